This is an optimization exercise on Yosys and OpenROAD, whose aim is small area, not a production implementation.
At most, simulation tests tie the RTL to the original design; equivalence was not proved.
Order is by start time. A run may have started before the one above it ended, and the first run may already hold edits.
Some runs may be left out. An edit can pass the tests and still lose a function that they never use.
The RTL of run 8 was laid out without a check of its function.
No driver is modelled on the clock port, so clocking that relies on it looks cheaper here than on a real chip.
Power is estimated from default activity; no workload was simulated.

==> flow/config.mk <==
export PLATFORM = sky130hd
export DESIGN_NAME = temp_ctrl_periph
export DESIGN_NICKNAME = temp_ctrl_periph
export VERILOG_FILES = /design/flow/design.v
export SDC_FILE = /design/flow/constraint.sdc
export NUM_CORES = 4
export LEC_CHECK = 0
export CAP_MARGIN = 20
export CORE_MARGIN = 2
export CORE_UTILIZATION = 40
export SLEW_MARGIN = 20
==> flow/constraint.sdc <==
create_clock -name core_clock -period 10.0 [get_ports {clk}]
set_input_delay 2.0000 -clock core_clock [delete_from_list [all_inputs] [get_ports {clk}]]
set_output_delay 2.0000 -clock core_clock [all_outputs]
set_load 0.01 [all_outputs]
==> flow/design.v <==
module spi_ctrl
(
    input wire i_clk,
    input wire i_rst,
    input wire i_en,
    input wire i_miso,
    output wire o_spi_clk,
    output wire o_spi_cs_n,
    output wire [15:0] o_data,
    output wire o_status
);
reg s1, s0;
reg [3:0] bit_count;
reg [15:0] data_r;
reg [15:0] clk_cnt;
reg latch_r;
wire recv = s0 & ~s1;
wire last = (bit_count == 4'd15);
always @(posedge i_clk, posedge i_rst)
    if (i_rst) begin
        s1        <= 1'b0;
        s0        <= 1'b0;
        bit_count <= 4'd0;
        data_r    <= 16'd0;
        clk_cnt   <= 16'd0;
        latch_r   <= 1'b0;
    end else begin
        clk_cnt   <= i_en ? clk_cnt + 16'd1 : 16'd0;
        latch_r   <= (clk_cnt[15:7] != 9'd0) && (clk_cnt[6:0] == 7'd10);
        s1        <= s0 & (s1 | last);
        s0        <= s0 ? ~s1 : i_en;
        bit_count <= recv ? bit_count + {3'd0, latch_r} : 4'd0;
        if (recv && latch_r)
            data_r <= {data_r[14:0], i_miso};
    end
assign o_spi_clk = clk_cnt[6];
assign o_status = s1;
assign o_data = data_r;
assign o_spi_cs_n = ~recv;
endmodule
module pwm_ctrl(
    input wire clk,
    input wire rst,
    input wire En,
    input wire [31:0] Ton,
    input wire [31:0] Tp,
    output wire  op,
    output wire [31:0] cnt_val,
    output wire [31:0] milli_cnt
);
reg [31:0] q_reg;
reg [31:0] q2_reg;
reg op_r;
wire milli_tick;
lfsr_prescaler #(
    .R    (17'h0e39a),
    .T    (17'h171cc),
    .MASK (17'h17dff),
    .J    (1)
) u_pre (
    .clk  (clk),
    .rst  (rst),
    .term (milli_tick)
);
always @(posedge clk, posedge rst)
    if (rst) begin
        q_reg  <= 32'd0;
        q2_reg <= 32'd0;
        op_r   <= 1'b0;
    end else begin
        q_reg  <= (En && (q_reg < Tp)) ? q_reg + 32'd1 : 32'd0;
        q2_reg <= q2_reg + {31'd0, milli_tick};
        op_r   <= En && (q_reg < Ton);
    end
assign op = op_r;
assign cnt_val = q_reg;
assign milli_cnt = q2_reg;
endmodule
module sevensegment(clk, reset, temp1, temp2, temp3, temp4, seg_out, seg_clk, anode);
input clk;
input reset;
input [3:0] temp1;
input [3:0] temp2;
input [3:0] temp3;
input [3:0] temp4;
output reg seg_clk;
output reg [6:0] seg_out;
output reg [3:0] anode;
wire term;
lfsr_prescaler #(
    .R    (17'h04da4),
    .T    (17'h126d6),
    .MASK (17'h17ffb),
    .J    (3)
) u_pre (
    .clk  (clk),
    .rst  (reset),
    .term (term)
);
wire seg_tick = term & ~seg_clk;
wire first = anode[3] & anode[2] & anode[1];
wire shown = ~(first & anode[0]);
reg [3:0] bcd;       
reg [3:0] disp;      
wire [3:0] sel = ({4{first}}     & temp1) |
                 ({4{~anode[3]}} & temp2) |
                 ({4{~anode[2]}} & temp3) |
                 ({4{~anode[1]}} & temp4);
always @(posedge clk, posedge reset)
    if (reset) begin
        seg_clk <= 1'b0;
    end else if (term) begin
        seg_clk <= ~seg_clk;
    end
always @(posedge clk, posedge reset)
    if (reset) begin
        bcd   <= 4'b0000;
        disp  <= 4'b0000;
        anode <= 4'b1111;
    end else if (seg_tick) begin
        bcd   <= sel;
        disp  <= bcd;
        anode <= {~first, anode[3:1]};
    end
always @* begin
    case (disp)
        4'd0: seg_out = 7'b100_0000;
        4'd1: seg_out = 7'b111_1001;
        4'd2: seg_out = 7'b010_0100;
        4'd3: seg_out = 7'b011_0000;
        4'd4: seg_out = 7'b001_1001;
        4'd5: seg_out = 7'b001_0010;
        4'd6: seg_out = 7'b000_0010;
        4'd7: seg_out = 7'b111_1000;
        4'd8: seg_out = 7'b000_0000;
        4'd9: seg_out = 7'b001_0000;
        default: seg_out = 7'b100_0000;
    endcase
    if (!shown) seg_out = 7'b111_1111;
end
endmodule
module temp_ctrl_periph (
    input  wire        clk,
    input  wire        rst,
    input  wire        spi_en,
    input  wire        spi_miso,
    output wire        spi_clk,
    output wire        spi_cs_n,
    output wire [15:0] spi_data,
    output wire        spi_status,
    input  wire        pwm_en,
    input  wire [31:0] pwm_ton,
    input  wire [31:0] pwm_tp,
    output wire        pwm_out,
    output wire [31:0] pwm_cnt,
    output wire [31:0] pwm_milli_cnt,
    input  wire [3:0]  disp_d0,
    input  wire [3:0]  disp_d1,
    input  wire [3:0]  disp_d2,
    input  wire [3:0]  disp_d3,
    output wire [6:0]  seg_out,
    output wire        seg_clk,
    output wire [3:0]  anode
);
spi_ctrl u_spi (
    .i_clk      (clk),
    .i_rst      (rst),
    .i_en       (spi_en),
    .i_miso     (spi_miso),
    .o_spi_clk  (spi_clk),
    .o_spi_cs_n (spi_cs_n),
    .o_data     (spi_data),
    .o_status   (spi_status)
);
pwm_ctrl u_pwm (
    .clk       (clk),
    .rst       (rst),
    .En        (pwm_en),
    .Ton       (pwm_ton),
    .Tp        (pwm_tp),
    .op        (pwm_out),
    .cnt_val   (pwm_cnt),
    .milli_cnt (pwm_milli_cnt)
);
sevensegment u_seg (
    .clk     (clk),
    .reset   (rst),
    .temp1   (disp_d0),
    .temp2   (disp_d1),
    .temp3   (disp_d2),
    .temp4   (disp_d3),
    .seg_out (seg_out),
    .seg_clk (seg_clk),
    .anode   (anode)
);
endmodule
module lfsr_prescaler #(
    parameter [16:0] R    = 17'h0,
    parameter [16:0] T    = 17'h0,
    parameter [16:0] MASK = 17'h1ffff,
    parameter integer J   = 0
) (
    input  wire clk,
    input  wire rst,
    output wire term
);
reg  [16:0] s;
wire [16:0] step = {s[15:0], s[16] ^ s[2]};
assign term = ((s ^ T) & MASK) == 17'b0;
integer i;
reg [16:0] nxt;
always @* begin
    nxt = step;
    if (term) nxt[J] = R[J];
end
always @(posedge clk, posedge rst)
    if (rst) s <= R;
    else     s <= nxt;
endmodule
==> flow/run.sh <==
#!/bin/bash
# synth_recipe.tcl (not shown) runs the flow's synth.tcl, then flattens the netlist and writes it again
# the make line also repeats each setting of config.mk as NAME=value (left out here)
make -C /OpenROAD-flow-scripts/flow DESIGN_CONFIG=/design/flow/config.mk WORK_HOME=/design/flow/orfs CLKGATE_MAP_FILE= SYNTH_SCRIPT=/design/flow/synth_recipe.tcl finish
==> results of run 1 <==
[stage by stage]
stage / utilization / cells / setup slack, ns / area, µm²
6_report: 0.546 / 1210 / 5.77 / 10600
5_1_grt: 0.546 / 1210 / 5.58 / 10600
4_1_cts: 0.546 / 1210 / 5.75 / 10600
3_5_place_dp: 0.515 / 1178 / 5.32 / 10000
3_3_place_gp: 0.515 / 1178 / 5.37 / 10000
2_1_floorplan: - / 742 / 3.97 / 7960
[logic make-up (layout without fill, tap and decap cells)]
logic type | Yosys count | count (layout) | synth area share
mux | 22 | 22 | 0.0310
simple gates | 243 | 243 | 0.176
fa+ha+maj | 73 | 73 | 0.115
buf+inv | 91 | 294 | 0.0479
compound gates | 85 | 85 | 0.0676
xor+xnor | 77 | 77 | 0.0847
flops | 151 | 151 | 0.478
[synthesized netlist by cell type (all sizes together), types with 2 or more instances]
cell,instances,share of area
dfrtp,131,0.41
inv,80,0.038
ha,73,0.11
nor2,69,0.054
nand2,46,0.022
nand3,44,0.028
xor2,41,0.045
xnor2,36,0.040
a21oi,32,0.020
o21ai,23,0.014
mux2,21,0.030
dfstp,20,0.066
nand4,19,0.015
and3,11,0.0086
and4,11,0.012
a21o,10,0.0094
nor3,10,0.0063
clkbuf,7,0.0033
and2,6,0.0047
a221oi,5,0.0055
nor4,5,0.0039
nor4b,4,0.0044
o22ai,4,0.0031
a211oi,3,0.0028
buf,3,0.0064
nand2b,3,0.0033
nand4b,3,0.0033
nor2b,3,0.0024
or3,3,0.0024
o2111ai,2,0.0022
or2,2,0.0016
[layer usage]
layer | share of wire | wire length (µm) | vias up | track usage
met5 | 0 | 0 | - | 0
met4 | 0.013 | 230 | 0 | 0.0500
met1 | 0.48 | 8420 | 2765 | 0.235
met2 | 0.45 | 7880 | 132 | 0.266
met3 | 0.050 | 874 | 20 | 0.0447
li1 | - | - | 2925 | -
[cell type report]
class | count | area, µm²
Clock inverter | 15 | 168
Clock buffer | 17 | 425
Fill cell | 1760 | 8840
Sequential cell | 151 | 3800
Tap cell | 265 | 332
Inverter | 81 | 309
Multi-Input combinational cell | 500 | 3780
Timing Repair Buffer | 181 | 1810
[power by group]
part | switching, mW | total, mW | internal [mW]
registers | 0.00413 | 0.618 | 0.614
logic | 0.0408 | 0.0877 | 0.0469
clock network | 0.263 | 0.636 | 0.374
[path summary, 6_finish.rpt]
check / slack (ns) / cells past startpoint / startpoint / endpoint
min in group asynchronous: 2.03 / 2 / rst / u_spi.data_r[0]
setup reg to reg: 6.93 / 11 / u_pwm.u_pre.s[0] / u_pwm.q2_reg[26]
setup / recovery: 5.77 / 9 / pwm_tp[27] / u_pwm.q_reg[2]
hold reg to reg: 0.35 / 0 / u_seg.u_pre.s[15] / u_seg.u_pre.s[16]
max in group asynchronous: 6.82 / 3 / rst / u_pwm.q_reg[2]
hold / removal: 0.35 / 0 / u_seg.u_pre.s[15] / u_seg.u_pre.s[16]
[worst register-to-register path, stage by stage, from the launching register on]
cell and delay (ns):
dfrtp_1 0.38, nor4b_1 0.34, nand4b_1 0.14, nor3_1 0.24
ha_1 0.26, ha_1 0.20, nand3_1 0.16, or2_2 0.35
nor3_1 0.36, and2_1 0.28, nand3_1 0.12, xnor2_1 0.13
==> summary.txt, run 1 <==
CTS max path bufs=2; commonest non-fill, non-tap cell in the layout=clkdlybuf4s50_1; status=timing/DRC/antenna clean; post-DP HPWL=around 13000 µm; GP Congestion=0.784; Post-DRT Antenna Nets=0; WL per Instance=14.4 µm; post-layout total power=1.34 mW; crit path DAT=4.49 ns; via count=5842; Clock Sink Count=151; routed wire length=roughly 17000 µm; Leak Pwr=between 4 and 5 nW; crit path cell chain=clkdlybuf4s50_1 -> inv_1 -> ha_1 -> and4_1 -> nor4b_1 -> nand2_1 -> o211ai_1 -> a41o_4 -> nor2_1; Iteration-0 DRC Markers=174; Slowest-stage cell, CP=a41o_4; Die Y=145 µm; Detailed Routing Iterations Pass 1=4; startpoint types=primary input; pin count of the biggest net entering global routing=90; Clock Latency Late Sink=0.42 ns; Mapped Cells=742; chip width=145 µm; cts hold-fix bufs=0; #FFs+latches synth=151; clk root buf=clkbuf_16; row count=between 50 and 60; top_reg_cell synth=dfrtp_1; f_max=0.237 GHz; HP Class=flop to flop; Nets=1090; CP required=between 10 and 15 ns; max-slew violations=0; most frequent cells in the layout=180 x clkdlybuf4s50_1, 131 x dfrtp_1, 79 x inv_1, 73 x ha_1, 46 x nand2_1; global-route wire length before repair=around 29000 µm; Antenna diodes=0; post-layout min period=about 4.2 ns; layout cell share with drive strength beyond 1=0.116; Slew headroom=0.453; Cell Pwr Density=between 100 and 150 nW/µm²; unrepaired setup endpoints after global routing=false; max incr delay on CP=0.63 ns; vias in the first global route=5738; setup TNS=0 ns; Post-CTS Repair Setup Buffers=0; Fin. Hold Viols=0; antenna violations before repair=0; All-Layer GR Usage=0.171; worst hold margin=approximately 0.35 ns; Vias per Instance=4.83; Crit path max-delay family=simple AND/OR/NAND/NOR gates; Mean Syn Cell Area=10.7 µm²; post-cts sizing count=0; yosys warns=5; H-Tree Depth=4; CP Max Fanout=32; worst vdd ir=approximately 0.10 mV; core area=19500 µm²; synthesized area=approximately 8000 µm²; Starting Density=0.409; Final setup viols=0; Worst-Margin Slew=0.813 ns; CTS Buf Count=17; Async SR Flop Fraction=1.00; grt total ovfl=0; Port-buffer cells=180; part of the Yosys area used for sequential elements=0.478; max_cap viols=0; CTS tree=done; Die ar.=21000 µm²; post-synthesis cell type count=47; setup clock skew after layout=0.00802 ns; Buf+Inv Stages, Crit Path=2; final period utilization=0.423; Remaining DRCs=0; Layout area overhead=33.5%; Setup CP Type=primary input to flop; number of flops mapped to enable cells by yosys=0; Crit. End Element=flop; clock-pin slew on the worst setup and hold paths=0.06 ns; I/O pin cnt=approximately 180
==> run 2, diff against run 1 <==
==> flow/flow/run.sh (new file) <==
#!/bin/bash
# The standard layout, with two changes: the port buffers are the smallest
# buffer (buf_1) and clock tree synthesis adds no dummy loads and uses the
# clock buffers listed in CTS_BUF_LIST.
set -euo pipefail
export BUFFER_PORTS_ARGS="-buffer_cell sky130_fd_sc_hd__buf_1"
export CTS_ARGS="-sink_clustering_enable -repair_clock_nets -dont_use_dummy_load -buf_list {${CTS_BUFS:-sky130_fd_sc_hd__clkbuf_4}}"
bash standard.sh > standard.log 2>&1
==> flow/standard.sh (new file) <==
#!/bin/bash
# synth_recipe.tcl (not shown) runs the flow's synth.tcl, then flattens the netlist and writes it again
# the make line also repeats each setting of config.mk as NAME=value (left out here)
make -C /OpenROAD-flow-scripts/flow DESIGN_CONFIG=/design/flow/config.mk WORK_HOME=/design/flow/orfs CLKGATE_MAP_FILE= SYNTH_SCRIPT=/design/flow/synth_recipe.tcl "${@:-finish}"
--- a/flow/config.mk
+++ b/flow/config.mk
@@ -6,4 +6,5 @@
 export NUM_CORES = 4
 export LEC_CHECK = 0
+export ABC_AREA = 1
 export CAP_MARGIN = 20
 export CORE_MARGIN = 2
removed: flow/run.sh
==> run 2 against run 1 <==
Worst setup slack gained 0.14 ns. Largest power group is now sequential cells. Cell count is 20% higher. Fmax is 3.4% higher. Power shrank 30%. Cell area decreased by 10%. Core utilization decreased by 8.8 points. Clock skew up 0.038 ns. Highest routed layer unchanged. Via count rose by 16%. Critical path depth is 4 lower. First-iteration DRC count up 44%. Routed wire length up 3.6%. Sequential power about the same.
==> summary.txt, run 2 <==
Net Switching=223 µW; Crit path max-delay family=simple AND/OR/NAND/NOR gates; layout cell share with drive strength beyond 1=0.0638; via count=between 6000 and 7000; Worst-Margin Slew=about 0.9 ns; Mapped Cells=986; GP Congestion=0.817; Remaining DRCs=0; Buf+Inv Stages, Crit Path=2; sequential share of power=0.659; worst hold margin=0.361 ns; P_int=712 µW; pin count of the biggest net entering global routing=90; Mean Syn Cell Area=8.54 µm²; Detailed Routing Iterations Pass 1=6; Post-Synth XOR/XNOR Area=0.0655; crit path cell chain=inv_1 -> nor3_2 -> nand2_1 -> o211ai_1 -> buf_1; row count=53; Die Y=149 µm; yosys warns=5; synth cell count leaders=186 x nand2_1, 159 x inv_1, 131 x dfrtp_1, 106 x nor2_1, 73 x ha_1; Clock Latency Late Sink=roughly 0.53 ns; core area=20800 µm²; number of flops mapped to enable cells by yosys=0; Starting Density=0.404; status=timing/DRC/antenna clean; combinational family with the most area after synthesis=simple AND/OR/NAND/NOR gates; Nets=1335; setup TNS=0 ns; Slew headroom=0.401; max incr delay on CP=0.55 ns; WL per Instance=about 12 µm; Post-CTS Repair Setup Buffers=0; Setup CP Type=flop to output pin; post-layout min period=4.09 ns; Crit. End Element=output pin; Fin. Hold Viols=0; I/O pin cnt=between 150 and 200; CTS max path bufs=2; sw frac=0.238; grt total ovfl=0; top_reg_cell synth=dfrtp_1; Cell Pwr Density=97.9 nW/µm²; setup clock skew after layout=0.0460 ns; worst vdd ir=0.0698 mV; Post-Synth Adder-Cell Area=0.108; cts hold-fix bufs=0; Synth Area in Simple Gates=0.226; Layout area overhead=13.4%; Post-DRT Antenna Nets=0; antenna violations before repair=1; routed wire length=between 15000 and 20000 µm; chip width=~150 µm; Synth top area share=0.389; post-synthesis mux area share=0; Vias per Instance=4.67; clock-pin slew on the worst setup and hold paths=roughly 0.12 ns; All-Layer GR Usage=0.168; post-DP HPWL=approximately 14000 µm; post-synthesis cell type count=45; most area-hungry cell type in the Yosys netlist=dfrtp_1; unrepaired setup endpoints after global routing=false; Clock Sink Count=151; synthesized area=8420 µm²; clk root buf=clkbuf_4; global-route wire length before repair=30400 µm; final period utilization=0.409; Slowest-stage cell, CP=dfstp_2; Iteration-0 DRC Markers=250; crit path DAT=between 2 and 2.5 ns; CP required=8.00 ns; CP Max Fanout=7; Final setup viols=0; most frequent cells in the layout=185 x nand2_1, 180 x buf_1, 158 x inv_1, 131 x dfrtp_1, 106 x nor2_1; CTS tree=done; Port-buffer cells=180; HP Class=flop to flop; Comb power frac=0.063; H-Tree Depth=4; #FFs+latches synth=151; Async SR Flop Fraction=1.00; max_cap viols=0; vias in the first global route=about 6400; commonest non-fill, non-tap cell in the layout=nand2_1; CTS Buf Count=17; Die ar.=roughly 22000 µm²; Synth Area in Compound Gates=0.0707; most common cell in the synthesized netlist=nand2_1; f_max=0.245 GHz; startpoint types=flop; Clock power frac=0.277; Synth area leaders=dfrtp_1 39%, ha_1 11%, nand2_1 8.3%; post-cts sizing count=0; max-slew violations=0; part of the Yosys area used for sequential elements=0.452; Leak Pwr=4.67 nW
-- run 2: cell count changes in the layout (fill, tap and decap cells not counted), moves of 22 or more --
cell,previous run,this run
nor2_1,39,106
nand2_1,46,185
clkdlybuf4s50_1,180,0
inv_1,79,158
nor3_1,10,32
buf_1,0,180
-- run 2: layout make-up --
cell class              instances  area [µm²]
well taps                     275         344
fillers                      2152       11300
clock buffers                  17         128
multi-input cells             663        3970
inverters                     163         617
repair buffers                181         683
diodes                          1        2.50
flip-flops and latches        151        3800
-- run 2: final timing paths --
| kind | startpoint | endpoint | slack (ns) | depth (start not counted) |
|---|---|---|---|---|
| min reg2reg | u_seg.u_pre.s[15] | u_seg.u_pre.s[16] | 0.36 | 0 |
| min in group asynchronous | rst | u_pwm.q2_reg[14] | 1.61 | 2 |
| max in group asynchronous | rst | u_pwm.q_reg[6] | 7.06 | 3 |
| min | u_seg.u_pre.s[15] | u_seg.u_pre.s[16] | 0.36 | 0 |
| max | u_seg.anode[2] | seg_out[6] | 5.91 | 5 |
| max reg2reg | u_pwm.u_pre.s[8] | u_pwm.q2_reg[24] | 7.34 | 15 |
-- run 2: stage by stage --
| stage | worst slack [ns] | power, mW | instances | util | instance area [µm²] |
|---|---|---|---|---|---|
| after floorplan | 3.97 | 0.665 | 986 | - | 8420 |
| after global placement | 5.99 | 0.688 | 1433 | 0.452 | 9410 |
| after detailed placement | 5.95 | 0.689 | 1433 | 0.452 | 9410 |
| after CTS | 5.86 | 0.951 | 1450 | 0.458 | 9540 |
| after global routing | 5.71 | 0.985 | 1451 | 0.458 | 9540 |
| final | 5.91 | 0.935 | 1451 | 0.458 | 9540 |
-- run 2: metal layers --
metal / up-vias / share of wire / GRT usage
li1: 3531 / - / -
met5: - / 0 / 0
met2: 123 / 0.46 / 0.270
met1: 3104 / 0.49 / 0.233
met4: 0 / 0.015 / 0.0500
met3: 21 / 0.036 / 0.0306
-- run 2: worst register-to-register path: cells and delay by family, from the launching register on --
family | cells | cell delay, ns
AO/OA/AOI/OAI | 1 | 0.14
adder cells (fa/ha/maj) | 2 | 0.38
buffers and inverters | 2 | 0.14
AND/OR/NAND/NOR | 10 | 1.37
flip-flops | 1 | 0.55
-- run 2: cell families (layout without fill, tap and decap cells) --
family	count (synthesis)	count (layout)
flip-flops	151	151
buffers and inverters	172	361
AO/OA/AOI/OAI	109	109
adder cells (fa/ha/maj)	73	73
AND/OR/NAND/NOR	418	418
XOR/XNOR	63	63
other	0	1
-- run 2: power groups by stage --
| stage | Sequential, mW | Clock [mW] | Combinational, mW |
|---|---|---|---|
| 4_1_cts | 0.617 | 0.273 | 0.0612 |
| 5_1_grt | 0.617 | 0.297 | 0.0707 |
| 3_3_place_gp | 0.628 | 0 | 0.0596 |
| 6_report | 0.616 | 0.259 | 0.0592 |
| 2_1_floorplan | 0.628 | 0 | 0.0369 |
| 3_5_place_dp | 0.628 | 0 | 0.0607 |
==> run 3, diff against run 2 <==
==> flow/flow/run.sh (replaced) <==
#!/bin/bash
# The standard layout with these changes: the port buffers are the smallest
# buffer (buf_1); after floorplan every logic cell is set to drive strength 1
# (repair_design and repair_timing size up what needs it); clock tree
# synthesis adds no dummy loads.
set -euo pipefail
here=$(pwd)
export BUFFER_PORTS_ARGS="-buffer_cell sky130_fd_sc_hd__buf_1"
export POST_FLOORPLAN_TCL="$here/flow/downsize.tcl"
export CTS_ARGS="-sink_clustering_enable -repair_clock_nets -dont_use_dummy_load -buf_list {$(cat flow/cts_bufs)} $(cat flow/cts_extra 2>/dev/null || true)"
bash standard.sh > standard.log 2>&1
==> flow/flow/cts_bufs (new file) <==
sky130_fd_sc_hd__clkbuf_8
==> flow/flow/downsize.tcl (new file) <==
# After synthesis and floorplan: put every logic cell at its smallest drive
# strength (X_1), leaving repair_design and repair_timing to size up what the
# layout needs.
set n 0
foreach inst [get_cells *] {
  set m [get_property $inst ref_name]
  if {[regexp {^(sky130_fd_sc_hd__[a-z0-9]+)_([0-9]+)$} $m -> base d]} {
    if {$d == 1 || [string match *tap* $base] || [string match *conb* $base]} { continue }
    set lc [get_lib_cells -quiet ${base}_1]
    if {$lc eq ""} { continue }
    if {[catch {replace_cell $inst $lc} err]} { puts "downsize: $inst $m: $err"; continue }
    incr n
  }
}
puts "downsize: $n cells set to drive strength 1"
--- a/flow/config.mk
+++ b/flow/config.mk
@@ -6,5 +6,4 @@
 export NUM_CORES = 4
 export LEC_CHECK = 0
-export ABC_AREA = 1
 export CAP_MARGIN = 20
 export CORE_MARGIN = 2
==> run 3 against run 2 <==
Sequential power about the same. Cell count down 18%. First-iteration DRC count down 12%. Routed wire length down 8.5%. Largest cell class is now sequential cells. Cell area down 6.3%. Still clean on timing, DRC and antenna. Worst setup slack better by 0.20 ns. Global-route usage down 0.35 points. Critical endpoint unchanged. Critical path depth down 1. Clock-buffer cell count unchanged.
==> summary.txt, run 3 <==
All-Layer GR Usage=0.165; Slew headroom=0.427; Synth area leaders=dfrtp_1 41%, ha_1 11%, dfstp_2 6.6%; f_max=0.258 GHz; most common cell in the synthesized netlist=dfrtp_1; post-layout min period=3.88 ns; top_reg_cell synth=dfrtp_1; Die ar.=21000 µm²; Starting Density=0.409; number of flops mapped to enable cells by yosys=0; setup TNS=0 ns; HP Class=flop to flop; post-cts sizing count=0; worst vdd ir=0.0630 mV; WL per Instance=13.8 µm; Cell Pwr Density=114 nW/µm²; clk root buf=clkbuf_8; Worst-Margin Slew=roughly 0.85 ns; synthesized area=roughly 8000 µm²; Crit. End Element=output pin; CTS tree=done; max-slew violations=0; yosys warns=5; commonest non-fill, non-tap cell in the layout=buf_1; worst hold path startpoint=u_seg.u_pre.s[15]; most area-hungry cell type in the Yosys netlist=dfrtp_1; Post-CTS Repair Setup Buffers=0; setup clock skew after layout=0.0198 ns; cts hold-fix bufs=0; Nets=1091; GP Congestion=0.815; reg2reg end=u_pwm.q2_reg[26]; setup ws final=6.12 ns; layout cell share with drive strength beyond 1=0.0226; chip width=around 150 µm; Buf+Inv Stages, Crit Path=1; Clock Sink Count=151; vias in the first global route=5769; max_cap viols=0; part of the Yosys area used for sequential elements=0.478; startpoint types=flop; post-DP HPWL=12400 µm; Async SR Flop Fraction=1.00; I/O pin cnt=181; Iteration-0 DRC Markers=220; Leak Pwr=4.39 nW; Die Y=145 µm; Post-DRT Antenna Nets=0; #FFs+latches synth=151; clock-pin slew on the worst setup and hold paths=about 0.070 ns; global-route wire length before repair=roughly 28000 µm; CTS Buf Count=17; grt total ovfl=0; status=timing/DRC/antenna clean; routed wire length=approximately 17000 µm; row count=roughly 50; post-synthesis cell type count=47; Fillers=1900; worst reg2reg path startpoint=u_pwm.u_pre.s[1]; Final setup viols=0; via count=around 5800; Mean Syn Cell Area=~11 µm²; Detailed Routing Iterations Pass 1=4; CP required=~8.0 ns; Remaining DRCs=0; crit path cell chain=and3_1 -> nand2_1 -> o21ai_1 -> buf_1; unrepaired setup endpoints after global routing=false; Port-buffer cells=180; Worst R2R Setup Slack=6.98 ns; CTS max path bufs=2; most frequent cells in the layout=180 x buf_1, 131 x dfrtp_1, 79 x inv_1, 73 x ha_1, 69 x nor2_1; final period utilization=0.388; Hold Path Sink=u_seg.u_pre.s[16]; Vias per Instance=a little under 5; core area=roughly 20000 µm²; hold-critical path depth=0; antenna violations before repair=0; worst r2r path cells=11; max incr delay on CP=between 0.6 and 0.7 ns; Crit path max-delay family=flip-flops; Clock Latency Late Sink=0.43 ns; Mapped Cells=around 740; dpl ws=5.52 ns; pin count of the biggest net entering global routing=82; H-Tree Depth=4; Synth top area share=0.412; Slowest-stage cell, CP=dfstp_1; Setup CP Type=flop to output pin; synth cell count leaders=131 x dfrtp_1, 80 x inv_1, 73 x ha_1, 46 x nand2_1, 44 x nand3_1; Layout area overhead=12.3%; crit path DAT=1.88 ns; CP Max Fanout=8; Fin. Hold Viols=0; Antenna diodes=0
[run 3: cell types whose count changed in the layout (fill, tap and decap cells not counted), moves of 17 or more]
cell,delta
mux2_1,+21
nand2_1,-139
clkbuf_4,-17
clkbuf_8,+17
nor2_1,-37
o21ai_0,-43
nor3_1,-22
dfstp_1,+20
dfstp_2,-20
o21ai_1,+19
inv_1,-79
[run 3: worst max-delay path by stage]
| stage | start | slack, ns | depth (start not counted) | endpoint |
|---|---|---|---|---|
| finish | u_seg.anode[1] | 6.12 | 4 | seg_out[6] |
| global route | u_seg.anode[2] | 5.95 | 4 | seg_out[1] |
| CTS | pwm_tp[27] | 5.97 | 9 | u_pwm.q_reg[2] |
| floorplan | rst | 3.97 | 1 | u_pwm.op_r |
| global placement | pwm_tp[27] | 5.61 | 9 | u_pwm.q_reg[26] |
| detailed placement | pwm_tp[27] | 5.52 | 9 | u_pwm.q_reg[5] |
[run 3: cell families (layout without fill, tap and decap cells)]
logic type,after synthesis,count (layout),synth area share
XOR/XNOR,77,77,0.0847
AND/OR/NAND/NOR,243,243,0.176
adder cells (fa/ha/maj),73,73,0.115
multiplexers,22,22,0.0310
flip-flops,151,151,0.478
AO/OA/AOI/OAI,85,85,0.0676
buffers and inverters,91,280,0.0479
[run 3: final cells by class]
cell class,count,area [µm²],area share
repair buffers,182,694,0.0777
clock buffers,17,234,0.0262
well taps,265,332,0.0371
inverters,81,309,0.0346
flip-flops and latches,151,3800,0.426
multi-input cells,500,3570,0.399
[run 3: routing by layer]
layer,GRT usage,wire length (µm),vias up
li1,-,-,2907
met1,0.224,8060,2744
met2,0.261,7320,135
met3,0.0412,846,20
met4,0.0495,268,0
met5,0,0,-
[run 3: per-stage QoR]
step                cell area, µm²  hold WS [ns]  power, mW   util  std cells
floorplan                     7960         0.331      0.672      -        742
global placement              8700         0.337      0.689  0.447       1179
detailed placement            8700         0.350      0.690  0.447       1179
CTS                           8930         0.356       1.03  0.459       1196
global route                  8940         0.368       1.07  0.459       1196
finish                        8940         0.355       1.02  0.459       1196
[run 3: where the power goes]
group	total, mW	internal [mW]	switching, mW	leakage (nW)
clock network	0.338	0.150	0.188	0.122
registers	0.618	0.613	0.00451	2.01
logic	0.0592	0.0216	0.0377	2.26
==> run 4, diff against run 3 <==
==> flow/flow/cts_bufs (replaced) <==
sky130_fd_sc_hd__clkbuf_4
==> flow/flow/cts_extra (new file) <==
-sink_clustering_size 10
==> run 4 against run 3 <==
Worst setup slack lost 0.11 ns. Global-route usage rose by 0.061 points. Routed wire length is essentially flat. Clock power is 24% lower. Register-to-register slack gained 0.02 ns. Die area did not move. Clock-buffer cell count unchanged. Fmax fell by 2.8%. Non-clock buffer count is the same. Critical path type unchanged. Critical endpoint unchanged. Largest power group unchanged.
==> summary.txt, run 4 <==
status=timing/DRC/antenna clean; clock-pin slew on the worst setup and hold paths=0.12 ns; clk root buf=clkbuf_4; CP required=8.00 ns; Leak Pwr=~4.3 nW; Final setup viols=0; Cell Area, Placed=8700 µm²; reg2reg end=u_pwm.q2_reg[26]; Die ar.=around 21000 µm²; Fillers=1912; vias in the first global route=roughly 5800; Antenna diodes=0; finished layout cell area=8830 µm²; most frequent cells in the layout=180 x buf_1, 131 x dfrtp_1, 79 x inv_1, 73 x ha_1, 69 x nor2_1; Port-buffer cells=180; most common cell in the synthesized netlist=dfrtp_1; All-Layer GR Usage=0.165; sequential share of power=0.662; Setup CP Type=flop to output pin; row count=51; most area-hungry cell type in the Yosys netlist=dfrtp_1; global-route wire length before repair=28300 µm; Crit. End Element=output pin; Critical Path Source=u_seg.anode[1]; Clock power frac=0.275; Mean Syn Cell Area=about 11 µm²; Post-DRT Antenna Nets=0; global routing usage on met3=0.0459; number of flops mapped to enable cells by yosys=0; core area=19500 µm²; Remaining DRCs=0; layout cell share with drive strength beyond 1=0.0226; Layout area overhead=11.0%; Detailed Routing Iterations Pass 1=4; worst r2r path cells=11; Fin. Hold Viols=0; H-Tree Depth=4; post-layout min period=3.99 ns; Post-CTS Repair Setup Buffers=0; CTS Buf Count=17; startpoint types=flop; synthesized area=7960 µm²; commonest non-fill, non-tap cell in the layout=buf_1; Async SR Flop Fraction=1.00; final period utilization=0.399; part of the Yosys area used for sequential elements=0.478; met1 GRT Util=0.223; #FFs+latches synth=about 150; f_max=0.250 GHz; Slew headroom=0.427; GRT met2 Usage=0.262; Die Y=145 µm; routed wire length=16500 µm; Mapped Cells=742; setup clock skew after layout=0.0322 ns; synth cell count leaders=131 x dfrtp_1, 80 x inv_1, 73 x ha_1, 46 x nand2_1, 44 x nand3_1; Net Switching=221 µW; I/O pin cnt=around 180; dpl ws=5.52 ns; Vias per Instance=4.83; cts hold-fix bufs=0; Starting Density=0.409; P_int=712 µW; Synth area leaders=dfrtp_1 41%, ha_1 11%, dfstp_2 6.6%; Nets=around 1100; CTS tree=done; worst vdd ir=0.0572 mV; Worst-Margin Slew=0.852 ns; setup ws final=6.01 ns; max_cap viols=0; Worst R2R Setup Slack=approximately 7.0 ns; max-slew violations=0; crit path DAT=1.99 ns; antenna violations before repair=0; worst hold margin=roughly 0.36 ns; FF+latch area=3800 µm²; WL per Instance=13.8 µm; Clock Latency Late Sink=0.55 ns; Clock Sink Count=151; post-DP HPWL=between 10000 and 15000 µm; Most Crowded Layer GR=met2; setup TNS=0 ns; worst setup path endpoint=seg_out[6]; pin count of the biggest net entering global routing=roughly 80; CTS max path bufs=2; yosys warns=5; grt total ovfl=0; chip width=145 µm; top_reg_cell synth=dfrtp_1; GP Congestion=0.815; Synth top area share=0.412; Iteration-0 DRC Markers=249; Cell Pwr Density=about 110 nW/µm²; area occupied by multi-input gates=approximately 3600 µm²; HP Class=flop to flop; unrepaired setup endpoints after global routing=false; sw frac=0.237; post-cts sizing count=0; post-layout total power=~930 µW; worst reg2reg path startpoint=u_pwm.u_pre.s[1]; Comb power frac=0.063; CP Max Fanout=8; via count=5778; post-synthesis cell type count=47
==> run 4: kinds of logic (layout without fill, tap and decap cells) <==
kind of cell / count (synthesis) / in the layout / share of synthesized area
AND/OR/NAND/NOR: 243 / 243 / 0.176
flip-flops: 151 / 151 / 0.478
buffers and inverters: 91 / 280 / 0.0479
AO/OA/AOI/OAI: 85 / 85 / 0.0676
XOR/XNOR: 77 / 77 / 0.0847
adder cells (fa/ha/maj): 73 / 73 / 0.115
multiplexers: 22 / 22 / 0.0310
==> run 4: worst min path at each step <==
stage / start / end / slack (ns) / depth (start not counted)
after global routing: u_pwm.u_pre.s[7] / u_pwm.u_pre.s[8] / 0.36 / 0
after global placement: u_seg.u_pre.s[15] / u_seg.u_pre.s[16] / 0.34 / 0
final: u_seg.u_pre.s[0] / u_seg.u_pre.s[1] / 0.36 / 0
after detailed placement: u_seg.u_pre.s[15] / u_seg.u_pre.s[16] / 0.35 / 0
after CTS: u_seg.u_pre.s[0] / u_seg.u_pre.s[1] / 0.36 / 0
after floorplan: u_seg.u_pre.s[15] / u_seg.u_pre.s[16] / 0.33 / 0
==> run 4: metal layers <==
metal | vias up | part of all wire | wire length [µm]
li1 | 2909 | - | -
met1 | 2715 | 0.49 | 8060
met4 | 0 | 0.014 | 228
met3 | 21 | 0.053 | 867
met2 | 133 | 0.45 | 7340
met5 | - | 0 | 0
==> run 4: power by group through the flow <==
stage | clock network (mW) | logic (mW) | registers, mW
after global routing | 0.302 | 0.0713 | 0.618
after CTS | 0.273 | 0.0611 | 0.618
final | 0.256 | 0.0592 | 0.617
after detailed placement | 0 | 0.0605 | 0.629
after global placement | 0 | 0.0598 | 0.629
after floorplan | 0 | 0.0436 | 0.628
==> run 4: metrics by stage <==
step	util	std cells
6_report	0.454	1196
5_1_grt	0.454	1196
4_1_cts	0.454	1196
3_5_place_dp	0.447	1179
3_3_place_gp	0.447	1179
2_1_floorplan	-	742
==> run 4: cell type report <==
class / count / area share
clock buffer: 17 / 0.0144
timing repair buffer: 182 / 0.0786
tap: 265 / 0.0375
inverter: 81 / 0.0350
sequential: 151 / 0.431
multi-input combinational: 500 / 0.404
==> run 4: critical path, stage by stage, from the launching register on <==
cell and delay (ns):
dfstp_1 0.66, and3_1 0.31, nand2_1 0.20, o21ai_1 0.13
buf_1 0.16
==> run 5, diff against run 4 <==
==> flow/flow/cts_bufs (replaced) <==
sky130_fd_sc_hd__clkbuf_8
==> flow/flow/cts_extra (replaced) <==
-sink_clustering_size 40 -sink_clustering_max_diameter 300
==> run 5 against run 4 <==
Still clean on timing, DRC and antenna. Cell count unchanged. Sequential power barely moved. Fmax rose by 2.9%. Synthesized cell count did not move. Register-to-register slack got worse by 0.02 ns. Worst hold slack got worse by 0.0035 ns. Flip-flop and latch count is the same. Combinational power about the same. Power increased by 8.8%. Critical endpoint unchanged.
==> summary.txt, run 5 <==
I/O pin cnt=around 180; All-Layer GR Usage=0.165; yosys warns=5; synthesized area=7960 µm²; CTS Buf Count=17; Iteration-0 DRC Markers=220; Layout area overhead=12.3%; setup TNS=0 ns; CTS tree=done; setup clock skew after layout=0.0198 ns; routed wire length=16500 µm; vias in the first global route=5769; max-slew violations=0; worst vdd ir=0.0630 mV; number of flops mapped to enable cells by yosys=0; Slowest-stage cell, CP=dfstp_1; most frequent cells in the layout=180 x buf_1, 131 x dfrtp_1, 79 x inv_1, 73 x ha_1, 69 x nor2_1; via count=5806; post-synthesis cell type count=47; status=timing/DRC/antenna clean; clk root buf=clkbuf_8; antenna violations before repair=0; f_max=between 0.2 and 0.3 GHz; Crit. End Element=output pin; post-layout min period=roughly 3.9 ns; cts hold-fix bufs=0; Mean Syn Cell Area=10.7 µm²; Fin. Hold Viols=0; clock-pin slew on the worst setup and hold paths=0.07 ns; pin count of the biggest net entering global routing=82; Starting Density=0.409; Detailed Routing Iterations Pass 1=4; synth cell count leaders=131 x dfrtp_1, 80 x inv_1, 73 x ha_1, 46 x nand2_1, 44 x nand3_1; GP Congestion=0.815; Clock Sink Count=151; CTS max path bufs=2; Async SR Flop Fraction=1.00; row count=51; chip width=roughly 150 µm; Slew headroom=0.427; max incr delay on CP=0.65 ns; Antenna diodes=0; Vias per Instance=4.85; part of the Yosys area used for sequential elements=0.478; Synth top area share=0.412; Mapped Cells=742; global-route wire length before repair=28300 µm; Clock Latency Late Sink=0.43 ns; HP Class=flop to flop; max_cap viols=0; top_reg_cell synth=dfrtp_1; Setup CP Type=flop to output pin; Cell Pwr Density=114 nW/µm²; Die Y=145 µm; core area=between 15000 and 20000 µm²; post-cts sizing count=0; Remaining DRCs=0; CP Max Fanout=8; post-DP HPWL=roughly 12000 µm; most common cell in the synthesized netlist=dfrtp_1; commonest non-fill, non-tap cell in the layout=buf_1; final core occ=0.459; Port-buffer cells=180; Post-CTS Repair Setup Buffers=0; startpoint types=flop; Crit path max-delay family=flip-flops; Die ar.=21000 µm²; Buf+Inv Stages, Crit Path=1; H-Tree Depth=4; Synth area leaders=dfrtp_1 41%, ha_1 11%, dfstp_2 6.6%; CP required=8.00 ns; Worst-Margin Slew=about 0.85 ns; worst hold margin=0.355 ns; crit path DAT=1.88 ns; most area-hungry cell type in the Yosys netlist=dfrtp_1; Nets=1091; layout cell share with drive strength beyond 1=0.0226; Leak Pwr=between 4 and 5 nW; WL per Instance=13.8 µm; final period utilization=0.388; Post-DRT Antenna Nets=0; unrepaired setup endpoints after global routing=false; #FFs+latches synth=151; crit path cell chain=and3_1 -> nand2_1 -> o21ai_1 -> buf_1; Fillers=1900; grt total ovfl=0; Final setup viols=0
[run 5: cell counts after synthesis]
No cell type changed its count.
[run 5: final cells by class]
cell class | count | area, µm² | area share
Clock buffer | 17 | 234 | 0.0262
Inverter | 81 | 309 | 0.0346
Multi-Input combinational cell | 500 | 3570 | 0.399
Sequential cell | 151 | 3800 | 0.426
Tap cell | 265 | 332 | 0.0371
Timing Repair Buffer | 182 | 694 | 0.0777
[run 5: worst paths after layout]
path,startpoint,end,slack [ns],depth (start not counted)
min,u_seg.u_pre.s[15],u_seg.u_pre.s[16],0.35,0
min reg2reg,u_seg.u_pre.s[15],u_seg.u_pre.s[16],0.35,0
max reg2reg,u_pwm.u_pre.s[1],u_pwm.q2_reg[26],6.98,11
min in group asynchronous,rst,u_spi.data_r[0],1.67,2
max in group asynchronous,rst,u_pwm.u_pre.s[11],7.17,3
max,u_seg.anode[1],seg_out[6],6.12,4
[run 5: report_power, final]
part	internal (mW)	total, mW	switching (mW)
Combinational	0.0216	0.0592	0.0377
Clock	0.150	0.338	0.188
Sequential	0.613	0.618	0.00451
Total	0.785	1.02	0.230
[run 5: through the flow]
stage	setup slack, ns	power [mW]	area [µm²]	std cells
finish	6.12	1.02	8940	1196
global route	5.95	1.07	8940	1196
CTS	5.97	1.03	8930	1196
detailed placement	5.52	0.690	8700	1179
global placement	5.61	0.689	8700	1179
floorplan	3.97	0.672	7960	742
[run 5: routing by layer]
| layer | track usage | part of all wire |
|---|---|---|
| met3 | 0.0412 | 0.051 |
| met5 | 0 | 0 |
| met4 | 0.0495 | 0.016 |
| met2 | 0.261 | 0.44 |
| met1 | 0.224 | 0.49 |
[run 5: kinds of logic after synthesis]
family	after synthesis	synth area share
AO/OA/AOI/OAI	85	0.0676
XOR/XNOR	77	0.0847
adder cells (fa/ha/maj)	73	0.115
buffers and inverters	91	0.0479
flip-flops	151	0.478
multiplexers	22	0.0310
AND/OR/NAND/NOR	243	0.176
==> run 6, diff against run 5 <==
==> flow/flow/cts_bufs (replaced) <==
sky130_fd_sc_hd__clkbuf_16
==> flow/flow/cts_extra (replaced) <==
-sink_clustering_size 60 -sink_clustering_max_diameter 300
==> run 6 against run 5 <==
Critical endpoint unchanged. Worst hold slack better by 0.0039 ns. Global-route usage increased by 0.28 points. Critical path depth did not move. Still clean. Critical path type unchanged. Largest power group unchanged.
==> summary.txt, run 6 <==
status=timing/DRC/antenna clean; Worst-Margin Slew=between 0.8 and 0.9 ns; Die Y=145 µm; CP required=about 8 ns; Comb power frac=0.050; Iteration-0 DRC Markers=237; worst hold path startpoint=u_seg.u_pre.s[13]; hold-critical path depth=0; setup TNS=0 ns; Fin. Hold Viols=0; FF+latch area=between 3000 and 4000 µm²; commonest non-fill, non-tap cell in the layout=buf_1; Async SR Flop Fraction=1.00; CTS Buf Count=17; area occupied by multi-input gates=3570 µm²; Starting Density=0.409; Worst R2R Setup Slack=~7 ns; most frequent cells in the layout=180 x buf_1, 131 x dfrtp_1, 79 x inv_1, 73 x ha_1, 69 x nor2_1; HP Class=flop to flop; Final setup viols=0; core area=about 19000 µm²; most common cell in the synthesized netlist=dfrtp_1; P_int=around 930 µW; WL per Instance=13.9 µm; Hold Path Sink=u_seg.u_pre.s[14]; Remaining DRCs=0; fin cells=around 1200; worst r2r path cells=11; CTS max path bufs=2; GP Congestion=0.815; post-DP HPWL=between 10000 and 15000 µm; number of flops mapped to enable cells by yosys=0; chip width=145 µm; final period utilization=0.386; Cell Pwr Density=129 nW/µm²; Port-buffer cells=180; Layout area overhead=14.7%; clock-pin slew on the worst setup and hold paths=0.06 ns; via count=5810; yosys warns=5; reg2reg end=u_pwm.q2_reg[26]; Setup CP Type=flop to output pin; Crit path max-delay family=flip-flops; Synth area leaders=dfrtp_1 41%, ha_1 11%, dfstp_2 6.6%; I/O pin cnt=181; Clock power frac=0.426; worst vdd ir=0.0995 mV; most area-hungry cell type in the Yosys netlist=dfrtp_1; worst hold margin=0.359 ns; synth cell count leaders=131 x dfrtp_1, 80 x inv_1, 73 x ha_1, 46 x nand2_1, 44 x nand3_1; Buf+Inv Stages, Crit Path=1; Fillers=between 1500 and 2000; synthesized area=7960 µm²; antenna violations before repair=0; unrepaired setup endpoints after global routing=false; final core occ=0.469; Antenna diodes=0; layout cell share with drive strength beyond 1=0.0226; Crit. End Element=output pin; post-synthesis cell type count=47; max-slew violations=0; Die ar.=21000 µm²; top_reg_cell synth=dfrtp_1; Detailed Routing Iterations Pass 1=4; Leak Pwr=4.48 nW; Inst Count DP=around 1200; CP Max Fanout=8; Post-DRT Antenna Nets=0; global-route wire length before repair=roughly 29000 µm; Synth top area share=0.412; crit path DAT=1.86 ns; CTS tree=done; Clock Sink Count=151; max_cap viols=0; dpl ws=5.52 ns; Vias per Instance=between 4 and 5; crit path cell chain=and3_1 -> nand2_1 -> o21ai_1 -> buf_1; grt total ovfl=0; f_max=0.259 GHz; post-layout min period=3.86 ns; Slew headroom=0.429; post-layout total power=approximately 1.2 mW; Clock Latency Late Sink=0.41 ns; finished layout cell area=9130 µm²; routed wire length=16700 µm; cts hold-fix bufs=0; row count=between 50 and 60; All-Layer GR Usage=0.167; #FFs+latches synth=151; clk root buf=clkbuf_16; sequential share of power=0.524; pin count of the biggest net entering global routing=82; part of the Yosys area used for sequential elements=0.478; max incr delay on CP=0.64 ns; Nets=1091; Mean Syn Cell Area=around 11 µm²; H-Tree Depth=4; sw frac=0.213; Net Switching=252 µW; Post-CTS Repair Setup Buffers=0; setup ws final=6.14 ns; setup clock skew after layout=0.0164 ns; worst reg2reg path startpoint=u_pwm.u_pre.s[1]; Mapped Cells=742; Slowest-stage cell, CP=dfstp_1; post-cts sizing count=0; vias in the first global route=5822; Cell Area, Placed=between 8000 and 9000 µm²; startpoint types=flop
## run 6: how the worst max path moves through the flow
stage,slack (ns),to,startpoint,depth (start not counted)
3_3_place_gp,5.61,u_pwm.q_reg[26],pwm_tp[27],9
6_report,6.14,seg_out[6],u_seg.anode[1],4
2_1_floorplan,3.97,u_pwm.op_r,rst,1
3_5_place_dp,5.52,u_pwm.q_reg[5],pwm_tp[27],9
5_1_grt,5.99,seg_out[1],u_seg.anode[2],4
4_1_cts,5.94,u_pwm.q_reg[2],pwm_tp[27],9
## run 6: cells by family after synthesis
logic type      synth area share
compound gates            0.0676
xor+xnor                  0.0847
fa+ha+maj                  0.115
buf+inv                   0.0479
flops                      0.478
mux                       0.0310
simple gates               0.176
## run 6: cell type report
type                       count  share of cell area
sequential                   151               0.417
inverter                      81              0.0338
clock buffer                  17              0.0466
timing repair buffer         182              0.0761
tap                          265              0.0363
multi-input combinational    500               0.391
## run 6: power by group through the flow
| stage | Clock, mW | Combinational, mW | Sequential (mW) |
|---|---|---|---|
| after floorplan | 0 | 0.0436 | 0.628 |
| after global placement | 0 | 0.0598 | 0.629 |
| after detailed placement | 0 | 0.0605 | 0.629 |
| after CTS | 0.522 | 0.0610 | 0.619 |
| after global routing | 0.551 | 0.0713 | 0.619 |
| final | 0.504 | 0.0592 | 0.619 |
## run 6: per-layer routing
| metal | routed length, µm | GRT usage |
|---|---|---|
| met1 | 8120 | 0.225 |
| met2 | 7460 | 0.268 |
| met3 | 820 | 0.0374 |
| met4 | 266 | 0.0583 |
| met5 | 0 | 0 |
==> run 7, diff against run 6 <==
--- a/flow/design.v
+++ b/flow/design.v
@@ -63,4 +63,12 @@
     .term (milli_tick)
 );
+wire [31:0] qn = ~q_reg;
+wire lt_tp, lt_ton;
+pwm_lt32 u_lt_tp  (.an(qn), .b(Tp),  .lt(lt_tp));
+pwm_lt32 u_lt_ton (.an(qn), .b(Ton), .lt(lt_ton));
+wire [31:0] q_inc, q2_inc;
+pwm_inc32 u_inc_q  (.a(q_reg),  .ci(1'b1),       .s(q_inc));
+pwm_inc32 u_inc_q2 (.a(q2_reg), .ci(milli_tick), .s(q2_inc));
+wire go = En & lt_tp;
 always @(posedge clk, posedge rst)
     if (rst) begin
@@ -69,11 +77,41 @@
         op_r   <= 1'b0;
     end else begin
-        q_reg  <= (En && (q_reg < Tp)) ? q_reg + 32'd1 : 32'd0;
-        q2_reg <= q2_reg + {31'd0, milli_tick};
-        op_r   <= En && (q_reg < Ton);
+        q_reg  <= q_inc & {32{go}};
+        q2_reg <= q2_inc;
+        op_r   <= En & lt_ton;
     end
 assign op = op_r;
 assign cnt_val = q_reg;
 assign milli_cnt = q2_reg;
+endmodule
+module pwm_maj(input wire a, input wire b, input wire c, output wire y);
+assign y = (a & b) | (a & c) | (b & c);
+endmodule
+module pwm_lt16(input wire [15:0] an, input wire [15:0] b, input wire ci, output wire lt);
+wire [16:0] c;
+assign c[0] = ci;
+genvar i;
+generate for (i = 0; i < 16; i = i + 1) begin : g
+    pwm_maj u (.a(an[i]), .b(b[i]), .c(c[i]), .y(c[i+1]));
+end endgenerate
+assign lt = c[16];
+endmodule
+module pwm_lt32(input wire [31:0] an, input wire [31:0] b, output wire lt);
+wire lo, hi0, hi1;
+pwm_lt16 u_lo  (.an(an[15:0]),  .b(b[15:0]),  .ci(1'b0), .lt(lo));
+pwm_lt16 u_hi0 (.an(an[31:16]), .b(b[31:16]), .ci(1'b0), .lt(hi0));
+pwm_lt16 u_hi1 (.an(an[31:16]), .b(b[31:16]), .ci(1'b1), .lt(hi1));
+assign lt = lo ? hi1 : hi0;
+endmodule
+module pwm_ha(input wire a, input wire b, output wire s, output wire co);
+assign {co, s} = a + b;
+endmodule
+module pwm_inc32(input wire [31:0] a, input wire ci, output wire [31:0] s);
+wire [32:0] c;
+assign c[0] = ci;
+genvar i;
+generate for (i = 0; i < 32; i = i + 1) begin : g
+    pwm_ha u (.a(a[i]), .b(c[i]), .s(s[i]), .co(c[i+1]));
+end endgenerate
 endmodule
 module sevensegment(clk, reset, temp1, temp2, temp3, temp4, seg_out, seg_clk, anode);
==> flow/flow/run.sh (replaced) <==
#!/bin/bash
# The standard layout with these changes: the port buffers are the smallest
# buffer (buf_1); after floorplan every logic cell is set to drive strength 1
# (repair_design and repair_timing size up what needs it); clock tree
# synthesis adds no dummy loads, and clock buffers whose flip-flops would see
# too slow a clock edge are made stronger (post_cts.tcl).
set -euo pipefail
here=$(pwd)
export BUFFER_PORTS_ARGS="-buffer_cell sky130_fd_sc_hd__buf_1"
export POST_FLOORPLAN_TCL="$here/flow/downsize.tcl"
export POST_CTS_TCL="$here/flow/post_cts.tcl"
export CTS_ARGS="-sink_clustering_enable -repair_clock_nets -dont_use_dummy_load -buf_list {$(cat flow/cts_bufs)} $(cat flow/cts_extra 2>/dev/null || true)"
bash standard.sh > standard.log 2>&1
==> flow/flow/cts_bufs (replaced) <==
sky130_fd_sc_hd__clkbuf_4
==> flow/flow/cts_extra (replaced) <==
-sink_clustering_size 10
==> flow/flow/post_cts.tcl (new file) <==
estimate_parasitics -placement
set big [get_lib_cells sky130_fd_sc_hd__clkbuf_8]
set n 0
foreach inst [get_cells *] {
  set m [get_property $inst ref_name]
  if {$m ne "sky130_fd_sc_hd__clkbuf_4"} { continue }
  set out [get_pins -of_objects $inst -filter "direction==output"]
  set net [get_nets -of_objects $out]
  set mx 0
  foreach p [get_pins -of_objects $net -filter "direction==input"] {
    set s [get_property $p slew_max]
    if {$s > $mx} { set mx $s }
  }
  if {$mx > 0.105} {
    replace_cell $inst $big
    incr n
  }
}
puts "post_cts: $n clock buffers set to clkbuf_8"
if {$n > 0} {
  detailed_placement
  check_placement -verbose
  estimate_parasitics -placement
}
--- a/flow/config.mk
+++ b/flow/config.mk
@@ -10,2 +10,3 @@
 export CORE_UTILIZATION = 40
 export SLEW_MARGIN = 20
+export SYNTH_HIERARCHICAL = 1
==> run 7 against run 6 <==
Still clean on timing, DRC and antenna. Worst hold slack lost 0.0039 ns. Synthesized cell count shrank 21%. Non-clock buffer count grew 1. Cell count shrank 16%. Clock skew grew 0.0078 ns. Sequential share of layout area grew 4.1 points. Cell area shrank 9.0%. Via count shrank 14%. Power shrank 20%. Clock power shrank 43%. Critical path type is now primary input to flop. Highest routed layer unchanged.
==> summary.txt, run 7 <==
startpoint types=primary input; chip width=140 µm; max-slew violations=0; setup TNS=0 ns; routed wire length=14600 µm; commonest non-fill, non-tap cell in the layout=buf_1; Slew headroom=0.444; antenna violations before repair=0; CP required=10.34 ns; Synth area leaders=dfrtp_1 44%, maj3_2 15%, ha_1 12%; vias in the first global route=5250; Vias per Instance=5.00; Layout area overhead=11.5%; combinational family with the most area after synthesis=adder cells; Clock Latency Late Sink=0.42 ns; layout cell share with drive strength beyond 1=0.0285; I/O pin cnt=181; Port-buffer cells=180; CTS tree=done; Final setup viols=0; final period utilization=0.858; most common cell in the synthesized netlist=dfrtp_1; worst hold margin=0.355 ns; worst r2r path cells=19; Die ar.=19700 µm²; Async SR Flop Fraction=1.00; Slowest-stage cell, CP=mux2_1; Fin. Hold Viols=0; pin count of the biggest net entering global routing=66; Post-Synth Adder-Cell Area=0.266; Mean Syn Cell Area=12.8 µm²; Antenna diodes=0; Leak Pwr=3.86 nW; Post-DRT Antenna Nets=0; Synth Area in Compound Gates=0.0373; hold-critical path depth=0; Detailed Routing Iterations Pass 1=5; GP Congestion=0.861; yosys warns=11; CP Max Fanout=32; Cell Pwr Density=114 nW/µm²; Remaining DRCs=0; global-route wire length before repair=24700 µm; number of flops mapped to enable cells by yosys=0; most frequent cells in the layout=179 x buf_1, 131 x dfrtp_1, 96 x maj3_1, 72 x ha_1, 49 x inv_1; max incr delay on CP=roughly 0.71 ns; crit path cell chain=buf_1 -> maj3_1 -> maj3_1 -> maj3_1 -> maj3_1 -> maj3_1 -> maj3_1 -> maj3_1 -> maj3_1 -> maj3_1 -> maj3_1 -> maj3_1 -> maj3_1 -> maj3_1 -> maj3_1 -> maj3_1 -> maj3_1 -> mux2_1 -> and3_1; via count=4996; unrepaired setup endpoints after global routing=false; row count=49; Iteration-0 DRC Markers=142; post-synthesis mux area share=0.0391; Nets=930; Clock Sink Count=151; crit path DAT=between 8 and 9 ns; post-layout min period=approximately 8.6 ns; Die Y=140 µm; Crit. End Element=flop; Post-Synth XOR/XNOR Area=0.00940; synth cell count leaders=131 x dfrtp_1, 96 x maj3_2, 72 x ha_1, 50 x inv_1, 30 x and3_2; Most Frequent Cell on Critical Path=maj3_1; Synth Area in Simple Gates=0.0982; clock-pin slew on the worst setup and hold paths=~0.08 ns; part of the Yosys area used for sequential elements=0.510; HP Class=flop to flop; Crit. path cell count=19; Worst-Margin Slew=0.834 ns; post-synthesis cell type count=between 40 and 50; max_cap viols=0; f_max=roughly 0.12 GHz; Synth top area share=0.440; top_reg_cell synth=dfrtp_1; core area=18100 µm²; Starting Density=0.411; setup clock skew after layout=0.0242 ns; WL per Instance=14.6 µm; Crit path max-delay family=adder cells; grt total ovfl=0; worst vdd ir=roughly 0.061 mV; status=timing/DRC/antenna clean; Mapped Cells=583; most area-hungry cell type in the Yosys netlist=dfrtp_1; synthesized area=7450 µm²; Setup CP Type=primary input to flop; Buf+Inv Stages, Crit Path=1; post-DP HPWL=11200 µm; All-Layer GR Usage=0.154; #FFs+latches synth=151
run 7: cell count changes after synthesis, sizes merged, moves of 21 or more:
cell,delta
and3,+22
xor2,-35
nand3,-35
inv,-30
maj3,+96
a21oi,-21
nor2,-56
xnor2,-34
nand2,-24
run 7: through the flow:
stage	setup slack [ns]	cell area (µm²)	utilization	total power [mW]	std cells
2_1_floorplan	2.40	7460	-	0.651	585
6_report	1.42	8310	0.458	0.946	1000
3_5_place_dp	0.967	8150	0.449	0.672	983
5_1_grt	1.16	8310	0.458	0.992	1000
3_3_place_gp	1.12	8150	0.449	0.670	983
run 7: worst paths after layout:
path	startpoint	to	slack [ns]
worst min register to register	u_seg.u_pre.s[15]	u_seg.u_pre.s[16]	0.35
max in group asynchronous	rst	u_pwm.q_reg[27]	7.51
worst max register to register	u_pwm.q_reg[0]	u_pwm.q_reg[3]	2.61
worst min-delay path	u_seg.u_pre.s[15]	u_seg.u_pre.s[16]	0.35
worst max-delay path	pwm_tp[0]	u_pwm.q_reg[3]	1.42
min in group asynchronous	rst	u_seg.disp[1]	1.72
run 7: cells by family after synthesis:
| group | count (synthesis) |
|---|---|
| compound gates | 44 |
| xor+xnor | 8 |
| fa+ha+maj | 168 |
| buf+inv | 64 |
| flops | 151 |
| mux | 25 |
| other cells | 5 |
| simple gates | 118 |
run 7: report_power, final:
| part | leakage (nW) | total (mW) | internal [mW] | switching [mW] |
|---|---|---|---|---|
| clock network | 0.0937 | 0.286 | 0.105 | 0.182 |
| logic | 1.76 | 0.0444 | 0.0154 | 0.0290 |
| registers | 2.01 | 0.615 | 0.612 | 0.00269 |
| total | 3.86 | 0.946 | 0.732 | 0.213 |
run 7: cell type report:
type | instances | area, µm²
repair buffers | 183 | 699
flip-flops and latches | 151 | 3800
inverters | 50 | 188
well taps | 229 | 287
clock buffers | 17 | 165
fillers | 1689 | 9840
multi-input cells | 370 | 3170
run 7: routing by layer:
layer	track usage	routed length, µm
met1	0.182	6210
met2	0.274	7460
met3	0.0349	720
met4	0.0553	215
met5	0	0
run 7: per-module statistics from Yosys, one instance, submodules excluded, excerpt:
| module | cell area [µm²] | cells |
|---|---|---|
| sevensegment | 768 | 83 |
| pwm_ctrl | 2030 | 138 |
| pwm_ha | 12.5 | 1 |
| pwm_maj | 11.3 | 1 |
| pwm_lt32 | 22.5 | 3 |
| spi_ctrl | 1720 | 145 |
run 7: worst reg2reg max path, delay by kind of cell, from the launching register on:
kind                       cells  cell delay, ns
adders and majority gates     16            5.86
buffers and inverters          1            0.08
DFF                            1            0.40
muxes                          1            0.71
and+or+nand+nor                1            0.28
==> run 8, diff against run 7 <==
--- a/flow/design.v
+++ b/flow/design.v
@@ -16,4 +16,6 @@
 reg latch_r;
 wire recv = s0 & ~s1;
+wire [15:0] cnt_inc;
+spi_inc16 u_inc (.a(clk_cnt), .s(cnt_inc));
 wire last = (bit_count == 4'd15);
 always @(posedge i_clk, posedge i_rst)
@@ -26,5 +28,5 @@
         latch_r   <= 1'b0;
     end else begin
-        clk_cnt   <= i_en ? clk_cnt + 16'd1 : 16'd0;
+        clk_cnt   <= cnt_inc & {16{i_en}};
         latch_r   <= (clk_cnt[15:7] != 9'd0) && (clk_cnt[6:0] == 7'd10);
         s1        <= s0 & (s1 | last);
@@ -38,4 +40,15 @@
 assign o_data = data_r;
 assign o_spi_cs_n = ~recv;
+endmodule
+module spi_inc16(input wire [15:0] a, output wire [15:0] s);
+wire [16:0] c;
+assign c[0] = 1'b1;
+assign s[0] = ~a[0];
+assign c[1] = a[0];
+genvar i;
+generate for (i = 1; i < 15; i = i + 1) begin : g
+    pwm_ha u (.a(a[i]), .b(c[i]), .s(s[i]), .co(c[i+1]));
+end endgenerate
+assign s[15] = a[15] ^ c[15];
 endmodule
 module pwm_ctrl(
@@ -68,5 +81,5 @@
 pwm_lt32 u_lt_ton (.an(qn), .b(Ton), .lt(lt_ton));
 wire [31:0] q_inc, q2_inc;
-pwm_inc32 u_inc_q  (.a(q_reg),  .ci(1'b1),       .s(q_inc));
+pwm_inc1_32 u_inc_q (.a(q_reg), .s(q_inc));
 pwm_inc32 u_inc_q2 (.a(q2_reg), .ci(milli_tick), .s(q2_inc));
 wire go = En & lt_tp;
@@ -88,9 +101,9 @@
 assign y = (a & b) | (a & c) | (b & c);
 endmodule
-module pwm_lt16(input wire [15:0] an, input wire [15:0] b, input wire ci, output wire lt);
+module pwm_lt16 #(parameter CI = 0) (input wire [15:0] an, input wire [15:0] b, output wire lt);
 wire [16:0] c;
-assign c[0] = ci;
-genvar i;
-generate for (i = 0; i < 16; i = i + 1) begin : g
+assign c[1] = CI ? (an[0] | b[0]) : (an[0] & b[0]);
+genvar i;
+generate for (i = 1; i < 16; i = i + 1) begin : g
     pwm_maj u (.a(an[i]), .b(b[i]), .c(c[i]), .y(c[i+1]));
 end endgenerate
@@ -99,7 +112,7 @@
 module pwm_lt32(input wire [31:0] an, input wire [31:0] b, output wire lt);
 wire lo, hi0, hi1;
-pwm_lt16 u_lo  (.an(an[15:0]),  .b(b[15:0]),  .ci(1'b0), .lt(lo));
-pwm_lt16 u_hi0 (.an(an[31:16]), .b(b[31:16]), .ci(1'b0), .lt(hi0));
-pwm_lt16 u_hi1 (.an(an[31:16]), .b(b[31:16]), .ci(1'b1), .lt(hi1));
+pwm_lt16 #(.CI(0)) u_lo  (.an(an[15:0]),  .b(b[15:0]),  .lt(lo));
+pwm_lt16 #(.CI(0)) u_hi0 (.an(an[31:16]), .b(b[31:16]), .lt(hi0));
+pwm_lt16 #(.CI(1)) u_hi1 (.an(an[31:16]), .b(b[31:16]), .lt(hi1));
 assign lt = lo ? hi1 : hi0;
 endmodule
@@ -111,7 +124,18 @@
 assign c[0] = ci;
 genvar i;
-generate for (i = 0; i < 32; i = i + 1) begin : g
+generate for (i = 0; i < 31; i = i + 1) begin : g
     pwm_ha u (.a(a[i]), .b(c[i]), .s(s[i]), .co(c[i+1]));
 end endgenerate
+assign s[31] = a[31] ^ c[31];
+endmodule
+module pwm_inc1_32(input wire [31:0] a, output wire [31:0] s);
+wire [31:0] c;
+assign s[0] = ~a[0];
+assign c[1] = a[0];
+genvar i;
+generate for (i = 1; i < 31; i = i + 1) begin : g
+    pwm_ha u (.a(a[i]), .b(c[i]), .s(s[i]), .co(c[i+1]));
+end endgenerate
+assign s[31] = a[31] ^ c[31];
 endmodule
 module sevensegment(clk, reset, temp1, temp2, temp3, temp4, seg_out, seg_clk, anode);
==> run 8 against run 7 <==
First-iteration DRC count decreased by 7.7%. Still clean. Flip-flop and latch count unchanged. Register-to-register slack improved by 0.17 ns. Sequential power about the same. Critical endpoint is now u_pwm.q_reg[19].
==> summary.txt, run 8 <==
status=timing/DRC/antenna clean; finished layout cell area=8160 µm²; Synth top area share=0.448; Die ar.=19400 µm²; worst r2r path cells=19; CTS tree=done; Mapped Cells=545; I/O pin cnt=181; Crit. End Element=flop; #FFs+latches synth=between 150 and 200; Slew headroom=0.495; final period utilization=0.839; Worst R2R Setup Slack=2.78 ns; Synth area leaders=dfrtp_1 45%, ha_1 14%, maj3_2 14%; Cell Area, Placed=7990 µm²; Antenna diodes=0; setup TNS=0 ns; GP Congestion=about 0.82; Port-buffer cells=180; Final setup viols=0; Fin. Hold Viols=0; Leak Pwr=3.97 nW; core area=18000 µm²; f_max=approximately 0.12 GHz; Nets=900; number of flops mapped to enable cells by yosys=0; HP Class=flop to flop; Detailed Routing Iterations Pass 1=4; most common cell in the synthesized netlist=dfrtp_1; row count=49; post-synthesis cell type count=43; yosys warns=11; post-layout min period=8.39 ns; All-Layer GR Usage=0.148; worst hold margin=0.351 ns; Critical Path Source=pwm_tp[16]; CP required=10.28 ns; CP Max Fanout=32; top_reg_cell synth=dfrtp_1; antenna violations before repair=0; Mean Syn Cell Area=13.4 µm²; max_cap viols=0; startpoint types=primary input; crit path DAT=8.67 ns; Die Y=139 µm; commonest non-fill, non-tap cell in the layout=buf_1; worst setup path endpoint=u_pwm.q_reg[19]; unrepaired setup endpoints after global routing=false; layout cell share with drive strength beyond 1=0.0301; Setup CP Type=primary input to flop; Iteration-0 DRC Markers=131; clock-pin slew on the worst setup and hold paths=0.10 ns; setup clock skew after layout=0.0333 ns; Layout area overhead=11.4%; most frequent cells in the layout=179 x buf_1, 131 x dfrtp_1, 90 x maj3_1, 81 x ha_1, 47 x inv_1; Vias per Instance=4.85; chip width=approximately 140 µm; routed wire length=approximately 13000 µm; part of the Yosys area used for sequential elements=0.520; Clock Latency Late Sink=0.42 ns; setup ws final=1.61 ns; post-layout total power=~940 µW; Cell Pwr Density=115 nW/µm²; synth cell count leaders=131 x dfrtp_1, 90 x maj3_2, 81 x ha_1, 47 x inv_1, 30 x and3_2; Starting Density=0.408; grt total ovfl=0; WL per Instance=between 10 and 15 µm; most area-hungry cell type in the Yosys netlist=dfrtp_1; worst vdd ir=0.0666 mV; synthesized area=7320 µm²; global-route wire length before repair=23400 µm; Async SR Flop Fraction=1.00; worst reg2reg path startpoint=u_pwm.q_reg[16]; dpl ws=around 1.2 ns; post-DP HPWL=approximately 10000 µm; Worst-Margin Slew=0.758 ns; pin count of the biggest net entering global routing=42; vias in the first global route=slightly above 5000; Remaining DRCs=0; Post-DRT Antenna Nets=0; via count=4657; max-slew violations=0; reg2reg end=u_pwm.q_reg[19]; Clock Sink Count=151
run 8: changes by cell type after synthesis, sizes merged, moves of 5 or more:
cell and change:
a21oi -7, and2 +21, conb -5, ha +9, maj3 -6, nand2 -7
nand2b -7, nand3 -7, o21ai -6
run 8: power by group:
part / switching [mW] / leakage (nW) / internal [mW]
Sequential: 0.00181 / 2.01 / 0.612
Clock: 0.178 / 0.0963 / 0.109
Combinational: 0.0258 / 1.87 / 0.0147
Total: 0.205 / 3.97 / 0.736
run 8: worst min path at each step:
| stage | from | end | cells past startpoint |
|---|---|---|---|
| detailed placement | u_seg.u_pre.s[15] | u_seg.u_pre.s[16] | 0 |
| finish | u_pwm.u_pre.s[7] | u_pwm.u_pre.s[8] | 0 |
| floorplan | u_seg.u_pre.s[15] | u_seg.u_pre.s[16] | 0 |
| global placement | u_seg.u_pre.s[15] | u_seg.u_pre.s[16] | 0 |
| global route | u_pwm.u_pre.s[7] | u_pwm.u_pre.s[8] | 0 |
run 8: area by class of cell:
class / instances / area (µm²)
Fill cell: 1724 / 9810
Clock buffer: 17 / 171
Timing Repair Buffer: 183 / 699
Multi-Input combinational cell: 333 / 3020
Sequential cell: 151 / 3800
Tap cell: 229 / 287
Inverter: 48 / 180
run 8: stage by stage:
stage	utilization	instances
after floorplan	-	545
after detailed placement	0.445	944
after global routing	0.454	961
after global placement	0.445	944
final	0.454	961
run 8: cells by family (layout without fill, tap and decap cells):
family | Yosys count | after routing | share of synthesized area
AO/OA/AOI/OAI | 29 | 29 | 0.0270
XOR/XNOR | 8 | 8 | 0.00957
adder cells (fa/ha/maj) | 171 | 171 | 0.277
buffers and inverters | 61 | 248 | 0.0357
flip-flops | 151 | 151 | 0.520
multiplexers | 21 | 21 | 0.0395
AND/OR/NAND/NOR | 104 | 104 | 0.0918
run 8: worst max-delay path, stage by stage:
cell    delay [ns]
buf_1         0.07
or2_1         0.22
maj3_1        0.36
maj3_1        0.37
maj3_1        0.36
maj3_1        0.36
maj3_1        0.36
maj3_1        0.36
maj3_1        0.36
maj3_1        0.37
maj3_1        0.36
maj3_1        0.36
maj3_1        0.38
maj3_1        0.37
maj3_1        0.36
maj3_1        0.37
maj3_1        0.35
mux2_1        0.62
and3_1        0.29
run 8: modules after synthesis (local to each module, per instance), excerpt:
| module | times used | cells | flip-flops and latches | area (µm²) |
|---|---|---|---|---|
| pwm_ctrl | 1 | 137 | 65 | 2020 |
| spi_ctrl | 1 | 96 | 39 | 1470 |
| sevensegment | 1 | 83 | 13 | 757 |
| pwm_lt32 | 2 | 1 | 0 | 15.0 |
| pwm_ha | 75 | 1 | 0 | 12.5 |
| pwm_inc1_32 | 1 | 2 | 0 | 12.5 |
| spi_inc16 | 1 | 2 | 0 | 12.5 |
| pwm_maj | 90 | 1 | 0 | 11.3 |
| pwm_inc32 | 1 | 1 | 0 | 8.76 |
run 8: layer usage:
layer | vias to the layer above | share of wire | wire length, µm | track usage
met3 | 15 | 0.063 | 849 | 0.0475
met2 | 120 | 0.49 | 6580 | 0.253
met1 | 2254 | 0.43 | 5840 | 0.174
met5 | - | 0 | 0 | 0
li1 | 2268 | - | - | -
met4 | 0 | 0.016 | 211 | 0.0532
==> run 9, diff against run 8 <==
--- a/flow/design.v
+++ b/flow/design.v
@@ -76,8 +76,7 @@
     .term (milli_tick)
 );
-wire [31:0] qn = ~q_reg;
 wire lt_tp, lt_ton;
-pwm_lt32 u_lt_tp  (.an(qn), .b(Tp),  .lt(lt_tp));
-pwm_lt32 u_lt_ton (.an(qn), .b(Ton), .lt(lt_ton));
+pwm_lt32 u_lt_tp  (.q(q_reg), .b(Tp),  .lt(lt_tp));
+pwm_lt32 u_lt_ton (.q(q_reg), .b(Ton), .lt(lt_ton));
 wire [31:0] q_inc, q2_inc;
 pwm_inc1_32 u_inc_q (.a(q_reg), .s(q_inc));
@@ -98,22 +97,21 @@
 assign milli_cnt = q2_reg;
 endmodule
-module pwm_maj(input wire a, input wire b, input wire c, output wire y);
-assign y = (a & b) | (a & c) | (b & c);
-endmodule
-module pwm_lt16 #(parameter CI = 0) (input wire [15:0] an, input wire [15:0] b, output wire lt);
-wire [16:0] c;
-assign c[1] = CI ? (an[0] | b[0]) : (an[0] & b[0]);
-genvar i;
-generate for (i = 1; i < 16; i = i + 1) begin : g
-    pwm_maj u (.a(an[i]), .b(b[i]), .c(c[i]), .y(c[i+1]));
-end endgenerate
-assign lt = c[16];
-endmodule
-module pwm_lt32(input wire [31:0] an, input wire [31:0] b, output wire lt);
-wire lo, hi0, hi1;
-pwm_lt16 #(.CI(0)) u_lo  (.an(an[15:0]),  .b(b[15:0]),  .lt(lo));
-pwm_lt16 #(.CI(0)) u_hi0 (.an(an[31:16]), .b(b[31:16]), .lt(hi0));
-pwm_lt16 #(.CI(1)) u_hi1 (.an(an[31:16]), .b(b[31:16]), .lt(hi1));
-assign lt = lo ? hi1 : hi0;
+module pwm_lt_e(input wire q, input wire b, input wire c, output wire yn);
+assign yn = ~((~q & b) | ((~q | b) & c));
+endmodule
+module pwm_lt_o(input wire q, input wire b, input wire cn, output wire y);
+assign y = ~((q | ~b) & ((q & ~b) | cn));
+endmodule
+module pwm_lt32(input wire [31:0] q, input wire [31:0] b, output wire lt);
+wire [32:0] c;
+assign c[0] = 1'b0;
+assign c[1] = ~(~q[0] & b[0]);
+pwm_lt_o u_o0 (.q(q[1]), .b(b[1]), .cn(c[1]), .y(c[2]));
+genvar i;
+generate for (i = 2; i < 32; i = i + 2) begin : g
+    pwm_lt_e ue (.q(q[i]),   .b(b[i]),   .c(c[i]),    .yn(c[i+1]));
+    pwm_lt_o uo (.q(q[i+1]), .b(b[i+1]), .cn(c[i+1]), .y(c[i+2]));
+end endgenerate
+assign lt = c[32];
 endmodule
 module pwm_ha(input wire a, input wire b, output wire s, output wire co);
==> run 9 against run 8 <==
Largest power group unchanged. Non-clock buffer count unchanged. Register-to-register slack worse by 0.69 ns. Critical path type unchanged. Power up 0.83%. Clock power up 2%. Routed wire length unchanged. Sequential share of layout area up 0.70 points. Via count up 7.0%. Synthesized cell count up 11%. Fmax down 6.7%. Critical endpoint is now u_pwm.q_reg[13].
==> summary.txt, run 9 <==
CP Max Fanout=32; post-layout min period=between 8 and 9 ns; Async SR Flop Fraction=1.00; part of the Yosys area used for sequential elements=0.538; Detailed Routing Iterations Pass 1=5; unrepaired setup endpoints after global routing=false; Slowest-stage cell, CP=o21a_4; grt total ovfl=0; crit path DAT=9.28 ns; Worst-Margin Slew=about 0.71 ns; commonest non-fill, non-tap cell in the layout=buf_1; Synth area leaders=dfrtp_1 46%, ha_1 14%, dfstp_2 7.4%; #FFs+latches synth=151; Port-buffer cells=180; I/O pin cnt=between 150 and 200; CTS tree=done; Most Frequent Cell on Critical Path=nor2_1; f_max=between 0.1 and 0.15 GHz; synth cell count leaders=131 x dfrtp_1, 81 x ha_1, 74 x nand2_1, 70 x nor2_1, 62 x o21a_1; Slew headroom=0.527; Fin. Hold Viols=0; Layout area overhead=13.6%; GP Congestion=0.800; synthesized area=7070 µm²; Clock Latency Late Sink=0.43 ns; HP Class=flop to flop; number of flops mapped to enable cells by yosys=0; Clock Sink Count=151; Crit. End Element=flop; status=timing/DRC/antenna clean; Cell Area, Placed=approximately 7900 µm²; max-slew violations=0; Mean Syn Cell Area=11.7 µm²; yosys warns=11; vias in the first global route=4710; Die Y=137 µm; chip width=137 µm; Nets=958; Antenna diodes=0; most area-hungry cell type in the Yosys netlist=dfrtp_1; row count=48; Setup CP Type=primary input to flop; Leak Pwr=4.21 nW; Post-DRT Antenna Nets=0; worst vdd ir=0.0823 mV; antenna violations before repair=0; All-Layer GR Usage=0.148; Final setup viols=0; Cell Pwr Density=118 nW/µm²; finished layout cell area=8040 µm²; Die ar.=~19000 µm²; most frequent cells in the layout=179 x buf_1, 131 x dfrtp_1, 81 x ha_1, 75 x nand2_1, 70 x nor2_1; setup clock skew after layout=0.0298 ns; startpoint types=primary input; final period utilization=0.899; max incr delay on CP=0.29 ns; setup TNS=0 ns; Vias per Instance=4.91; global-route wire length before repair=21700 µm; Remaining DRCs=0; core area=17300 µm²; Mapped Cells=603; post-DP HPWL=between 10000 and 15000 µm; Iteration-0 DRC Markers=between 150 and 200; via count=about 5000; Synth top area share=0.463; post-synthesis cell type count=41; Starting Density=0.409; layout cell share with drive strength beyond 1=0.0291; CP required=10.28 ns; top_reg_cell synth=dfrtp_1; max_cap viols=0; pin count of the biggest net entering global routing=57; WL per Instance=between 10 and 15 µm; clock-pin slew on the worst setup and hold paths=roughly 0.09 ns; routed wire length=about 13000 µm; most common cell in the synthesized netlist=dfrtp_1
==> run 9: area by class of cell <==
| type | instances | area [µm²] |
|---|---|---|
| Clock buffer | 17 | 178 |
| Tap cell | 225 | 282 |
| Fill cell | 1690 | 9260 |
| Timing Repair Buffer | 183 | 699 |
| Sequential cell | 151 | 3800 |
| Multi-Input combinational cell | 422 | 3010 |
| Inverter | 17 | 63.8 |
==> run 9: worst paths after layout <==
check                                  startpoint                 to  slack, ns  cells past startpoint
worst min-delay path            u_seg.u_pre.s[15]  u_seg.u_pre.s[16]       0.36                      0
worst max register to register     u_pwm.q_reg[0]    u_pwm.q_reg[13]       2.09                     64
max in group asynchronous                     rst    u_pwm.q_reg[22]       7.47                      3
min in group asynchronous                     rst    u_pwm.q2_reg[1]       1.53                      2
worst min register to register  u_seg.u_pre.s[15]  u_seg.u_pre.s[16]       0.36                      0
worst max-delay path                    pwm_tp[0]    u_pwm.q_reg[13]       1.01                     65
==> run 9: report_power, final <==
| group | switching (mW) | internal [mW] |
|---|---|---|
| clock network | 0.179 | 0.113 |
| registers | 0.00258 | 0.612 |
| logic | 0.0270 | 0.0154 |
| total | 0.208 | 0.741 |
==> run 9: critical path: cells and delay by family <==
kind	cells	cell delay (ns)
AOI/OAI and AO/OA	31	4.98
and+or+nand+nor	33	2.22
buffers and inverters	1	0.07
==> run 9: kinds of logic (layout without fill, tap and decap cells) <==
logic type	after synthesis	in the layout	synth area share
AOI/OAI and AO/OA	92	92	0.0941
and+or+nand+nor	222	222	0.157
adders and majority gates	81	81	0.143
xor gates and xnor gates	8	8	0.00990
DFF	151	151	0.538
muxes	19	19	0.0366
buffers and inverters	30	217	0.0214
==> run 9: Yosys stat by module (local to each module, per instance), excerpt <==
module | area [µm²] | cells inside
pwm_lt_e | 15.0 | 3
pwm_lt_o | 15.0 | 3
pwm_inc1_32 | 12.5 | 2
spi_ctrl | 1470 | 96
pwm_lt32 | 6.26 | 1
pwm_ha | 12.5 | 1
spi_inc16 | 12.5 | 2
pwm_ctrl | 1900 | 105
pwm_inc32 | 8.76 | 1
sevensegment | 768 | 83
==> run 9: routing by layer <==
layer	GRT usage	vias up	wire length, µm
met5	0	-	0
met4	0.0567	0	196
met3	0.0456	19	977
met2	0.251	136	6570
met1	0.177	2379	5730
li1	-	2448	-
==> run 9: per-stage QoR <==
stage | total power [mW] | hold WS, ns | util | setup WS, ns | std cells
global placement | 0.669 | 0.337 | 0.454 | 0.471 | 998
global route | 1.00 | 0.375 | 0.465 | 0.0855 | 1015
detailed placement | 0.671 | 0.350 | 0.454 | 0.234 | 998
floorplan | 0.649 | 0.331 | - | 1.10 | 603
finish | 0.949 | 0.365 | 0.465 | 1.01 | 1015
==> run 10, diff against run 9 <==
--- a/flow/config.mk
+++ b/flow/config.mk
@@ -8,5 +8,5 @@
 export CAP_MARGIN = 20
 export CORE_MARGIN = 2
-export CORE_UTILIZATION = 40
+export CORE_UTILIZATION = 60
 export SLEW_MARGIN = 20
 export SYNTH_HIERARCHICAL = 1
==> run 10 against run 9 <==
Still clean on timing, DRC and antenna. Fmax grew 0.31%. Via count fell by 2.1%. Cell area decreased by 1.4%. Non-clock buffer count stayed put. Worst setup slack improved by 0.028 ns. Sequential share of layout area increased by 0.69 points. Sequential power about the same. Clock-buffer cell count unchanged. Critical endpoint is now u_pwm.q_reg[28].
==> summary.txt, run 10 <==
status=timing/DRC/antenna clean; Setup CP Type=primary input to flop; Cell Area, Placed=7750 µm²; Layout area overhead=12.0%; post-DP HPWL=between 9000 and 10000 µm; antenna violations before repair=0; WL per Instance=13.7 µm; Die Y=~110 µm; max_cap viols=0; Clock Sink Count=around 150; Mean Syn Cell Area=11.7 µm²; All-Layer GR Usage=0.216; Detailed Routing Iterations Pass 1=5; Starting Density=0.617; top_reg_cell synth=dfrtp_1; Cell Pwr Density=119 nW/µm²; final period utilization=0.897; CTS tree=done; Final setup viols=0; pin count of the biggest net entering global routing=57; Port-buffer cells=180; GP Congestion=0.808; Buf+Inv Stages, Crit Path=1; Clock Latency Late Sink=0.43 ns; vias in the first global route=4793; Fin. Hold Viols=0; post-layout min period=8.97 ns; grt total ovfl=0; Slowest-stage cell, CP=o21a_2; Die ar.=12700 µm²; crit path DAT=9.27 ns; synthesized area=7070 µm²; Crit path max-delay family=compound AO/OA/AOI/OAI gates; worst vdd ir=0.0937 mV; most area-hungry cell type in the Yosys netlist=dfrtp_1; max incr delay on CP=0.35 ns; I/O pin cnt=181; global-route wire length before repair=21800 µm; Fillers=888; synth cell count leaders=131 x dfrtp_1, 81 x ha_1, 74 x nand2_1, 70 x nor2_1, 62 x o21a_1; Crit. End Element=flop; yosys warns=11; routed wire length=about 13000 µm; layout cell share with drive strength beyond 1=0.0291; Remaining DRCs=0; startpoint types=primary input; core area=~11000 µm²; commonest non-fill, non-tap cell in the layout=buf_1; Synth area leaders=dfrtp_1 46%, ha_1 14%, dfstp_2 7.4%; fin cells=933; row count=39; #FFs+latches synth=~150; number of flops mapped to enable cells by yosys=0; setup clock skew after layout=0.0355 ns; HP Class=flop to flop; Nets=958; Iteration-0 DRC Markers=roughly 300; chip width=113 µm; Antenna diodes=0; Inst Count DP=916; CP required=10.30 ns; post-synthesis cell type count=41; finished layout cell area=7920 µm²; f_max=between 0.1 and 0.15 GHz; CP Max Fanout=32; Most Frequent Cell on Critical Path=nor2_1; Synth top area share=0.463; most common cell in the synthesized netlist=dfrtp_1; most frequent cells in the layout=179 x buf_1, 131 x dfrtp_1, 81 x ha_1, 75 x nand2_1, 70 x nor2_1; Post-DRT Antenna Nets=0; Leak Pwr=between 4 and 5 nW; clock-pin slew on the worst setup and hold paths=0.10 ns; via count=a little under 5000; max-slew violations=0; part of the Yosys area used for sequential elements=0.538; Vias per Instance=5.23; setup TNS=0 ns; Mapped Cells=603; Async SR Flop Fraction=1.00; unrepaired setup endpoints after global routing=false; Slew headroom=0.517; Worst-Margin Slew=0.725 ns
## run 10: per-module statistics from Yosys (local to each module, per instance), excerpt
module,flops+latches,cell area [µm²]
pwm_inc1_32,0,12.5
sevensegment,13,768
pwm_lt32,0,6.26
spi_inc16,0,12.5
pwm_inc32,0,8.76
pwm_ha,0,12.5
pwm_lt_o,0,15.0
pwm_ctrl,65,1900
spi_ctrl,39,1470
pwm_lt_e,0,15.0
## run 10: worst paths after layout
kind                            slack (ns)  cells after the start        startpoint               end
worst max-delay path                  1.03                     65         pwm_tp[0]   u_pwm.q_reg[28]
worst min-delay path                  0.35                      0  u_seg.u_pre.s[6]  u_seg.u_pre.s[7]
min in group asynchronous             1.58                      2               rst  u_pwm.q2_reg[20]
max in group asynchronous             7.41                      3               rst  u_pwm.q2_reg[30]
worst min register to register        0.35                      0  u_seg.u_pre.s[6]  u_seg.u_pre.s[7]
worst max register to register        2.17                     64    u_pwm.q_reg[0]   u_pwm.q_reg[12]
## run 10: area by class of cell
class,count,area (µm²),area share
tap,143,179,0.0226
clock buffer,17,171,0.0216
multi-input combinational,422,3000,0.379
timing repair buffer,183,699,0.0883
inverter,17,63.8,0.00806
sequential,151,3800,0.480
## run 10: per-layer routing
layer  global-route usage  share of wire  vias to the layer above
met4               0.0846          0.018                        0
met1                0.276           0.44                     2290
met5                    0              0                        -
met2                0.358           0.48                      125
met3               0.0535          0.054                       21
li1                     -              -                     2442
## run 10: kinds of logic after synthesis
family                   share of synthesized area
AND/OR/NAND/NOR                              0.157
buffers and inverters                       0.0214
XOR/XNOR                                   0.00990
adder cells (fa/ha/maj)                      0.143
AO/OA/AOI/OAI                               0.0941
multiplexers                                0.0366
flip-flops                                   0.538
## run 10: where the power goes
part	switching, mW	internal [mW]	total, mW
Clock	0.175	0.108	0.284
Combinational	0.0269	0.0154	0.0422
Sequential	0.00241	0.612	0.615
## run 10: through the flow
stage / hold slack (ns) / worst slack, ns / total power [mW] / util
global route: 0.371 / 0.0818 / 0.988 / 0.691
finish: 0.355 / 1.03 / 0.941 / 0.691
floorplan: 0.331 / 1.10 / 0.649 / -
global placement: 0.340 / 0.507 / 0.668 / 0.676
detailed placement: 0.343 / 0.337 / 0.670 / 0.676
==> run 11, diff against run 10 <==
--- a/flow/design.v
+++ b/flow/design.v
@@ -23,17 +23,17 @@
         s1        <= 1'b0;
         s0        <= 1'b0;
-        bit_count <= 4'd0;
         data_r    <= 16'd0;
         clk_cnt   <= 16'd0;
-        latch_r   <= 1'b0;
     end else begin
         clk_cnt   <= cnt_inc & {16{i_en}};
-        latch_r   <= (clk_cnt[15:7] != 9'd0) && (clk_cnt[6:0] == 7'd10);
         s1        <= s0 & (s1 | last);
         s0        <= s0 ? ~s1 : i_en;
-        bit_count <= recv ? bit_count + {3'd0, latch_r} : 4'd0;
         if (recv && latch_r)
             data_r <= {data_r[14:0], i_miso};
     end
+always @(posedge i_clk) begin
+    latch_r   <= (clk_cnt[15:7] != 9'd0) && (clk_cnt[6:0] == 7'd10);
+    bit_count <= recv ? bit_count + {3'd0, latch_r} : 4'd0;
+end
 assign o_spi_clk = clk_cnt[6];
 assign o_status = s1;
@@ -176,27 +176,22 @@
     if (reset) begin
         bcd   <= 4'b0000;
-        disp  <= 4'b0000;
         anode <= 4'b1111;
     end else if (seg_tick) begin
         bcd   <= sel;
-        disp  <= bcd;
         anode <= {~first, anode[3:1]};
     end
-always @* begin
-    case (disp)
-        4'd0: seg_out = 7'b100_0000;
-        4'd1: seg_out = 7'b111_1001;
-        4'd2: seg_out = 7'b010_0100;
-        4'd3: seg_out = 7'b011_0000;
-        4'd4: seg_out = 7'b001_1001;
-        4'd5: seg_out = 7'b001_0010;
-        4'd6: seg_out = 7'b000_0010;
-        4'd7: seg_out = 7'b111_1000;
-        4'd8: seg_out = 7'b000_0000;
-        4'd9: seg_out = 7'b001_0000;
-        default: seg_out = 7'b100_0000;
-    endcase
-    if (!shown) seg_out = 7'b111_1111;
-end
+always @(posedge clk)
+    if (seg_tick) disp <= bcd;
+wire [6:0] dec = (disp == 4'd1) ? 7'b111_1001 :
+                 (disp == 4'd2) ? 7'b010_0100 :
+                 (disp == 4'd3) ? 7'b011_0000 :
+                 (disp == 4'd4) ? 7'b001_1001 :
+                 (disp == 4'd5) ? 7'b001_0010 :
+                 (disp == 4'd6) ? 7'b000_0010 :
+                 (disp == 4'd7) ? 7'b111_1000 :
+                 (disp == 4'd8) ? 7'b000_0000 :
+                 (disp == 4'd9) ? 7'b001_0000 :
+                                  7'b100_0000;
+always @* seg_out = (first & anode[0]) ? 7'b111_1111 : dec;
 endmodule
 module temp_ctrl_periph (
--- a/flow/config.mk
+++ b/flow/config.mk
@@ -8,5 +8,5 @@
 export CAP_MARGIN = 20
 export CORE_MARGIN = 2
-export CORE_UTILIZATION = 60
+export CORE_UTILIZATION = 40
 export SLEW_MARGIN = 20
 export SYNTH_HIERARCHICAL = 1
==> run 11 against run 10 <==
Area after synthesis shrank 1.1%. Clock skew shrank 0.0056 ns. Synthesized cell count shrank 2.0%. Combinational power shrank 2%. Cell count grew 7.3%.
==> summary.txt, run 11 <==
status=timing/DRC/antenna clean; layout cell share with drive strength beyond 1=0.0296; Worst-Margin Slew=~0.81 ns; Port-buffer cells=180; Final setup viols=0; Async SR Flop Fraction=0.940; global-route wire length before repair=21200 µm; Vias per Instance=4.87; post-DP HPWL=about 10000 µm; yosys warns=11; via count=4871; #FFs+latches synth=151; most common cell in the synthesized netlist=dfrtp_1; crit path DAT=about 9.3 ns; Die Y=between 100 and 150 µm; GP Congestion=approximately 0.8; row count=48; Mapped Cells=between 500 and 600; commonest non-fill, non-tap cell in the layout=buf_1; Layout area overhead=13.4%; I/O pin cnt=181; Clock Latency Late Sink=0.42 ns; Crit. End Element=flop; grt total ovfl=0; Synth area leaders=dfrtp_1 44%, ha_1 14%, dfstp_2 7.5%; reg2reg end=u_pwm.q_reg[12]; fin cells=around 1000; WL per Instance=13.1 µm; sw frac=0.216; unrepaired setup endpoints after global routing=false; most area-hungry cell type in the Yosys netlist=dfrtp_1; Post-DRT Antenna Nets=0; setup TNS=0 ns; routed wire length=13100 µm; vias in the first global route=4599; final core occ=0.462; Mean Syn Cell Area=between 10 and 15 µm²; Die ar.=~19000 µm²; hold-critical path depth=0; clock-pin slew on the worst setup and hold paths=0.08 ns; part of the Yosys area used for sequential elements=0.543; Inst Count DP=984; worst hold path startpoint=u_seg.u_pre.s[15]; Clock power frac=0.301; Slew headroom=0.460; Fin. Hold Viols=0; setup clock skew after layout=0.0299 ns; sequential share of power=0.655; worst r2r path cells=64; Hold Path Sink=u_seg.u_pre.s[16]; Crit path max-delay family=compound AO/OA/AOI/OAI gates; HP Class=flop to flop; worst vdd ir=0.0768 mV; CP required=10.28 ns; Detailed Routing Iterations Pass 1=5; post-layout total power=942 µW; Comb power frac=0.044; Starting Density=0.407; CTS tree=done; startpoint types=primary input; chip width=136 µm; max incr delay on CP=0.35 ns; Most Frequent Cell on Critical Path=nor2_1; Slowest-stage cell, CP=o21a_2; antenna violations before repair=0; P_int=738 µW; Cell Pwr Density=119 nW/µm²; All-Layer GR Usage=0.146; Buf+Inv Stages, Crit Path=1; worst hold margin=around 0.34 ns; Worst R2R Setup Slack=2.09 ns; core area=between 15000 and 20000 µm²; Iteration-0 DRC Markers=220; synth cell count leaders=122 x dfrtp_1, 77 x ha_1, 71 x nor2_1, 70 x nand2_1, 62 x o21a_1; top_reg_cell synth=dfrtp_1; max-slew violations=0; worst reg2reg path startpoint=u_pwm.q_reg[0]; post-synthesis cell type count=47; Nets=940; number of flops mapped to enable cells by yosys=4; most frequent cells in the layout=179 x buf_1, 122 x dfrtp_1, 77 x ha_1, 72 x nand2_1, 71 x nor2_1; Clock Sink Count=151; f_max=0.111 GHz; Setup CP Type=primary input to flop; max_cap viols=0; synthesized area=7000 µm²; pin count of the biggest net entering global routing=66; final period utilization=0.901; Remaining DRCs=0; CP Max Fanout=32; Leak Pwr=4.12 nW; Synth top area share=0.436; Antenna diodes=0; post-layout min period=9.01 ns; Net Switching=204 µW
==> run 11: cells by family (layout without fill, tap and decap cells) <==
| kind of cell | after synthesis | in the layout | synth area share |
|---|---|---|---|
| AND/OR/NAND/NOR | 220 | 220 | 0.157 |
| flip-flops | 151 | 151 | 0.543 |
| AO/OA/AOI/OAI | 85 | 85 | 0.0915 |
| adder cells (fa/ha/maj) | 77 | 77 | 0.138 |
| buffers and inverters | 28 | 213 | 0.0218 |
| multiplexers | 18 | 18 | 0.0343 |
| XOR/XNOR | 12 | 12 | 0.0150 |
==> run 11: power groups by stage <==
stage	logic (mW)	registers [mW]	clock network [mW]
5_1_grt	0.0492	0.617	0.326
3_3_place_gp	0.0411	0.628	0
6_report	0.0415	0.617	0.284
3_5_place_dp	0.0427	0.629	0
2_1_floorplan	0.0215	0.629	0
==> run 11: modules after synthesis, one instance, submodules excluded, a selection <==
module / area [µm²] / cells inside
sevensegment: 717 / 71
pwm_lt_e: 15.0 / 3
pwm_inc32: 8.76 / 1
spi_ctrl: 1450 / 96
pwm_ha: 12.5 / 1
spi_inc16: 12.5 / 2
pwm_ctrl: 1900 / 105
pwm_lt_o: 15.0 / 3
pwm_lt32: 6.26 / 1
pwm_inc1_32: 12.5 / 2
==> run 11: metal layers <==
metal / part of all wire / wire length (µm) / vias to the layer above / global-route usage
met2: 0.48 / 6250 / 143 / 0.242
met1: 0.43 / 5690 / 2311 / 0.180
li1: - / - / 2404 / -
met3: 0.074 / 972 / 13 / 0.0425
met5: 0 / 0 / - / 0
met4: 0.014 / 186 / 0 / 0.0556
==> run 11: area by class of cell <==
type | count | area [µm²]
fill | 1643 | 9240
sequential | 151 | 3800
multi-input combinational | 412 | 2940
timing repair buffer | 182 | 692
tap | 225 | 282
clock buffer | 17 | 171
inverter | 14 | 52.6
==> run 11: worst register-to-register path, delay by kind of cell, from the launching register on <==
| kind | cells | cell delay, ns |
|---|---|---|
| flops | 1 | 0.46 |
| simple gates | 33 | 2.43 |
| compound gates | 31 | 4.92 |
==> run 11: how the worst max path moves through the flow <==
stage / endpoint / cells after the start / slack [ns] / start
3_5_place_dp: u_pwm.q_reg[12] / 65 / 0.29 / pwm_tp[0]
3_3_place_gp: u_pwm.q_reg[4] / 65 / 0.47 / pwm_tp[0]
5_1_grt: u_pwm.q_reg[12] / 65 / 0.08 / pwm_tp[0]
2_1_floorplan: u_pwm.q_reg[20] / 65 / 1.10 / pwm_tp[0]
6_report: u_pwm.q_reg[12] / 65 / 0.99 / pwm_tp[0]
==> run 11: metrics by stage <==
stage / setup WS, ns / cell area, µm²
2_1_floorplan: 1.10 / 7000
3_3_place_gp: 0.473 / 7760
3_5_place_dp: 0.288 / 7760
5_1_grt: 0.0848 / 7940
6_report: 0.990 / 7940
==> run 12, diff against run 11 <==
--- a/flow/flow/post_cts.tcl
+++ b/flow/flow/post_cts.tcl
@@ -12,5 +12,5 @@
     if {$s > $mx} { set mx $s }
   }
-  if {$mx > 0.105} {
+  if {$mx > 0.118} {
     replace_cell $inst $big
     incr n
--- a/flow/config.mk
+++ b/flow/config.mk
@@ -8,5 +8,5 @@
 export CAP_MARGIN = 20
 export CORE_MARGIN = 2
-export CORE_UTILIZATION = 40
+export CORE_UTILIZATION = 60
 export SLEW_MARGIN = 20
 export SYNTH_HIERARCHICAL = 1
==> run 12 against run 11 <==
Routed wire length fell by 2.6%. Flip-flop and latch count did not move. Sequential share of layout area rose by 0.68 points. Clock power fell by 8.8%. Worst setup slack got worse by 0.090 ns. Cell area fell by 1.4%. First-iteration DRC count rose by 22%. Via count rose by 0.27%. Largest power group unchanged. Core utilization rose by 22 points. Critical path type unchanged. Critical endpoint is now u_pwm.q_reg[3]. Area after synthesis did not move.
==> summary.txt, run 12 <==
Most Frequent Cell on Critical Path=nor2_1; Synth top area share=0.436; finished layout cell area=7830 µm²; chip width=112 µm; max_cap viols=0; unrepaired setup endpoints after global routing=false; Clock Latency Late Sink=0.40 ns; post-layout total power=918 µW; Layout area overhead=11.9%; antenna violations before repair=0; Final setup viols=0; commonest non-fill, non-tap cell in the layout=buf_1; worst r2r path cells=64; Die Y=112 µm; fin cells=920; worst vdd ir=0.102 mV; core area=11400 µm²; row count=39; status=timing/DRC/antenna clean; dpl ws=0.260 ns; Slew headroom=0.527; HP Class=flop to flop; Post-DRT Antenna Nets=0; max incr delay on CP=0.35 ns; post-layout min period=9.10 ns; Mean Syn Cell Area=around 12 µm²; hold-critical path depth=0; Vias per Instance=5.31; #FFs+latches synth=about 150; layout cell share with drive strength beyond 1=0.0309; FF+latch area=3800 µm²; Async SR Flop Fraction=0.940; setup ws final=0.900 ns; Antenna diodes=0; area occupied by multi-input gates=2950 µm²; worst hold margin=0.350 ns; Die ar.=between 10000 and 15000 µm²; Setup CP Type=primary input to flop; Clock Sink Count=151; Inst Count DP=902; Fillers=930; vias in the first global route=4760; startpoint types=primary input; Nets=941; Crit. End Element=flop; global-route wire length before repair=21800 µm; CTS tree=done; CP Max Fanout=32; setup TNS=0 ns; f_max=0.110 GHz; final core occ=0.686; Slowest-stage cell, CP=o21a_2; setup clock skew after layout=0.0313 ns; Remaining DRCs=0; WL per Instance=13.9 µm; All-Layer GR Usage=0.216; Starting Density=0.613; most frequent cells in the layout=180 x buf_1, 122 x dfrtp_1, 77 x ha_1, 72 x nand2_1, 70 x nor2_1; top_reg_cell synth=dfrtp_1; post-DP HPWL=around 10000 µm; final period utilization=0.910; grt total ovfl=0; pin count of the biggest net entering global routing=between 50 and 60; synth cell count leaders=122 x dfrtp_1, 77 x ha_1, 71 x nor2_1, 70 x nand2_1, 62 x o21a_1; yosys warns=11; GP Congestion=about 0.85; Detailed Routing Iterations Pass 1=4; Worst-Margin Slew=0.709 ns; clock-pin slew on the worst setup and hold paths=between 0.1 and 0.15 ns; I/O pin cnt=about 180; routed wire length=12800 µm; via count=4884; Fin. Hold Viols=0; synthesized area=approximately 7000 µm²; post-synthesis cell type count=47; most area-hungry cell type in the Yosys netlist=dfrtp_1; max-slew violations=0; part of the Yosys area used for sequential elements=0.543; crit path DAT=9.36 ns; Cell Area, Placed=7660 µm²; Port-buffer cells=between 150 and 200; Cell Pwr Density=between 100 and 150 nW/µm²; CP required=10.26 ns; Synth area leaders=dfrtp_1 44%, ha_1 14%, dfstp_2 7.5%; number of flops mapped to enable cells by yosys=4; Leak Pwr=4.11 nW; Mapped Cells=a little under 600; Iteration-0 DRC Markers=268; most common cell in the synthesized netlist=dfrtp_1
run 12: cell type report:
type                    instances  area share
flip-flops and latches        151       0.485
multi-input cells             412       0.376
repair buffers                183      0.0902
well taps                     143      0.0229
clock buffers                  17      0.0187
inverters                      14     0.00671
run 12: worst paths after layout:
path,startpoint,endpoint,slack (ns)
max,pwm_tp[0],u_pwm.q_reg[3],0.90
min,u_pwm.u_pre.s[14],u_pwm.u_pre.s[15],0.35
max reg2reg,u_pwm.q_reg[0],u_pwm.q_reg[8],2.07
min reg2reg,u_pwm.u_pre.s[14],u_pwm.u_pre.s[15],0.35
max in group asynchronous,rst,u_pwm.q2_reg[16],7.47
min in group asynchronous,rst,u_pwm.q2_reg[2],1.56
run 12: routing by layer:
metal | GRT usage | vias to the layer above | wire length (µm)
li1 | - | 2416 | -
met1 | 0.277 | 2315 | 5410
met2 | 0.366 | 143 | 6450
met3 | 0.0533 | 10 | 801
met4 | 0.0683 | 0 | 97
met5 | 0 | - | 0
run 12: power breakdown:
part / internal, mW / switching, mW / leakage [nW]
Sequential: 0.614 / 0.00251 / 1.97
Clock: 0.0921 / 0.167 / 0.0860
Combinational: 0.0159 / 0.0264 / 2.05
run 12: per-module statistics from Yosys, one instance, submodules excluded, excerpt:
module        flip-flops and latches  cells inside  cell area [µm²]
pwm_ctrl                          65           105             1900
pwm_ha                             0             1             12.5
pwm_inc1_32                        0             2             12.5
pwm_inc32                          0             1             8.76
pwm_lt32                           0             1             6.26
pwm_lt_e                           0             3             15.0
pwm_lt_o                           0             3             15.0
sevensegment                      13            71              717
spi_ctrl                          39            96             1450
spi_inc16                          0             2             12.5
run 12: worst max-delay path: cells and delay by family:
| family | cells | cell delay, ns |
|---|---|---|
| compound gates | 31 | 5.04 |
| simple gates | 33 | 2.25 |
| buf+inv | 1 | 0.07 |
run 12: logic make-up (layout without fill, tap and decap cells):
group | after synthesis | after routing | share of synthesized area
simple gates | 220 | 220 | 0.157
mux | 18 | 18 | 0.0343
xor+xnor | 12 | 12 | 0.0150
flops | 151 | 151 | 0.543
compound gates | 85 | 85 | 0.0915
buf+inv | 28 | 214 | 0.0218
fa+ha+maj | 77 | 77 | 0.138
==> run 13, diff against run 12 <==
--- a/flow/config.mk
+++ b/flow/config.mk
@@ -9,4 +9,5 @@
 export CORE_MARGIN = 2
 export CORE_UTILIZATION = 60
+export PLACE_DENSITY = 0.85
 export SLEW_MARGIN = 20
 export SYNTH_HIERARCHICAL = 1
==> run 13 against run 12 <==
Cell area down 0.14%. Critical path type unchanged. Still clean. Die area unchanged. Fmax up 0.44%. Non-clock buffer count down 1. Register-to-register slack better by 0.04 ns. Clock power about the same. First-iteration DRC count up 16%. Via count up 1.9%. Global-route usage down 0.093 points.
==> summary.txt, run 13 <==
Worst-Margin Slew=approximately 0.99 ns; Synth top area share=0.436; vias in the first global route=4915; core area=11400 µm²; Final setup viols=0; Starting Density=0.613; Remaining DRCs=0; Layout area overhead=11.7%; Async SR Flop Fraction=0.940; clock-pin slew on the worst setup and hold paths=0.08 ns; global-route wire length before repair=21800 µm; Clock Latency Late Sink=0.41 ns; yosys warns=11; Die Y=112 µm; row count=39; Leak Pwr=4.10 nW; max-slew violations=0; worst hold margin=roughly 0.36 ns; worst vdd ir=between 0.1 and 0.15 mV; grt total ovfl=0; Slowest-stage cell, CP=o21a_4; Cell Area, Placed=7660 µm²; Post-DRT Antenna Nets=0; most area-hungry cell type in the Yosys netlist=dfrtp_1; GP Congestion=between 0.8 and 0.9; max incr delay on CP=between 0.2 and 0.3 ns; Mapped Cells=591; part of the Yosys area used for sequential elements=0.543; Slew headroom=0.338; synth cell count leaders=122 x dfrtp_1, 77 x ha_1, 71 x nor2_1, 70 x nand2_1, 62 x o21a_1; Vias per Instance=5.41; All-Layer GR Usage=0.215; Iteration-0 DRC Markers=around 310; commonest non-fill, non-tap cell in the layout=buf_1; setup clock skew after layout=0.0291 ns; startpoint types=primary input; Mean Syn Cell Area=11.8 µm²; most frequent cells in the layout=180 x buf_1, 122 x dfrtp_1, 77 x ha_1, 72 x nand2_1, 71 x nor2_1; Crit. End Element=flop; post-layout min period=roughly 9 ns; I/O pin cnt=181; number of flops mapped to enable cells by yosys=4; crit path DAT=9.33 ns; Nets=940; synthesized area=7000 µm²; Clock Sink Count=151; final period utilization=0.906; antenna violations before repair=0; HP Class=flop to flop; Most Frequent Cell on Critical Path=nor2_1; post-DP HPWL=10100 µm; max_cap viols=0; #FFs+latches synth=roughly 150; Die ar.=12500 µm²; f_max=0.110 GHz; Synth area leaders=dfrtp_1 44%, ha_1 14%, dfstp_2 7.5%; Setup CP Type=primary input to flop; setup TNS=0 ns; top_reg_cell synth=dfrtp_1; unrepaired setup endpoints after global routing=false; Antenna diodes=0; WL per Instance=14.3 µm; Port-buffer cells=180; Detailed Routing Iterations Pass 1=5; finished layout cell area=7820 µm²; Fin. Hold Viols=0; most common cell in the synthesized netlist=dfrtp_1; post-layout total power=918 µW; final core occ=0.685; Cell Pwr Density=117 nW/µm²; status=timing/DRC/antenna clean; chip width=112 µm; post-synthesis cell type count=47; CP required=10.27 ns; pin count of the biggest net entering global routing=66; CTS tree=done; CP Max Fanout=32; via count=4976; layout cell share with drive strength beyond 1=0.0284; routed wire length=13100 µm
run 13: cells by family after synthesis:
group | count (synthesis) | synth area share
AOI/OAI and AO/OA | 85 | 0.0915
xor gates and xnor gates | 12 | 0.0150
adders and majority gates | 77 | 0.138
buffers and inverters | 28 | 0.0218
DFF | 151 | 0.543
muxes | 18 | 0.0343
and+or+nand+nor | 220 | 0.157
run 13: metrics by stage:
step,cells,setup slack (ns)
6_report,919,0.940
3_5_place_dp,902,0.299
2_1_floorplan,591,1.10
5_1_grt,919,0.0684
3_3_place_gp,902,0.540
run 13: area by class of cell:
type / instances / area [µm²]
Fill cell: 881 / 3600
Clock buffer: 17 / 146
Multi-Input combinational cell: 412 / 2950
Timing Repair Buffer: 182 / 691
Tap cell: 143 / 179
Sequential cell: 151 / 3800
Inverter: 14 / 52.6
run 13: power breakdown:
group          total (mW)  leakage [nW]  switching (mW)  internal (mW)
clock               0.259        0.0860           0.167         0.0920
sequential          0.617          1.97         0.00259          0.614
combinational      0.0418          2.05          0.0265         0.0153
run 13: path summary, 6_finish.rpt:
path,startpoint,to,slack [ns],depth (start not counted)
max,pwm_tp[0],u_pwm.q_reg[12],0.94,65
min,u_seg.u_pre.s[15],u_seg.u_pre.s[16],0.36,0
max reg2reg,u_pwm.q_reg[0],u_pwm.q_reg[12],2.11,64
min reg2reg,u_seg.u_pre.s[15],u_seg.u_pre.s[16],0.36,0
max in group asynchronous,rst,u_pwm.q2_reg[20],7.53,3
min in group asynchronous,rst,u_seg.bcd[0],1.64,2
run 13: critical path: cells and delay by family:
family,cells,cell delay [ns]
AOI/OAI and AO/OA,31,5.01
and+or+nand+nor,33,2.22
buffers and inverters,1,0.07
run 13: per-layer routing:
layer / GRT usage / vias up / part of all wire
li1: - / 2408 / -
met1: 0.262 / 2399 / 0.42
met2: 0.381 / 154 / 0.51
met3: 0.0474 / 15 / 0.048
met4: 0.0732 / 0 / 0.013
met5: 0 / - / 0
run 13: per-module statistics from Yosys (local to each module, per instance), a selection:
module | cell area (µm²) | cells inside | times used | flops+latches
spi_ctrl | 1450 | 96 | 1 | 39
pwm_inc32 | 8.76 | 1 | 1 | 0
pwm_inc1_32 | 12.5 | 2 | 1 | 0
pwm_ctrl | 1900 | 105 | 1 | 65
sevensegment | 717 | 71 | 1 | 13
pwm_lt_o | 15.0 | 3 | 32 | 0
pwm_lt_e | 15.0 | 3 | 30 | 0
==> run 14, diff against run 13 <==
--- a/flow/design.v
+++ b/flow/design.v
@@ -13,9 +13,14 @@
 reg [3:0] bit_count;
 reg [15:0] data_r;
-reg [15:0] clk_cnt;
+reg [5:0] lo;
+reg b6;
+reg [8:0] hi;
 reg latch_r;
 wire recv = s0 & ~s1;
-wire [15:0] cnt_inc;
-spi_inc16 u_inc (.a(clk_cnt), .s(cnt_inc));
+wire lo_z = (lo[4:0] == 5'd0);
+wire lo_wrap = lo_z & lo[5];                  
+wire [5:0] lo_step = {lo[4:0], lo[5] ^ lo[4] ^ lo_z};
+wire [8:0] hi_inc;
+spi_inc9 u_inc (.a(hi), .ci(lo_wrap & b6), .s(hi_inc));
 wire last = (bit_count == 4'd15);
 always @(posedge i_clk, posedge i_rst)
@@ -24,7 +29,11 @@
         s0        <= 1'b0;
         data_r    <= 16'd0;
-        clk_cnt   <= 16'd0;
+        lo        <= 6'd0;
+        b6        <= 1'b0;
+        hi        <= 9'd0;
     end else begin
-        clk_cnt   <= cnt_inc & {16{i_en}};
+        lo        <= lo_step & {6{i_en}};
+        b6        <= (b6 ^ lo_wrap) & i_en;
+        hi        <= hi_inc & {9{i_en}};
         s1        <= s0 & (s1 | last);
         s0        <= s0 ? ~s1 : i_en;
@@ -33,22 +42,20 @@
     end
 always @(posedge i_clk) begin
-    latch_r   <= (clk_cnt[15:7] != 9'd0) && (clk_cnt[6:0] == 7'd10);
+    latch_r   <= (hi != 9'd0) && !b6 && (lo == 6'b011000);
     bit_count <= recv ? bit_count + {3'd0, latch_r} : 4'd0;
 end
-assign o_spi_clk = clk_cnt[6];
+assign o_spi_clk = b6;
 assign o_status = s1;
 assign o_data = data_r;
 assign o_spi_cs_n = ~recv;
 endmodule
-module spi_inc16(input wire [15:0] a, output wire [15:0] s);
-wire [16:0] c;
-assign c[0] = 1'b1;
-assign s[0] = ~a[0];
-assign c[1] = a[0];
-genvar i;
-generate for (i = 1; i < 15; i = i + 1) begin : g
+module spi_inc9(input wire [8:0] a, input wire ci, output wire [8:0] s);
+wire [8:0] c;
+assign c[0] = ci;
+genvar i;
+generate for (i = 0; i < 8; i = i + 1) begin : g
     pwm_ha u (.a(a[i]), .b(c[i]), .s(s[i]), .co(c[i+1]));
 end endgenerate
-assign s[15] = a[15] ^ c[15];
+assign s[8] = a[8] ^ c[8];
 endmodule
 module pwm_ctrl(
--- a/flow/config.mk
+++ b/flow/config.mk
@@ -9,5 +9,4 @@
 export CORE_MARGIN = 2
 export CORE_UTILIZATION = 60
-export PLACE_DENSITY = 0.85
 export SLEW_MARGIN = 20
 export SYNTH_HIERARCHICAL = 1
==> run 14 against run 13 <==
Combinational power grew 3%. Synthesized cell count rose by 0.17%. Critical path depth stayed put. Core utilization barely moved.
==> summary.txt, run 14 <==
status=timing/DRC/antenna clean; Setup CP Type=primary input to flop; Slowest-stage cell, CP=o21a_2; sequential share of power=0.671; Final setup viols=0; Slew headroom=0.306; P_int=722 µW; via count=~5000; Cell Pwr Density=roughly 120 nW/µm²; Vias per Instance=5.29; number of flops mapped to enable cells by yosys=4; HP Class=flop to flop; Most Frequent Cell on Critical Path=nor2_1; Clock power frac=0.282; Synth top area share=0.438; Post-DRT Antenna Nets=0; chip width=112 µm; hold-critical path depth=0; Worst-Margin Slew=1.04 ns; Layout area overhead=11.6%; Clock Sink Count=151; post-layout min period=about 9.1 ns; Crit. End Element=flop; synthesized area=6980 µm²; #FFs+latches synth=between 150 and 200; Async SR Flop Fraction=0.940; antenna violations before repair=0; Mapped Cells=between 500 and 600; WL per Instance=13.5 µm; f_max=0.110 GHz; Comb power frac=0.047; dpl ws=0.301 ns; CTS tree=done; Detailed Routing Iterations Pass 1=5; most area-hungry cell type in the Yosys netlist=dfrtp_1; max incr delay on CP=0.36 ns; row count=39; finished layout cell area=7790 µm²; unrepaired setup endpoints after global routing=false; routed wire length=approximately 12000 µm; Net Switching=197 µW; Port-buffer cells=180; top_reg_cell synth=dfrtp_1; All-Layer GR Usage=0.209; worst r2r path cells=64; CP required=approximately 10 ns; setup ws final=between 0.9 and 1 ns; max_cap viols=0; Remaining DRCs=0; Die Y=~110 µm; Die ar.=12500 µm²; yosys warns=11; worst vdd ir=0.115 mV; core area=11400 µm²; grt total ovfl=0; I/O pin cnt=181; global-route wire length before repair=around 21000 µm; crit path DAT=9.34 ns; layout cell share with drive strength beyond 1=0.0296; sw frac=0.214; Nets=937; Starting Density=0.614; synth cell count leaders=122 x dfrtp_1, 73 x ha_1, 71 x nand2_1, 71 x nor2_1, 62 x o21a_1; Leak Pwr=around 4.1 nW; pin count of the biggest net entering global routing=66; post-DP HPWL=~9800 µm; CP Max Fanout=32; setup clock skew after layout=0.0278 ns; post-synthesis cell type count=51; setup TNS=0 ns; GP Congestion=0.837; most frequent cells in the layout=180 x buf_1, 122 x dfrtp_1, 73 x ha_1, 73 x nand2_1, 70 x nor2_1; most common cell in the synthesized netlist=dfrtp_1; Synth area leaders=dfrtp_1 44%, ha_1 13%, dfstp_2 7.5%; Cell Area, Placed=7630 µm²; Clock Latency Late Sink=0.41 ns; startpoint types=primary input; post-layout total power=919 µW; Mean Syn Cell Area=11.8 µm²; part of the Yosys area used for sequential elements=0.544; vias in the first global route=4578; Antenna diodes=0; max-slew violations=0; Iteration-0 DRC Markers=roughly 260; final period utilization=0.906; Fin. Hold Viols=0; clock-pin slew on the worst setup and hold paths=0.09 ns; commonest non-fill, non-tap cell in the layout=buf_1
[run 14: power by group through the flow]
stage	Sequential [mW]	Clock (mW)	Combinational, mW
floorplan	0.629	0	0.0236
global placement	0.629	0	0.0426
detailed placement	0.629	0	0.0440
global route	0.617	0.294	0.0508
finish	0.617	0.260	0.0431
[run 14: cell families (layout without fill, tap and decap cells)]
group,count (synthesis),after routing,synth area share
muxes,18,18,0.0344
xor gates and xnor gates,12,12,0.0151
adders and majority gates,73,73,0.131
buffers and inverters,28,213,0.0219
DFF,151,151,0.544
and+or+nand+nor,225,225,0.162
AOI/OAI and AO/OA,85,85,0.0916
[run 14: layout make-up]
| type | count | area [µm²] |
|---|---|---|
| sequential | 151 | 3800 |
| fill | 900 | 3580 |
| multi-input combinational | 413 | 2920 |
| clock buffer | 17 | 146 |
| timing repair buffer | 182 | 691 |
| tap | 143 | 179 |
| inverter | 14 | 52.6 |
[run 14: layer usage]
layer	routed length [µm]	up-vias	track usage
met5	0	-	0
met4	192	0	0.0708
met3	716	14	0.0523
met2	6100	132	0.347
met1	5440	2306	0.271
li1	-	2412	-
[run 14: Yosys stat by module, one instance, submodules excluded, a selection]
module        flops+latches  cells inside  area (µm²)
pwm_ctrl                 65           105        1900
spi_ctrl                 39           104        1510
sevensegment             13            71         717
pwm_lt_e                  0             3        15.0
pwm_lt_o                  0             3        15.0
pwm_inc1_32               0             2        12.5
pwm_ha                    0             1        12.5
pwm_lt32                  0             1        6.26
[run 14: stage by stage]
| stage | cells | hold slack, ns | utilization |
|---|---|---|---|
| floorplan | 592 | 0.331 | - |
| global placement | 903 | 0.340 | 0.672 |
| global route | 920 | 0.360 | 0.685 |
| detailed placement | 903 | 0.339 | 0.672 |
| finish | 920 | 0.339 | 0.685 |
[run 14: critical path, delay by kind of cell]
family / cells / cell delay, ns
compound gates: 31 / 5.02
simple gates: 33 / 2.25
buf+inv: 1 / 0.07
[run 14: final timing paths]
check	start	to	slack (ns)
min in group asynchronous	rst	u_seg.bcd[2]	1.61
max reg2reg	u_pwm.q_reg[0]	u_pwm.q_reg[30]	2.10
min	u_seg.u_pre.s[15]	u_seg.u_pre.s[16]	0.34
max	pwm_tp[0]	u_pwm.q_reg[30]	0.94
min reg2reg	u_seg.u_pre.s[15]	u_seg.u_pre.s[16]	0.34
max in group asynchronous	rst	u_pwm.q_reg[9]	7.57
==> run 15, diff against run 14 <==
--- a/flow/config.mk
+++ b/flow/config.mk
@@ -8,5 +8,6 @@
 export CAP_MARGIN = 20
 export CORE_MARGIN = 2
-export CORE_UTILIZATION = 60
+export CORE_UTILIZATION = 70
+export PLACE_DENSITY = 0.9
 export SLEW_MARGIN = 20
 export SYNTH_HIERARCHICAL = 1
==> run 15 against run 14 <==
Cell count decreased by 1.1%. Highest routed layer unchanged. Via count increased by 2.8%. Global-route usage increased by 5.7 points. Critical path type unchanged.
==> summary.txt, run 15 <==
pin count of the biggest net entering global routing=66; antenna violations before repair=0; Port-buffer cells=between 150 and 200; Async SR Flop Fraction=0.940; Iteration-0 DRC Markers=392; Most Frequent Cell on Critical Path=nor2_1; Remaining DRCs=0; Die ar.=about 11000 µm²; max-slew violations=0; number of flops mapped to enable cells by yosys=4; Post-DRT Antenna Nets=0; global-route wire length before repair=23000 µm; setup TNS=0 ns; post-DP HPWL=10400 µm; Setup CP Type=primary input to flop; FF+latch area=3800 µm²; finished layout cell area=about 8000 µm²; layout cell share with drive strength beyond 1=0.0296; most frequent cells in the layout=179 x buf_1, 122 x dfrtp_1, 73 x ha_1, 73 x nand2_1, 71 x nor2_1; I/O pin cnt=181; max_cap viols=0; worst vdd ir=approximately 0.095 mV; post-synthesis cell type count=51; worst reg2reg path startpoint=u_pwm.q_reg[0]; Crit. End Element=flop; synth cell count leaders=122 x dfrtp_1, 73 x ha_1, 71 x nand2_1, 71 x nor2_1, 62 x o21a_1; Fin. Hold Viols=0; setup clock skew after layout=0.0296 ns; Cell Pwr Density=118 nW/µm²; Slowest-stage cell, CP=o21a_4; via count=between 4000 and 5000; post-layout total power=920 µW; Starting Density=0.717; most area-hungry cell type in the Yosys netlist=dfrtp_1; Worst-Margin Slew=0.796 ns; commonest non-fill, non-tap cell in the layout=buf_1; Clock Latency Late Sink=0.41 ns; part of the Yosys area used for sequential elements=0.544; unrepaired setup endpoints after global routing=false; row count=36; startpoint types=primary input; status=timing/DRC/antenna clean; Leak Pwr=between 4 and 5 nW; CP required=10.27 ns; Detailed Routing Iterations Pass 1=5; All-Layer GR Usage=0.266; area occupied by multi-input gates=2920 µm²; Worst R2R Setup Slack=2.10 ns; Antenna diodes=0; Slew headroom=0.470; Clock Sink Count=151; f_max=0.110 GHz; worst setup path endpoint=u_pwm.q_reg[11]; most common cell in the synthesized netlist=dfrtp_1; Fillers=between 600 and 700; Synth area leaders=dfrtp_1 44%, ha_1 13%, dfstp_2 7.5%; Inst Count DP=893; HP Class=flop to flop; Critical Path Source=pwm_tp[0]; clock-pin slew on the worst setup and hold paths=0.10 ns; routed wire length=13300 µm; #FFs+latches synth=around 150; WL per Instance=14.6 µm; Vias per Instance=5.49; Synth top area share=0.438; post-layout min period=9.06 ns; synthesized area=6980 µm²; final period utilization=0.906; CTS tree=done; final core occ=0.800; worst r2r path cells=64; max incr delay on CP=between 0.2 and 0.3 ns; chip width=104 µm; reg2reg end=u_pwm.q_reg[11]; top_reg_cell synth=dfrtp_1; fin cells=910; vias in the first global route=5012; Cell Area, Placed=approximately 7600 µm²; Mean Syn Cell Area=11.8 µm²; Final setup viols=0; core area=just under 10000 µm²; Die Y=about 100 µm; yosys warns=11; Layout area overhead=11.5%; crit path DAT=9.34 ns; grt total ovfl=0; Mapped Cells=592; GP Congestion=0.879; CP Max Fanout=32; Nets=937
==> run 15: cell counts after synthesis <==
Identical to the previous run, type by type.
==> run 15: modules after synthesis (local to each module, per instance), a selection <==
module | area [µm²] | flip-flops and latches
pwm_ctrl | 1900 | 65
spi_ctrl | 1510 | 39
sevensegment | 717 | 13
pwm_lt_o | 15.0 | 0
pwm_lt_e | 15.0 | 0
pwm_ha | 12.5 | 0
pwm_inc1_32 | 12.5 | 0
spi_inc9 | 8.76 | 0
pwm_inc32 | 8.76 | 0
==> run 15: critical path: cells and delay by family <==
family,cells,cell delay [ns]
compound gates,31,5.01
buf+inv,1,0.07
simple gates,33,2.21
==> run 15: area by class of cell <==
class                           count  share of cell area
Clock buffer                       17              0.0188
Multi-Input combinational cell    413               0.376
Inverter                           14             0.00675
Timing Repair Buffer              182              0.0889
Sequential cell                   151               0.488
Tap cell                          133              0.0214
==> run 15: logic make-up (layout without fill, tap and decap cells) <==
group                      Yosys count  count (layout)  share of synthesized area
AOI/OAI and AO/OA                   85              85                     0.0916
and+or+nand+nor                    225             225                      0.162
xor gates and xnor gates            12              12                     0.0151
buffers and inverters               28             213                     0.0219
adders and majority gates           73              73                      0.131
muxes                               18              18                     0.0344
DFF                                151             151                      0.544
==> run 15: worst min-delay path by stage <==
stage,slack (ns),depth (start not counted),end,startpoint
floorplan,0.33,0,u_seg.u_pre.s[16],u_seg.u_pre.s[15]
global placement,0.33,0,u_seg.u_pre.s[16],u_seg.u_pre.s[15]
detailed placement,0.35,0,u_seg.u_pre.s[16],u_seg.u_pre.s[15]
global route,0.38,0,u_seg.u_pre.s[16],u_seg.u_pre.s[15]
finish,0.37,0,u_seg.u_pre.s[16],u_seg.u_pre.s[15]
==> run 15: power breakdown <==
| part | switching, mW | internal (mW) | total [mW] |
|---|---|---|---|
| sequential | 0.00264 | 0.614 | 0.617 |
| combinational | 0.0276 | 0.0160 | 0.0436 |
| clock | 0.167 | 0.0921 | 0.259 |
| total | 0.197 | 0.722 | 0.920 |
==> run 15: metrics by stage <==
step,hold slack [ns],setup WS (ns)
5_1_grt,0.375,0.0689
6_report,0.367,0.939
3_5_place_dp,0.347,0.264
3_3_place_gp,0.335,0.556
2_1_floorplan,0.331,1.10
==> run 15: metal layers <==
layer / GRT usage / part of all wire / vias up
li1: - / - / 2420
met4: 0.110 / 0.020 / 0
met2: 0.455 / 0.51 / 161
met5: 0 / 0 / -
met3: 0.0623 / 0.061 / 28
met1: 0.326 / 0.41 / 2389
==> run 16, diff against run 15 <==
--- a/flow/config.mk
+++ b/flow/config.mk
@@ -8,6 +8,7 @@
 export CAP_MARGIN = 20
 export CORE_MARGIN = 2
-export CORE_UTILIZATION = 70
-export PLACE_DENSITY = 0.9
+export CORE_UTILIZATION = 60
+export GPL_ROUTABILITY_DRIVEN = 0
+export GPL_TIMING_DRIVEN = 0
 export SLEW_MARGIN = 20
 export SYNTH_HIERARCHICAL = 1
==> run 16 against run 15 <==
Highest routed layer unchanged. Fmax decreased by 1.2%. Sequential power about the same. Largest power group unchanged. Power decreased by 0.12%. Non-clock buffer count increased by 13. Synthesized cell count unchanged. Flip-flop and latch count unchanged.
==> summary.txt, run 16 <==
status=timing/DRC/antenna clean; Synth area leaders=dfrtp_1 44%, ha_1 13%, dfstp_2 7.5%; post-layout min period=roughly 9.2 ns; post-DP HPWL=9960 µm; worst setup path endpoint=u_pwm.q_reg[22]; Antenna diodes=0; #FFs+latches synth=151; clock-pin slew on the worst setup and hold paths=0.10 ns; CP required=10.27 ns; part of the Yosys area used for sequential elements=0.544; Slew headroom=0.550; reg2reg end=u_pwm.q_reg[22]; dpl ws=0.401 ns; max incr delay on CP=between 0.2 and 0.25 ns; Nets=950; number of flops mapped to enable cells by yosys=4; via count=approximately 4900; global-route wire length before repair=21500 µm; crit path DAT=9.44 ns; fin cells=933; Inst Count DP=916; f_max=between 0.1 and 0.15 GHz; post-synthesis cell type count=just over 50; top_reg_cell synth=dfrtp_1; vias in the first global route=4657; Clock Sink Count=approximately 150; Worst R2R Setup Slack=2.03 ns; Remaining DRCs=0; P_int=723 µW; Die ar.=12500 µm²; unrepaired setup endpoints after global routing=true; routed wire length=12500 µm; grt total ovfl=0; Clock Latency Late Sink=0.40 ns; Crit. End Element=flop; Mean Syn Cell Area=11.8 µm²; setup ws final=around 0.83 ns; commonest non-fill, non-tap cell in the layout=buf_1; chip width=112 µm; synth cell count leaders=122 x dfrtp_1, 73 x ha_1, 71 x nand2_1, 71 x nor2_1, 62 x o21a_1; worst reg2reg path startpoint=u_pwm.q_reg[0]; Cell Area, Placed=7700 µm²; Die Y=about 110 µm; antenna violations before repair=0; setup TNS=0 ns; Final setup viols=0; CTS tree=done; worst vdd ir=roughly 0.11 mV; setup clock skew after layout=0.0295 ns; final period utilization=0.917; Worst-Margin Slew=0.674 ns; Comb power frac=0.049; Async SR Flop Fraction=0.940; Vias per Instance=5.29; Detailed Routing Iterations Pass 1=5; Leak Pwr=4.09 nW; most frequent cells in the layout=187 x buf_1, 122 x dfrtp_1, 73 x ha_1, 73 x nand2_1, 70 x nor2_1; Layout area overhead=12.6%; startpoint types=primary input; synthesized area=6980 µm²; max_cap viols=0; most area-hungry cell type in the Yosys netlist=dfrtp_1; Critical Path Source=pwm_tp[0]; Net Switching=196 µW; Fin. Hold Viols=0; sw frac=0.213; Cell Pwr Density=117 nW/µm²; Port-buffer cells=180; layout cell share with drive strength beyond 1=0.0316; worst hold margin=~0.33 ns; Synth top area share=0.438; Clock power frac=0.280; WL per Instance=13.4 µm; pin count of the biggest net entering global routing=63; Iteration-0 DRC Markers=roughly 260; I/O pin cnt=between 150 and 200; HP Class=flop to flop; max-slew violations=0; yosys warns=11; most common cell in the synthesized netlist=dfrtp_1; sequential share of power=0.671; Starting Density=0.614; row count=39; Slowest-stage cell, CP=o21a_2; finished layout cell area=7860 µm²; CP Max Fanout=10; All-Layer GR Usage=0.214; Mapped Cells=592; worst r2r path cells=65; Setup CP Type=primary input to flop; core area=~11000 µm²; Post-DRT Antenna Nets=0
==> run 16: cell counts after synthesis <==
No cell type changed its count.
==> run 16: power groups by stage <==
stage,combinational (mW),sequential (mW),clock [mW]
2_1_floorplan,0.0236,0.629,0
3_3_place_gp,0.0425,0.629,0
3_5_place_dp,0.0455,0.629,0
5_1_grt,0.0529,0.617,0.295
6_report,0.0447,0.617,0.257
==> run 16: worst min path at each step <==
| stage | to | slack (ns) | startpoint | cells after the start |
|---|---|---|---|---|
| 2_1_floorplan | u_seg.u_pre.s[16] | 0.33 | u_seg.u_pre.s[15] | 0 |
| 3_3_place_gp | u_seg.u_pre.s[16] | 0.34 | u_seg.u_pre.s[15] | 0 |
| 3_5_place_dp | u_seg.u_pre.s[16] | 0.34 | u_seg.u_pre.s[15] | 0 |
| 5_1_grt | u_seg.u_pre.s[16] | 0.34 | u_seg.u_pre.s[15] | 0 |
| 6_report | u_seg.u_pre.s[16] | 0.33 | u_seg.u_pre.s[15] | 0 |
==> run 16: final cells by class <==
class,count,area [µm²]
inverter,14,55.1
buffer,14,58.8
tap,143,179
multi-input combinational,413,2920
fill,896,3510
sequential,151,3800
timing repair buffer,181,703
clock buffer,17,146
==> run 16: critical path, delay by kind of cell <==
family	cells	cell delay (ns)
buffers and inverters	2	0.24
AND/OR/NAND/NOR	33	2.17
AO/OA/AOI/OAI	31	4.99
==> run 16: cells by family (layout without fill, tap and decap cells) <==
kind of cell | after synthesis | count (layout) | synth area share
multiplexers | 18 | 18 | 0.0344
AND/OR/NAND/NOR | 225 | 225 | 0.162
flip-flops | 151 | 151 | 0.544
adder cells (fa/ha/maj) | 73 | 73 | 0.131
buffers and inverters | 28 | 226 | 0.0219
XOR/XNOR | 12 | 12 | 0.0151
AO/OA/AOI/OAI | 85 | 85 | 0.0916
==> run 16: modules after synthesis, one instance, submodules excluded, excerpt <==
module / flip-flops and latches / area [µm²] / copies in the design
spi_ctrl: 39 / 1510 / 1
sevensegment: 13 / 717 / 1
pwm_lt_o: 0 / 15.0 / 32
pwm_inc32: 0 / 8.76 / 1
spi_inc9: 0 / 8.76 / 1
pwm_ha: 0 / 12.5 / 69
==> run 16: layer usage <==
metal / part of all wire / GRT usage
met5: 0 / 0
met3: 0.060 / 0.0501
met1: 0.44 / 0.277
met4: 0.017 / 0.0815
met2: 0.48 / 0.355
==> run 16: stage by stage <==
step            util  total power, mW
6_report       0.691            0.919
5_1_grt        0.691            0.965
3_5_place_dp   0.677            0.674
3_3_place_gp   0.675            0.671
2_1_floorplan      -            0.653

-- afterwards: timing with drivers on the ports --
No port has a modelled driver above. Below, the same layouts with a new extraction and two added sets of constraints.
Step 1 (the two cells are an assumption about what drives the block):
set clk [get_ports {clk}]
set_driving_cell -lib_cell sky130_fd_sc_hd__clkbuf_16 $clk
set_driving_cell -lib_cell sky130_fd_sc_hd__buf_2 [delete_from_list [all_inputs] $clk]
Step 2 adds t to the input delays and takes it off the output delays; t is the mean of the earliest and latest rising clock arrival at the registers after step 1. Input paths then give back, and output paths get back, about the clock's delay inside the block.
Slacks: ideal / step 1 / step 2; pairs: ideal / step 1.
run	t (ns)	slack for setup (ns)	hold WS [ns]	worst register clock-pin slew, ns
run 1	0.452	5.774 / 5.785 / 5.333	0.354 / 0.354 / 0.354	0.06 / 0.06
run 2	0.547	5.914 / 5.879 / 6.297	0.361 / 0.361 / 0.361	0.12 / 0.12
run 3	0.459	6.119 / 6.084 / 5.824	0.355 / 0.355 / 0.355	0.08 / 0.08
run 4	0.556	6.007 / 5.974 / 5.805	0.358 / 0.358 / 0.358	0.12 / 0.12
run 5	0.459	6.119 / 6.084 / 5.824	0.355 / 0.355 / 0.355	0.08 / 0.08
run 6	0.446	6.143 / 6.103 / 5.815	0.359 / 0.359 / 0.359	0.06 / 0.06
run 7	0.449	1.419 / 1.432 / 0.983	0.355 / 0.355 / 0.355	0.10 / 0.10
run 8	0.443	1.612 / 1.627 / 1.184	0.351 / 0.351 / 0.351	0.10 / 0.10
run 9	0.443	1.005 / 1.017 / 0.574	0.365 / 0.365 / 0.365	0.10 / 0.10
run 10	0.452	1.033 / 1.046 / 0.595	0.355 / 0.355 / 0.355	0.10 / 0.10
run 11	0.439	0.990 / 1.005 / 0.566	0.345 / 0.345 / 0.345	0.09 / 0.09
run 12	0.418	0.900 / 0.908 / 0.490	0.350 / 0.350 / 0.350	0.11 / 0.11
run 13	0.423	0.940 / 0.952 / 0.529	0.360 / 0.360 / 0.360	0.11 / 0.11
run 14	0.427	0.936 / 0.946 / 0.519	0.339 / 0.339 / 0.339	0.10 / 0.10
run 15	0.423	0.939 / 0.944 / 0.521	0.367 / 0.367 / 0.367	0.11 / 0.11
run 16	0.417	0.827 / 0.833 / 0.416	0.327 / 0.327 / 0.327	0.11 / 0.11
After both steps every run listed still meets setup and hold. For run 1, which loses most, drivers alone change the setup slack by +0.011 ns; drivers and shift together by -0.441 ns.
